This is an optimization exercise on Yosys and OpenROAD, whose aim is small area and a short achievable clock period, not a production implementation.
RTL that was checked went through simulation tests only; none was proved equivalent to the original.
Order is by start time. A run may have started before the one above it ended, and the first run may already hold edits.
The series may have gaps, and a smaller design here may also do less where the tests do not look.
The RTL of run 2 was laid out without a check of its function.
The flow treats the clock pin as an ideal source, which a real chip does not have.
No activity file was given, so power comes from the tool's default toggle rates.

File: flow/design.v
module ram_design(input logic clk,
                  input logic en_a, en_b,  
                  input logic [4:0] addr_a, addr_b,
                  input logic [7:0] data_in_a, data_in_b,
                  output logic [7:0] data_out_a, data_out_b
                  );
  logic [31:0][7:0] ram;  
  always@(posedge clk) begin
    if(en_a)
      ram [addr_a] <= data_in_a;  
    if(en_b)
      ram [addr_b] <= data_in_b;  
  end
  always@(posedge clk)    
    if(en_a) begin
      data_out_a <= data_in_a;
    end
    else begin 
      data_out_a <= ram [addr_a];  
    end
  always@(posedge clk)   
    if(en_b) begin
      data_out_b <= data_in_b;
    end
    else begin 
      data_out_b <= ram [addr_b];
    end
endmodule
File: flow/run.sh
#!/bin/bash
# synth_recipe.tcl (not shown) runs the flow's synth.tcl, then flattens the netlist and writes it again
# the make line also repeats each setting of config.mk as NAME=value (left out here)
make -C /OpenROAD-flow-scripts/flow DESIGN_CONFIG=/design/flow/config.mk WORK_HOME=/design/flow/orfs CLKGATE_MAP_FILE= SYNTH_SCRIPT=/design/flow/synth_recipe.tcl finish
File: flow/config.mk
export PLATFORM = sky130hd
export DESIGN_NAME = ram_design
export DESIGN_NICKNAME = ram_design
export VERILOG_FILES = /design/flow/design.v
export SDC_FILE = /design/flow/constraint.sdc
export NUM_CORES = 4
export LEC_CHECK = 0
export CAP_MARGIN = 20
export CORE_MARGIN = 2
export CORE_UTILIZATION = 40
export SLEW_MARGIN = 20
File: flow/constraint.sdc
create_clock -name core_clock -period 3.0 [get_ports {clk}]
set_input_delay 0.6000 -clock core_clock [delete_from_list [all_inputs] [get_ports {clk}]]
set_output_delay 0.6000 -clock core_clock [all_outputs]
set_load 0.01 [all_outputs]
==> reports/metrics.cfg, run 1 <==
[pwr]
pwr-share-seq_pct = 40.7
intPower_uw = 9670
comb_power_share_pct = 31.8
p_leak_uw = 0.00824
irDropWorstVdd_uv = 520
p_per_area_nw_per_um2 = 687
p_switching_uw = 4790
swShare_pct = 33.1
clockPowerShare_pct = 27.4

[route]
wl_um = 71800
drc = 0
viasPerCell = 6.64
vias = 16800
wl_per_cell_um = 28.4
first_iter_violations = 2330
antenna_left = 0
drt_first_pass_iters = 6

[floorplan]
die_width_um = 207
io_pins = 45
fp.dieArea_sq_um = 42900
initial_utilization_pct = 40.5
die_h_um = 207
core_area_sq_um = 40700
std_cell_rows = 74

[critical_path]
slowest_delay_ns = 0.76
cp_slowest_cell = o41ai_1
crit_chain = clkdlybuf4s50_1 -> buf_4 -> and2_1 -> buf_12 -> a22o_1 -> a221oi_1 -> o22ai_1 -> o41ai_1 -> buf_4
cp.required_ns = 3.55
cp_common_cell = buf_4
start_kind = input pin
crit_fanout = 24
critPathKind = in -> reg
arrival_ns = 3.37
cp-end-kind = register
reg2regPathDepth = 6

[cts]
holdBufCountCts = 0
cts_max_level = 1
cts_resized = 0
clock_path_buffers = 3
insertion_delay_ns = 0.61
root_buffer = clkbuf_16
post_cts.repair.setup_buffers = 0
numCtsBuffers = 30
clkTransAtPathRegs_ns = 0.06
cts_tree = done
cts_num_sinks = 272

[placement]
post_dp_cell_area_sq_um = 20000
dpl.hpwl_um = 50600
place.gp.congestion = 1.01
portBuffers = 44
post-place-ws_ns = -0.279

[timing]
tightest_slew_ns = 1.01
max_freq_mhz = 355
finalCritPeriodShare_pct = 93.8
relSlewSlack_pct = 32.3
final_hold_viol_count = 0
final.setup.worst_slack_ns = 0.187
setup-violations-final = 0
grt_setup_unrepaired = no
fin_tns_setup_ns = 0
finClkSkew_ns = 0.0420
maxSlewViolCount = 0
timing.final.crit_period_ns = 2.81

[synthesis]
synth-seq-cells = 272
synthCells = 1815
ys.flop_type = dfxtp_1
ys_warn_count = 1
seq_area_frac_synth_pct = 33.0
synth_cell_types = 71
netlist_area_sq_um = 16500
synth_nets = 1851
syn_area_per_cell_sq_um = 9.09
synthArstFlopShare_pct = 0
synth_edf_count = 0

[flow_run]
cap_violations = 0

[finish]
fillCellCount = 3635
drive_gt1_share_pct = 28.4
multi_input_comb_area_sq_um = 10700
nNetsFinal = 2003
final_area_sq_um = 21100
area_growth_pct = 27.8
ff_latch_area_sq_um = 5450

[grt]
grt_max_degree = 46
grt_usage_pct = 32.3
grt_pass1_vias = 15900
overflow = 0
antenna_found_initial = 1
grt_pass1_wl_um = 105000

[worst_hold_path]
min_path_type = reg -> reg
min_delay_path_depth = 2

[status]
status = finished clean

[metrics by stage]
step,util (%),total power (uW),cells,hold slack (ns)
5_1_grt,51.7,15000,2523,0.569
3_5_place_dp,49.2,10400,2467,0.534
4_1_cts,51.7,14300,2523,0.543
2_1_floorplan,-,8750,1815,0.499
6_report,51.7,14500,2525,0.545
3_3_place_gp,49.2,10200,2467,0.521
[state kept, by name, indices dropped and copies added (netlist names)]
signal / flops
ram: 256
data_out_a: 8
data_out_b: 8
[Yosys cell counts, types with 9 or more instances]
cell type / n / area (sq um)
nor3_1: 12 / 60.1
a32oi_1: 105 / 920
mux2i_1: 207 / 2070
a32o_1: 38 / 380
o21ai_0: 140 / 701
and2_1: 20 / 125
buf_2: 33 / 165
mux2_2: 109 / 1230
o31ai_1: 13 / 97.6
inv_1: 19 / 71.3
a2bb2oi_1: 25 / 219
a22o_1: 16 / 140
o22ai_1: 27 / 169
or3_1: 9 / 56.3
a31oi_1: 12 / 75.1
a221oi_1: 34 / 298
nand3_1: 28 / 140
mux4_2: 34 / 766
dfxtp_1: 272 / 5450
nand2_1: 177 / 664
a21oi_1: 88 / 440
o2bb2ai_1: 11 / 96.3
nor2b_1: 9 / 56.3
clkbuf_1: 144 / 541
nor2_1: 79 / 297
a22oi_1: 32 / 240
[power by group through the flow]
stage               Clock [uW]  Sequential [uW]  Combinational [uW]
floorplan                    0             5580                3170
CTS                       3990             5820                4520
finish                    3970             5890                4610
global placement             0             5830                4380
detailed placement           0             5890                4510
global route              4130             5990                4920
[cell usage in the layout (no fill, tap or decap), types with 34 or more instances in the layout]
cell type and count:
nor2_1 76, clkdlybuf4s50_1 35, buf_4 215, nand2_1 177
o21ai_0 127, a32oi_1 105, a221oi_1 34, a21oi_1 64
dfxtp_1 272, buf_12 55, mux4_2 34, mux2_2 77
mux2i_1 207, a32o_1 38
[final cells by class]
| cell class | count | share of cell area (%) |
|---|---|---|
| clock buffers | 41 | 4.04 |
| flip-flops and latches | 272 | 25.8 |
| inverters | 20 | 0.398 |
| repair buffers | 314 | 14.8 |
| diodes | 2 | 0.0237 |
| multi-input cells | 1329 | 50.8 |
| clock inverters | 15 | 0.908 |
| well taps | 532 | 3.16 |
[per-layer routing]
layer  vias up  GRT usage, %  share of wire, %  wire length [um]
li1       7279             -                 -                 -
met1      8092          43.6                40             28400
met2      1181          49.5                44             31400
met3       225          5.78                11              7890
met4         0          16.2               5.6              4030
met5         -             0                 0                 0
[critical path: cells and delay by family]
kind,cells,cell delay (ns)
AO/OA/AOI/OAI,4,1.58
buffers and inverters,4,0.98
AND/OR/NAND/NOR,1,0.18
[cell families (layout without fill, tap and decap cells)]
logic type / after synthesis / after routing / synth area share (%)
mux: 353 / 353 / 24.9
flops: 272 / 272 / 33.0
fa+ha+maj: 7 / 7 / 0.531
buf+inv: 214 / 390 / 5.33
compound gates: 576 / 576 / 24.8
xor+xnor: 5 / 5 / 0.266
simple gates: 388 / 388 / 11.2
other cells: 0 / 2 / 0
[worst paths after layout]
check	from	endpoint	slack (ns)
max reg2reg	ram[119]$_DFF_P_	data_out_b[7]$_DFF_P_	0.69
max	addr_b[1]	data_out_b[7]$_DFF_P_	0.19
min reg2reg	ram[215]$_DFF_P_	ram[215]$_DFF_P_	0.55
min	ram[215]$_DFF_P_	ram[215]$_DFF_P_	0.55
==> run 2: changes to the inputs <==
==> flow/design.v (replaced) <==
module ram_design(input logic clk,
                  input logic en_a, en_b,  
                  input logic [4:0] addr_a, addr_b,
                  input logic [7:0] data_in_a, data_in_b,
                  output logic [7:0] data_out_a, data_out_b
                  );
  logic [31:0][7:0] ram;  
  logic [31:0] dec_a, dec_b;
  logic [31:0] wr_a, wr_b, hold;
  always_comb begin
    for (int i = 0; i < 32; i++) begin
      dec_a[i] = (addr_a == i[4:0]);
      dec_b[i] = (addr_b == i[4:0]);
      wr_b[i]  = en_b & dec_b[i];
      wr_a[i]  = en_a & dec_a[i] & ~wr_b[i];  
      hold[i]  = ~(wr_a[i] | wr_b[i]);
    end
  end
  always_ff @(posedge clk)
    for (int i = 0; i < 32; i++)
      ram[i] <= ({8{wr_a[i]}} & data_in_a) |
                ({8{wr_b[i]}} & data_in_b) |
                ({8{hold[i]}} & ram[i]);
  logic [7:0] rd_a, rd_b;
  always_comb begin
    rd_a = '0;
    rd_b = '0;
    for (int i = 0; i < 32; i++) begin
      rd_a = rd_a | ({8{dec_a[i]}} & ram[i]);
      rd_b = rd_b | ({8{dec_b[i]}} & ram[i]);
    end
  end
  always_ff @(posedge clk) begin
    data_out_a <= en_a ? data_in_a : rd_a;
    data_out_b <= en_b ? data_in_b : rd_b;
  end
endmodule
==> flow/flow/run.sh (new file) <==
#!/bin/bash
# Own layout flow: the standard flow (standard.sh), except that Yosys's abc
# call maps the combinational logic with flow/map.abc (an area-oriented &nf
# cut mapping) instead of ORFS's abc speed script. Registers, names, flattening
# and every later step are the standard ones.
set -euo pipefail
W=$(pwd)
F=$W/flow
{
  echo "proc abc {args} {"
  echo "  set i [lsearch -exact \$args -script]"
  echo "  if {\$i >= 0} { lset args [expr {\$i + 1}] $F/map.abc }"
  echo "  yosys abc {*}\$args"
  echo "}"
  cat "$W/synth_recipe.tcl"
} > "$W/own_synth.tcl"
sed -e "s|SYNTH_SCRIPT=[^ ]*|SYNTH_SCRIPT=$W/own_synth.tcl|" "$W/standard.sh" > "$W/own_standard.sh"
grep -q "SYNTH_SCRIPT=$W/own_synth.tcl" "$W/own_standard.sh"
bash "$W/own_standard.sh" finish > "$W/orfs_make.log" 2>&1
==> flow/flow/map.abc (new file) <==
strash
dch -f
&get -n
&nf -R 1000
&put
topo
==> flow/standard.sh (new file) <==
#!/bin/bash
# synth_recipe.tcl (not shown) runs the flow's synth.tcl, then flattens the netlist and writes it again
# the make line also repeats each setting of config.mk as NAME=value (left out here)
make -C /OpenROAD-flow-scripts/flow DESIGN_CONFIG=/design/flow/config.mk WORK_HOME=/design/flow/orfs CLKGATE_MAP_FILE= SYNTH_SCRIPT=/design/flow/synth_recipe.tcl "${@:-finish}"
removed: flow/run.sh
==> run 2 against run 1 <==
Net effect: still clean; non-clock buffer count is 86 lower; combinational power is 58% lower; clock power is 5.8% lower; first-iteration DRC count is 43% higher; wire length is 16% lower; critical path depth is 1 lower; register-to-register slack better by 0.48 ns.
==> reports/metrics.cfg, run 2 <==
[status]
status = finished clean

[synthesis]
synth_area_leader_cell = dfxtp_1
synthTopCellsByCount = 272 x a222oi_1, 272 x clkinv_1, 272 x dfxtp_1
yosys.area.top_type_share_pct = 42.9  ; +9.8 points
syn_area_per_cell_sq_um = 9.25  ; +1.7%
synth_area_leaders = dfxtp_1 43%, a222oi_1 21%, a22oi_1 9.8%, clkinv_1 8.0%, a21oi_1 2.5%
synth_edf_count = 0  ; unchanged
synthCells = 1374  ; -24%
synth_cell_types = 17  ; -76%
synth-seq-cells = 272  ; unchanged
ys_warn_count = 1  ; unchanged
seq_area_frac_synth_pct = 42.9  ; +9.8 points
netlist_area_sq_um = 12700  ; -23%
ys.flop_type = dfxtp_1
synthArstFlopShare_pct = 0  ; unchanged
synth_nets = 1403  ; -24%

[critical_path]
arrival_ns = 3.23  ; -0.14 ns
ff2ff_setup_slack_ns = 1.17  ; +0.48 ns
crit_chain = clkdlybuf4s50_1 -> and2_0 -> and3_1 -> a22o_1 -> a221oi_1 -> nand4_1 -> nor4_1 -> a21oi_1
cp-end-kind = register
crit_start = addr_a[1]
cp.required_ns = 3.44  ; -0.11 ns
critPathKind = in -> reg
reg2regPathDepth = 5  ; -1
cp_slowest_cell = clkdlybuf4s50_1
r2r_start = ram[254]$_DFF_P_
crit_buf_inv = 1  ; -3
critical_path.top_delay_family = simple AND/OR/NAND/NOR gates
slowest_delay_ns = 0.56  ; -0.20 ns
crit_fanout = 10  ; -58%
path_depth = 8  ; -1
r2r-end = data_out_a[6]$_DFF_P_
crit_path_end = data_out_a[6]$_DFF_P_
start_kind = input pin

[cts]
clock_path_buffers = 3  ; unchanged
holdBufCountCts = 0  ; unchanged
cts_num_sinks = 272  ; unchanged
insertion_delay_ns = 0.57  ; -0.04 ns
cts_tree = done
cts_resized = 0  ; unchanged
cts_max_level = 1  ; unchanged
numCtsBuffers = 30  ; unchanged
post_cts.repair.setup_buffers = 0  ; unchanged
clkTransAtPathRegs_ns = 0.06  ; about the same
root_buffer = clkbuf_16

[finish]
final_area_sq_um = 16000  ; -24%
nNetsFinal = 1663  ; -17%
ff_latch_area_sq_um = 5450  ; unchanged
area_growth_pct = 26.3
layout_common_cells = 272 x a222oi_1, 272 x clkinv_1, 272 x dfxtp_1
reg.largest.list = ram x256, data_out_a x8, data_out_b x8
largest_register_ffs = 256  ; unchanged
regMostFlops = ram
multi_input_comb_area_sq_um = 6250  ; -42%
drive_gt1_share_pct = 14.8  ; -14 points
fillCellCount = 2938  ; -19%

[grt]
antenna_found_initial = 3  ; +2
grt_max_degree = 53  ; +15%
grt_pass1_wl_um = 88300  ; -16%
overflow = 0  ; unchanged
grt_usage_pct = 35.1  ; +2.9 points
grt_pass1_vias = 13300  ; -16%

[pwr]
comb_power_share_pct = 17.4  ; -14 points
intPower_uw = 7670  ; -21%
p_switching_uw = 3550  ; -26%
p_total_uw = 11200  ; -22%
irDropWorstVdd_uv = 529  ; +1.8%
swShare_pct = 31.6  ; -1.5 points
p_leak_uw = 0.00599  ; -27%
clockPowerShare_pct = 33.3  ; +5.9 points
pwr-share-seq_pct = 49.3  ; +8.6 points
p_per_area_nw_per_um2 = 699  ; +1.9%

[timing]
final_hold_viol_count = 0  ; unchanged
timing.final.crit_period_ns = 2.79  ; -0.0267 ns
holdWs_ns = 0.483  ; -0.0623 ns
finClkSkew_ns = 0.0139  ; -0.0281 ns
relSlewSlack_pct = 21.4  ; -11 points
fin_tns_setup_ns = 0  ; unchanged
maxSlewViolCount = 0  ; unchanged
max_freq_mhz = 359  ; +0.96%
finalCritPeriodShare_pct = 92.9  ; -0.89 points
grt_setup_unrepaired = no
tightest_slew_ns = 1.18  ; +0.171 ns
setup-violations-final = 0  ; unchanged

[placement]
post_dp_cell_area_sq_um = 15100  ; -25%
portBuffers = 44  ; unchanged
dpl.hpwl_um = 42700  ; -16%
place.gp.congestion = 1.01  ; +0.48%

[route]
drt_first_pass_iters = 14  ; +8
vias = 14700  ; -12%
viasPerCell = 7.15  ; +7.6%
antenna_left = 0  ; unchanged
drc = 0  ; unchanged
wl_per_cell_um = 29.4  ; +3.2%
first_iter_violations = 3332  ; +43%
wl_um = 60300  ; -16%

[floorplan]
die_width_um = 182  ; -12%
std_cell_rows = 65  ; -12%
die_h_um = 182  ; -12%
io_pins = 45  ; unchanged
fp.dieArea_sq_um = 33200  ; -23%
initial_utilization_pct = 40.5  ; about the same
core_area_sq_um = 31400  ; -23%

[worst_hold_path]
min_path_type = in -> reg

[flow_run]
cap_violations = 0  ; unchanged

run 2: cell type report:
cell class,instances,area share [%]
antenna,1,0.0156
clock buffer,40,5.23
clock inverter,10,0.874
inverter,272,6.37
multi-input combinational,830,39.0
sequential,272,33.9
tap,402,3.14
timing repair buffer,228,11.5
run 2: cells by family after synthesis:
logic type	share of synthesized area, %
compound gates	37.8
buf+inv	8.04
flops	42.9
simple gates	11.3
run 2: power by group through the flow:
stage,sequential (uW),combinational (uW),clock [uW]
after global routing,5570,2130,3910
after detailed placement,5510,1920,0
final,5520,1950,3740
after CTS,5450,1930,3750
after floorplan,5100,1220,0
after global placement,5520,1870,0
run 2: how the worst min path moves through the flow:
| stage | startpoint | to | slack [ns] | cells after the start |
|---|---|---|---|---|
| floorplan | ram[152]$_DFF_P_ | ram[152]$_DFF_P_ | 0.47 | 2 |
| global placement | ram[72]$_DFF_P_ | ram[72]$_DFF_P_ | 0.49 | 2 |
| detailed placement | ram[72]$_DFF_P_ | ram[72]$_DFF_P_ | 0.50 | 2 |
| CTS | data_in_a[6] | data_out_a[6]$_DFF_P_ | 0.47 | 3 |
| global route | data_in_b[2] | data_out_b[2]$_DFF_P_ | 0.50 | 3 |
| finish | data_in_a[6] | data_out_a[6]$_DFF_P_ | 0.48 | 3 |
run 2: worst min-delay path, stage by stage:
cell	delay, ns
buf_2	0.24
clkinv_1	0.08
a21oi_1	0.06
run 2: per-layer routing:
metal / up-vias / share of wire [%] / GRT usage [%]
li1: 6263 / - / -
met1: 7135 / 40 / 49.3
met2: 1122 / 43 / 53.8
met3: 165 / 13 / 6.23
met4: 4 / 4.1 / 13.4
met5: - / 0.060 / 0
run 2: stage by stage:
step                      std cells  setup slack [ns]  util [%]
after CTS                      2054             0.279      51.1
after global routing           2054             0.165      51.1
final                          2055             0.214      51.1
after detailed placement       2004            -0.288      48.0
after global placement         2004            -0.339      48.0
after floorplan                1374             0.394         -
==> run 3: changes to the inputs <==
==> flow/design.v (replaced) <==
module ram_design(input logic clk,
                  input logic en_a, en_b,  
                  input logic [4:0] addr_a, addr_b,
                  input logic [7:0] data_in_a, data_in_b,
                  output logic [7:0] data_out_a, data_out_b
                  );
  logic [31:0][7:0] ram;  
  logic [7:0] hi_a_n, hi_b_n;
  logic [3:0] lr_a_n, lw_a_n, lr_b_n, lw_b_n;
  ram_predec u_pd_a (.addr(addr_a), .en(en_a), .hi_n(hi_a_n), .lr_n(lr_a_n), .lw_n(lw_a_n));
  ram_predec u_pd_b (.addr(addr_b), .en(en_b), .hi_n(hi_b_n), .lr_n(lr_b_n), .lw_n(lw_b_n));
  logic [31:0] rs_a, rs_b, wr_a, wr_b, wr;
  for (genvar i = 0; i < 32; i++) begin : g_sel
    ram_wordsel u_sel (.hi_a_n(hi_a_n[i/4]), .lr_a_n(lr_a_n[i%4]), .lw_a_n(lw_a_n[i%4]),
                       .hi_b_n(hi_b_n[i/4]), .lr_b_n(lr_b_n[i%4]), .lw_b_n(lw_b_n[i%4]),
                       .rs_a(rs_a[i]), .rs_b(rs_b[i]), .wa(wr_a[i]), .wb(wr_b[i]), .w(wr[i]));
  end
  wire [7:0] nd_a = ~data_in_a;
  wire [7:0] nd_b = ~data_in_b;
  logic [31:0][7:0] ram_next;
  for (genvar i = 0; i < 32; i++) begin : g_word
    for (genvar j = 0; j < 8; j++) begin : g_bit
      ram_bitcell u_cell (.q(ram[i][j]), .wa(wr_a[i]), .wb(wr_b[i]), .w(wr[i]),
                          .nda(nd_a[j]), .ndb(nd_b[j]), .d(ram_next[i][j]));
    end
  end
  always_ff @(posedge clk)
    ram <= ram_next;
  logic [7:0] rd_a, rd_b;
  for (genvar j = 0; j < 8; j++) begin : g_rd
    logic [32:0] v;
    for (genvar i = 0; i < 32; i++) begin : g_w
      assign v[i] = ram[i][j];
    end
    assign v[32] = 1'b0;
    ram_rdbit u_rd_a (.s({en_a, rs_a}), .v({data_in_a[j], v[31:0]}), .y(rd_a[j]));
    ram_rdbit u_rd_b (.s({en_b, rs_b}), .v({data_in_b[j], v[31:0]}), .y(rd_b[j]));
  end
  always_ff @(posedge clk) begin
    data_out_a <= rd_a;
    data_out_b <= rd_b;
  end
endmodule
module ram_predec(input logic [4:0] addr,
                  input logic en,
                  output logic [7:0] hi_n,
                  output logic [3:0] lr_n, lw_n);
  always_comb begin
    for (int m = 0; m < 8; m++)
      hi_n[m] = ~(addr[4:2] == m[2:0]);
    for (int k = 0; k < 4; k++) begin
      lr_n[k] = ~((addr[1:0] == k[1:0]) & ~en);
      lw_n[k] = ~((addr[1:0] == k[1:0]) & en);
    end
  end
endmodule
module ram_wordsel(input logic hi_a_n, lr_a_n, lw_a_n, hi_b_n, lr_b_n, lw_b_n,
                   output logic rs_a, rs_b, wa, wb, w);
  assign rs_a = ~(hi_a_n | lr_a_n);
  assign rs_b = ~(hi_b_n | lr_b_n);
  assign wb   = ~(hi_b_n | lw_b_n);
  assign wa   = ~(hi_a_n | lw_a_n | wb);
  assign w    = wa | wb;
endmodule
module ram_bitcell(input logic q, wa, wb, w, nda, ndb,
                   output logic d);
  assign d = ~((wa & nda) | (wb & ndb) | ~(q | w));
endmodule
module ram_rdbit(input logic [32:0] s, v,
                 output logic y);
  logic [10:0] p;
  for (genvar k = 0; k < 11; k++) begin : g_grp
    ram_aoi222 u_grp (.s(s[3*k+2:3*k]), .v(v[3*k+2:3*k]), .y(p[k]));
  end
  assign y = ~&p;
endmodule
module ram_aoi222(input logic [2:0] s, v,
                  output logic y);
  assign y = ~|(s & v);
endmodule
==> flow/flow/run.sh (replaced) <==
#!/bin/bash
# Own layout flow: the standard flow (standard.sh) with three changes:
#  - Yosys's abc call maps the logic with flow/map.abc (an area-oriented &nf
#    cut mapping) instead of ORFS's abc speed script; registers, names,
#    flattening and renaming are the standard synthesis's;
#  - port buffers are sky130_fd_sc_hd__buf_2 rather than the delay cell
#    buffer_ports picks by default;
#  - CTS uses clkbuf_4/clkbuf_8 and inserts no dummy loads.
# Every tool's output stays in orfs/logs; make's own output goes to
# orfs_make.log.
set -euo pipefail
W=$(pwd)
F=$W/flow
{
  echo "proc abc {args} {"
  echo "  set i [lsearch -exact \$args -script]"
  echo "  if {\$i >= 0} { lset args [expr {\$i + 1}] $F/map.abc }"
  echo "  yosys abc {*}\$args"
  echo "}"
  cat "$W/synth_recipe.tcl"
} > "$W/own_synth.tcl"
sed -e "s|SYNTH_SCRIPT=[^ ]*|SYNTH_SCRIPT=$W/own_synth.tcl|" "$W/standard.sh" > "$W/own_standard.sh"
grep -q "SYNTH_SCRIPT=$W/own_synth.tcl" "$W/own_standard.sh"
bash "$W/own_standard.sh" \
  "BUFFER_PORTS_ARGS=-buffer_cell sky130_fd_sc_hd__buf_2" \
  "CTS_ARGS=-sink_clustering_enable -repair_clock_nets -dont_use_dummy_load -buf_list {sky130_fd_sc_hd__clkbuf_4 sky130_fd_sc_hd__clkbuf_8}" \
  finish > "$W/orfs_make.log" 2>&1
--- a/flow/config.mk
+++ b/flow/config.mk
@@ -8,4 +8,8 @@
 export CAP_MARGIN = 20
 export CORE_MARGIN = 2
 export CORE_UTILIZATION = 40
+export GPL_TIMING_DRIVEN = 0
+export SETUP_SLACK_MARGIN = 1.2
 export SLEW_MARGIN = 20
+export SYNTH_HIERARCHICAL = 1
+export SYNTH_MINIMUM_KEEP_SIZE = 0
==> run 3 against run 2 <==
Net effect: highest routed layer is now met4; clock-buffer cell count increased by 8; clock power is 25% lower; combinational power about the same; non-clock buffer count shrank 93; die area decreased by 7.1%; register-to-register slack better by 0.05 ns; largest power group unchanged; sequential cell count unchanged; maximum frequency rose by 40%.
==> reports/metrics.cfg, run 3 <==
[timing]
finalCritPeriodShare_pct = 66.5  ; -26 points
grt_setup_unrepaired = yes
max_freq_mhz = 501  ; +40%
finClkSkew_ns = 0.0641  ; +0.0502 ns
final_hold_viol_count = 0  ; unchanged
maxSlewViolCount = 0  ; unchanged
tightest_slew_ns = 0.841  ; -0.337 ns
holdWs_ns = 0.299  ; -0.185 ns
relSlewSlack_pct = 43.9  ; +22 points
setup-violations-final = 0  ; unchanged
timing.final.crit_period_ns = 1.99  ; -0.792 ns

[synthesis]
synth_edf_count = 0  ; unchanged
ys_warn_count = 8  ; +7
synth_nets = 1265  ; -9.8%
synth_area_leader_cell = dfxtp_1
synthArstFlopShare_pct = 0  ; unchanged
syn_area_per_cell_sq_um = 9.54  ; +3.1%
ys.flop_type = dfxtp_1
synthCells = 1236  ; -10%
synth-seq-cells = 272  ; unchanged
synth_cell_types = 13  ; -4
yosysMostFrequentCell = nor2_1
seq_area_frac_synth_pct = 46.2  ; +3.3 points
yosys.area.top_type_share_pct = 46.2  ; +3.3 points
synth_area_leaders = dfxtp_1 46%, a221oi_1 19%, a222oi_1 15%, nor2_1 12%, nand4_1 2.5%
synthTopCellsByCount = 372 x nor2_1, 272 x dfxtp_1, 256 x a221oi_1
netlist_area_sq_um = 11800  ; -7.2%

[placement]
portBuffers = 44  ; unchanged
place_inst = 1667  ; -17%
dpl.hpwl_um = 33200  ; -22%
place.gp.congestion = 1.02  ; +0.51%

[flow_run]
cap_violations = 0  ; unchanged

[cts]
holdBufCountCts = 0  ; unchanged
cts_tree = done
insertion_delay_ns = 0.60  ; +0.03 ns
cts_max_level = 2  ; +1
numCtsBuffers = 48  ; +60%
root_buffer = clkbuf_8
clock_path_buffers = 3  ; unchanged
cts_num_sinks = 272  ; unchanged
clkTransAtPathRegs_ns = 0.07  ; about the same

[critical_path]
cp-end-kind = register
r2r_start = ram[175]$_DFF_P_
arrival_ns = 2.40  ; -0.83 ns
critPathKind = in -> reg
crit_start = en_b
crit_buf_inv = 3  ; +2
cp_common_cell = nand4_1
cp.required_ns = 3.40  ; -0.04 ns
crit_chain = buf_12 -> nand3b_1 -> buf_4 -> buf_8 -> nor2_4 -> a222oi_1 -> nand4_1 -> nor2_1 -> nand4_1
cp_slowest_cell = a222oi_1
crit_fanout = 8  ; -2
critical_path.top_delay_family = simple AND/OR/NAND/NOR gates
start_kind = input pin
slowest_delay_ns = 0.55  ; about the same

[grt]
grt_usage_pct = 34.1  ; -1.1 points
grt_pass1_wl_um = 80000  ; -9.4%
grt_max_degree = 33  ; -38%
grt_pass1_vias = 12800  ; -3.9%
antenna_found_initial = 0  ; -3
overflow = 0  ; unchanged

[floorplan]
initial_utilization_pct = 40.8  ; +0.38 points
io_pins = 45  ; unchanged
die_h_um = 176  ; -3.6%
die_width_um = 176  ; -3.6%
std_cell_rows = 62  ; -4.6%
core_area_sq_um = 28900  ; -8.1%
fp.dieArea_sq_um = 30900  ; -7.1%

[pwr]
irDropWorstVdd_uv = 266  ; -50%
p_leak_uw = 0.00531  ; -11%
p_per_area_nw_per_um2 = 693  ; -0.95%
p_total_uw = 10400  ; -6.8%

[finish]
fin_util_pct = 52.3  ; +1.2 points
multi_input_comb_area_sq_um = 7140  ; +14%
layout_common_cells = 288 x nor2_1, 272 x dfxtp_1, 256 x a221oi_1
final_common_cell = nor2_1
drive_gt1_share_pct = 25.4  ; +11 points
area_growth_pct = 28.0
reg.largest.list = ram x256, data_out_a x8, data_out_b x8
nNetsFinal = 1450  ; -13%
ff_latch_area_sq_um = 5450  ; unchanged
fillCellCount = 2647  ; -9.9%
largest_register_ffs = 256  ; unchanged
regMostFlops = ram
diodes = 0  ; -1
final_cells = 1803  ; -12%

[route]
drc = 0  ; unchanged
first_iter_violations = 3191  ; -4.2%
drt_first_pass_iters = 13  ; -1
wl_um = 55100  ; -8.7%
antenna_left = 0  ; unchanged
viasPerCell = 7.74  ; +8.2%
vias = 13900  ; -5.1%
wl_per_cell_um = 30.5  ; +4.1%

[worst_hold_path]
min_path_type = in -> reg
hp-start = data_in_a[0]

[status]
status = finished clean

==> run 3: cell types whose count changed after synthesis, sizes merged, moves of 34 or more <==
cell | before | now
a21oi | 64 | 0
a221oi | 29 | 256
a222oi | 272 | 176
a22oi | 166 | 0
and2 | 36 | 0
clkinv | 272 | 16
nand2 | 38 | 4
nor2 | 38 | 372
==> run 3: final cells by class <==
type	instances	share of cell area (%)
inverters	16	0.531
well taps	384	3.18
multi-input cells	948	47.3
flip-flops and latches	272	36.1
repair buffers	135	8.50
clock buffers	48	4.38
==> run 3: final timing paths <==
kind                                              end  slack (ns)  cells past startpoint
worst max register to register  data_out_a[7]$_DFF_P_        1.22                      4
worst max-delay path            data_out_b[1]$_DFF_P_        1.01                      9
worst min-delay path            data_out_a[0]$_DFF_P_        0.30                      3
worst min register to register       ram[110]$_DFF_P_        0.50                      2
==> run 3: power by group <==
part / leakage, uW / switching [uW] / internal (uW)
logic: 0.00267 / 1100 / 877
clock network: 0.000345 / 1400 / 1400
registers: 0.00229 / 972 / 4700
==> run 3: metrics by stage <==
step                cell area [sq um]  setup slack (ns)  TNS, ns
floorplan                       12000             0.965        0
global placement                12700            -0.224   -14.39
detailed placement              12800            -0.347   -14.89
CTS                             14500              1.14        0
global route                    15100              1.03        0
finish                          15100              1.01        0
==> run 3: cells by family after synthesis <==
| family | after synthesis | share of synthesized area (%) |
|---|---|---|
| simple gates | 484 | 17.6 |
| compound gates | 464 | 35.7 |
| flops | 272 | 46.2 |
| buf+inv | 16 | 0.510 |
==> run 3: repair_timing <==
item                                    in CTS  in global routing
resized for setup                          156                 68
buffers inserted                            57                 31
pin swaps                                   66                 73
endpoints found under the setup margin     270                145
==> run 3: per-layer routing <==
| metal | vias up | share of wire, % | GRT usage [%] |
|---|---|---|---|
| met2 | 1193 | 42 | 51.0 |
| met3 | 246 | 14 | 9.70 |
| met1 | 6695 | 38 | 44.7 |
| li1 | 5813 | - | - |
| met4 | 0 | 6.3 | 17.5 |
| met5 | - | 0 | 0 |
==> run 3: per-module statistics from Yosys, one instance, submodules excluded <==
module	cells inside	area (sq um)	times used
ram_predec	18	118	2
ram_wordsel	5	22.5	32
ram_design	288	5510	1
ram_aoi222	1	10.0	176
ram_rdbit	4	22.5	16
ram_bitcell	2	12.5	256
==> run 3: worst reg2reg max path: stages (launching register included) <==
cell and delay [ns]:
dfxtp_1 0.32, a222oi_1 0.60, nand4_1 0.38, nor2_2 0.27, nand4_1 0.12
==> run 4: changes to the inputs <==
--- a/flow/design.v
+++ b/flow/design.v
@@ -68,13 +68,14 @@
 endmodule
 module ram_rdbit(input logic [32:0] s, v,
                  output logic y);
-  logic [10:0] p;
-  for (genvar k = 0; k < 11; k++) begin : g_grp
-    ram_aoi222 u_grp (.s(s[3*k+2:3*k]), .v(v[3*k+2:3*k]), .y(p[k]));
+  logic [16:0] p;
+  for (genvar k = 0; k < 16; k++) begin : g_grp
+    ram_aoi22 u_grp (.s(s[2*k+1:2*k]), .v(v[2*k+1:2*k]), .y(p[k]));
   end
+  assign p[16] = ~(s[32] & v[32]);
   assign y = ~&p;
 endmodule
-module ram_aoi222(input logic [2:0] s, v,
-                  output logic y);
+module ram_aoi22(input logic [1:0] s, v,
+                 output logic y);
   assign y = ~|(s & v);
 endmodule
--- a/flow/flow/run.sh
+++ b/flow/flow/run.sh
@@ -23,5 +23,5 @@
 grep -q "SYNTH_SCRIPT=$W/own_synth.tcl" "$W/own_standard.sh"
 bash "$W/own_standard.sh" \
   "BUFFER_PORTS_ARGS=-buffer_cell sky130_fd_sc_hd__buf_2" \
-  "CTS_ARGS=-sink_clustering_enable -repair_clock_nets -dont_use_dummy_load -buf_list {sky130_fd_sc_hd__clkbuf_4 sky130_fd_sc_hd__clkbuf_8}" \
+  "CTS_ARGS=-sink_clustering_enable -repair_clock_nets -dont_use_dummy_load -sink_clustering_size 16 -sink_clustering_max_diameter 80 -buf_list {sky130_fd_sc_hd__clkbuf_4 sky130_fd_sc_hd__clkbuf_8}" \
   finish > "$W/orfs_make.log" 2>&1
==> run 4 against run 3 <==
Net effect: clock power down 34%; critical path type unchanged; wire length up 7.1%; largest power group unchanged; sequential cell count unchanged; synthesized area up 3.6%; highest routed layer unchanged; via count up 3.1%; non-clock buffer count down 4; die area up 3.5%.
==> reports/metrics.cfg, run 4 <==
[cts]
cts_num_sinks = 272  ; unchanged
clock_path_buffers = 3  ; unchanged
cts_tree = done
cts_max_level = 1  ; -1
root_buffer = clkbuf_8
numCtsBuffers = 21  ; -56%
clkTransAtPathRegs_ns = 0.10  ; +0.03 ns
insertion_delay_ns = 0.59  ; about the same
holdBufCountCts = 0  ; unchanged

[floorplan]
die_width_um = 179  ; +1.7%
die_h_um = 179  ; +1.7%
initial_utilization_pct = 40.9  ; about the same
std_cell_rows = 63  ; +1.6%
fp.dieArea_sq_um = 31900  ; +3.5%
core_area_sq_um = 29900  ; +3.5%
io_pins = 45  ; unchanged

[pwr]
clockPowerShare_pct = 19.2  ; -7.6 points
comb_power_share_pct = 21.2  ; +2.3 points
p_leak_uw = 0.00522  ; -1.7%
p_per_area_nw_per_um2 = 633  ; -8.7%
pwr-share-seq_pct = 59.6  ; +5.3 points
swShare_pct = 35.6  ; +2.5 points
intPower_uw = 6200  ; -11%
p_switching_uw = 3430  ; -0.95%
irDropWorstVdd_uv = 417  ; +57%

[synthesis]
syn_area_per_cell_sq_um = 8.95  ; -6.2%
yosys.area.top_type_share_pct = 44.6  ; -1.6 points
seq_area_frac_synth_pct = 44.6  ; -1.6 points
ys.flop_type = dfxtp_1
synth_cell_types = 14  ; +1
synthArstFlopShare_pct = 0  ; unchanged
synth_nets = 1393  ; +10%
synth_edf_count = 0  ; unchanged
synth-seq-cells = 272  ; unchanged
synth_area_leader_cell = dfxtp_1
synthTopCellsByCount = 356 x nor2_1, 272 x dfxtp_1, 256 x a221oi_1, 256 x a22oi_1, 64 x nand4_1
ys_warn_count = 8  ; unchanged
synth_area_leaders = dfxtp_1 45%, a221oi_1 18%, a22oi_1 16%, nor2_1 11%, nand4_1 3.3%
netlist_area_sq_um = 12200  ; +3.6%
yosysMostFrequentCell = nor2_1
synthCells = 1364  ; +10%

[timing]
setup-violations-final = 0  ; unchanged
timing.final.crit_period_ns = 1.88  ; -0.114 ns
maxSlewViolCount = 0  ; unchanged
finalCritPeriodShare_pct = 62.7  ; -3.8 points
final.setup.worst_slack_ns = 1.12  ; +0.114 ns
finClkSkew_ns = 0.0641  ; +0.0000235 ns
relSlewSlack_pct = 42.6  ; -1.3 points
tightest_slew_ns = 0.860  ; +0.0187 ns
max_freq_mhz = 532  ; +6.0%
final_hold_viol_count = 0  ; unchanged
holdWs_ns = 0.240  ; -0.0583 ns
fin_tns_setup_ns = 0  ; unchanged
grt_setup_unrepaired = yes

[route]
vias = 14400  ; +3.1%
viasPerCell = 7.54  ; -2.5%
wl_um = 59000  ; +7.1%
wl_per_cell_um = 30.9  ; +1.3%
drt_first_pass_iters = 7  ; -6
drc = 0  ; unchanged
first_iter_violations = 2392  ; -25%
antenna_left = 0  ; unchanged

[finish]
multi_input_comb_area_sq_um = 7740  ; +8.4%
final_cells = 1907  ; +5.8%
reg.largest.list = ram x256, data_out_a x8, data_out_b x8
largest_register_ffs = 256  ; unchanged
area_growth_pct = 24.8
drive_gt1_share_pct = 23.9  ; -1.6 points
final_area_sq_um = 15200  ; +0.96%
regMostFlops = ram
fillCellCount = 2828  ; +6.8%
nNetsFinal = 1548  ; +6.8%
diodes = 0  ; unchanged
ff_latch_area_sq_um = 5450  ; unchanged
layout_common_cells = 272 x dfxtp_1, 267 x nor2_1, 256 x a221oi_1
final_common_cell = dfxtp_1

[flow_run]
cap_violations = 0  ; unchanged

[grt]
grt_usage_pct = 35.7  ; +1.6 points
grt_pass1_vias = 12900  ; +0.39%
grt_pass1_wl_um = 84400  ; +5.5%
overflow = 0  ; unchanged
antenna_found_initial = 0  ; unchanged
grt_max_degree = 33  ; unchanged

[critical_path]
start_kind = input pin
reg2regPathDepth = 4  ; unchanged
cp-end-kind = register
crit_fanout = 16  ; +8
arrival_ns = 2.37  ; -0.03 ns
critPathKind = in -> reg
cp.required_ns = 3.49  ; +0.09 ns

[placement]
post_dp_cell_area_sq_um = 13500  ; +5.6%
place.gp.congestion = 0.958  ; -5.9%
dpl.hpwl_um = 38100  ; +15%
portBuffers = 44  ; unchanged
place_inst = 1815  ; +8.9%
post-place-ws_ns = -0.269  ; +0.0778 ns

[worst_hold_path]
min_delay_path_depth = 3  ; unchanged
min_path_type = in -> reg

[status]
status = finished clean

-- run 4: changes by cell type after synthesis --
cell	previous run	this run
a21oi_1	0	16
nand4_1	48	64
nor3_1	32	48
a222oi_1	176	0
a22oi_1	0	256
nand2_1	4	20
nor2_1	372	356
-- run 4: critical path, cell delays in order --
cell	delay (ns)
buf_2	0.15
nor2_1	0.20
nand2_4	0.37
nor2_2	0.50
nor3_2	0.19
a221oi_1	0.34
-- run 4: final cells by class --
cell class / count / share of cell area [%]
clock buffer: 21 / 1.90
inverter: 16 / 0.526
multi-input combinational: 1077 / 50.8
sequential: 272 / 35.7
tap: 390 / 3.20
timing repair buffer: 131 / 7.82
-- run 4: final timing paths --
kind              slack [ns]                    end              from
setup / recovery        1.12       ram[230]$_DFF_P_         addr_b[1]
hold / removal          0.24  data_out_a[1]$_DFF_P_      data_in_a[1]
setup reg to reg        1.51  data_out_a[0]$_DFF_P_  ram[112]$_DFF_P_
hold reg to reg         0.51       ram[149]$_DFF_P_  ram[149]$_DFF_P_
-- run 4: cells by family (layout without fill, tap and decap cells) --
| group | after synthesis | after routing | share of synthesized area, % |
|---|---|---|---|
| AOI/OAI and AO/OA | 560 | 560 | 36.4 |
| buffers and inverters | 16 | 168 | 0.492 |
| DFF | 272 | 272 | 44.6 |
| and+or+nand+nor | 516 | 517 | 18.5 |
-- run 4: repair_timing --
item	CTS	global route
pin swaps	13	23
setup buffers	37	33
resized for setup	96	104
cloned	0	1
setup endpoints to repair	272	217
-- run 4: per-module statistics from Yosys, one instance, submodules excluded --
| module | copies in the design | cells | area [sq um] |
|---|---|---|---|
| ram_predec | 2 | 18 | 118 |
| ram_design | 1 | 288 | 5510 |
| ram_bitcell | 256 | 2 | 12.5 |
| ram_rdbit | 16 | 7 | 38.8 |
| ram_wordsel | 32 | 5 | 22.5 |
| ram_aoi22 | 256 | 1 | 7.51 |
-- run 4: per-layer routing --
| layer | GRT usage [%] | routed length, um | up-vias |
|---|---|---|---|
| met1 | 49.4 | 23200 | 7007 |
| li1 | - | - | 6024 |
| met4 | 16.5 | 3180 | 0 |
| met5 | 0 | 0 | - |
| met2 | 53.7 | 25300 | 1124 |
| met3 | 6.64 | 7260 | 222 |
-- run 4: through the flow --
step | power (uW) | utilization (%)
global placement | 7420 | 44.0
finish | 9640 | 51.0
global route | 10000 | 51.0
floorplan | 6590 | -
CTS | 9420 | 48.4
detailed placement | 7530 | 45.1
-- run 4: power groups by stage --
stage          registers, uW  logic, uW  clock network [uW]
6_report                5740       2050                1850
5_1_grt                 5840       2230                1970
4_1_cts                 5670       1890                1860
3_5_place_dp            5730       1800                   0
3_3_place_gp            5730       1690                   0
2_1_floorplan           5370       1220                   0
==> run 5: changes to the inputs <==
--- a/flow/flow/run.sh
+++ b/flow/flow/run.sh
@@ -5,7 +5,9 @@
 #    flattening and renaming are the standard synthesis's;
 #  - port buffers are sky130_fd_sc_hd__buf_2 rather than the delay cell
 #    buffer_ports picks by default;
-#  - CTS uses clkbuf_4/clkbuf_8 and inserts no dummy loads.
+#  - CTS uses clkbuf_4/clkbuf_8 and inserts no dummy loads;
+#  - after the timing repair of CTS and of global routing, flow/recover.tcl
+#    downsizes cells whose extra drive does not help the worst slack.
 # Every tool's output stays in orfs/logs; make's own output goes to
 # orfs_make.log.
 set -euo pipefail
@@ -24,4 +26,6 @@
 bash "$W/own_standard.sh" \
   "BUFFER_PORTS_ARGS=-buffer_cell sky130_fd_sc_hd__buf_2" \
   "CTS_ARGS=-sink_clustering_enable -repair_clock_nets -dont_use_dummy_load -sink_clustering_size 16 -sink_clustering_max_diameter 80 -buf_list {sky130_fd_sc_hd__clkbuf_4 sky130_fd_sc_hd__clkbuf_8}" \
+  "POST_CTS_TCL=$F/post_cts.tcl" \
+  "PRE_GLOBAL_ROUTE_TCL=$F/pre_grt.tcl" \
   finish > "$W/orfs_make.log" 2>&1
==> flow/flow/post_cts.tcl (new file) <==
# POST_CTS_TCL hook: area recovery on placement parasitics after CTS repair.
source [file join [file dirname [info script]] recover.tcl]
estimate_parasitics -placement
area_recover -placement
==> flow/flow/pre_grt.tcl (new file) <==
# PRE_GLOBAL_ROUTE_TCL hook: global_route.tcl calls recover_power_helper between
# global_route -start_incremental and -end_incremental, after its own repair;
# run the area recovery there instead (on global-route parasitics), so the
# nets it touches are routed again.
source [file join [file dirname [info script]] recover.tcl]
proc recover_power_helper { } {
  estimate_parasitics -global_routing
  area_recover -global_routing
}
==> flow/flow/recover.tcl (new file) <==
# Area recovery: after repair_timing has sized the design, try each
# combinational cell at smaller drive strengths of the same function and keep
# the smallest that leaves the worst setup slack at least the slack before
# recovery (less 5 ps) and the worst hold slack non-negative. Clock-tree cells,
# registers and delay cells are left alone. Parasitics are estimated again
# after every change (parasitics is -placement or -global_routing).
proc area_recover { parasitics } {
  set wns0 [sta::worst_slack -max]
  set hold0 [sta::worst_slack -min]
  set setup_floor [expr {$wns0 - 0.005}]
  set hold_floor [expr {min(0.0, $hold0)}]
  set area0 [rsz::design_area]
  set db [ord::get_db]
  set n 0
  foreach inst [[ord::get_db_block] getInsts] {
    set m [[$inst getMaster] getName]
    if {![regexp {^(sky130_fd_sc_hd__(\w+?))_(\d+)$} $m -> base fn drv]} continue
    if {[regexp {^(df|clk|tap|fill|decap|conb|dly|sdf|edf|lpflow)} $fn]} continue
    if {[$inst isFixed]} continue
    set iname [$inst getName]
    foreach d {0 1 2 4 6 8 12 16} {
      if {$d >= $drv} break
      set cand "${base}_$d"
      if {[$db findMaster $cand] eq "NULL"} continue
      if {[get_lib_cells -quiet $cand] eq ""} continue
      if {[get_property [get_lib_cells $cand] dont_use]} continue
      replace_cell $iname $cand
      estimate_parasitics $parasitics
      if {[sta::worst_slack -max] >= $setup_floor && [sta::worst_slack -min] >= $hold_floor} {
        incr n
        break
      }
      replace_cell $iname $m
      estimate_parasitics $parasitics
    }
  }
  puts "area_recover: resized $n cells down, area [format %.1f [expr {$area0 * 1e12}]] -> [format %.1f [expr {[rsz::design_area] * 1e12}]] um2, setup wns $wns0 -> [sta::worst_slack -max], hold wns $hold0 -> [sta::worst_slack -min]"
}
==> run 5 against run 4 <==
Net effect: setup slack worse by 0.12 ns; utilization is 3.1 points lower; register-to-register slack worse by 0.07 ns; wire length hardly changed; critical path type unchanged; largest cell class unchanged.
==> reports/metrics.cfg, run 5 <==
[status]
status = finished clean

[worst_hold_path]
min_delay_path_depth = 3  ; unchanged
min_to = data_out_a[1]$_DFF_P_
hp-start = data_in_a[1]
min_path_type = in -> reg

[timing]
final_hold_viol_count = 0  ; unchanged
max_freq_mhz = 501  ; -5.8%
tightest_slew_ns = 0.994  ; +0.134 ns
finClkSkew_ns = 0.0701  ; +0.00599 ns
fin_tns_setup_ns = 0  ; unchanged
finalCritPeriodShare_pct = 66.6  ; +3.9 points
setup-violations-final = 0  ; unchanged
relSlewSlack_pct = 33.7  ; -8.9 points
timing.final.crit_period_ns = 2.00  ; +0.116 ns
holdWs_ns = 0.280  ; +0.0400 ns
maxSlewViolCount = 0  ; unchanged
grt_setup_unrepaired = yes

[critical_path]
cp.required_ns = 3.43  ; -0.06 ns
r2r_start = ram[66]$_DFF_P_
r2r-end = data_out_b[2]$_DFF_P_
crit_fanout = 8  ; -8
cp-end-kind = register
critPathKind = in -> reg
ff2ff_setup_slack_ns = 1.44  ; -0.07 ns
start_kind = input pin
arrival_ns = 2.43  ; +0.06 ns
reg2regPathDepth = 4  ; unchanged

[route]
antenna_left = 0  ; unchanged
drc = 0  ; unchanged
wl_met3_um = 6800  ; -6.4%
drt_first_pass_iters = 9  ; +2
wl_met1_um = 23500  ; +1.3%
vias = 14300  ; -0.43%
viasPerCell = 7.48  ; -0.80%
wl_per_cell_um = 30.8  ; -0.33%
wl_met2_um = 25400  ; +0.34%
first_iter_violations = 2204  ; -7.9%
top_layer = met5
wl_um = 59000  ; about the same

[synthesis]
synth-seq-cells = 272  ; unchanged
synth_xor_area_share_pct = 0  ; unchanged
synth_area_leader_cell = dfxtp_1
yosys.area.top_type_share_pct = 44.6  ; unchanged
syn_area_per_cell_sq_um = 8.95  ; unchanged
synth_top_family_by_area = compound AO/OA/AOI/OAI gates
seq_area_frac_synth_pct = 44.6  ; unchanged
synth_nets = 1393  ; unchanged
synth_area_leaders = dfxtp_1 45%, a221oi_1 18%, a22oi_1 16%, nor2_1 11%, nand4_1 3.3%
yosysMostFrequentCell = nor2_1
netlist_area_sq_um = 12200  ; unchanged
yosys.area_share.simple_pct = 18.5  ; unchanged
synth_edf_count = 0  ; unchanged
synthTopCellsByCount = 356 x nor2_1, 272 x dfxtp_1, 256 x a221oi_1, 256 x a22oi_1, 64 x nand4_1
synth.mux.area_fraction_pct = 0  ; unchanged
synthCells = 1364  ; unchanged
synth-compound-area-share_pct = 36.4  ; unchanged
ys.flop_type = dfxtp_1
synthArstFlopShare_pct = 0  ; unchanged
synthAdderAreaFrac_pct = 0  ; unchanged
ys_warn_count = 8  ; unchanged
synth_cell_types = 14  ; unchanged

[finish]
drive_gt1_share_pct = 16.3  ; -7.5 points
area_growth_pct = 17.2
fillCellCount = 2995  ; +5.9%
final_common_cell = nor2_1
reg.largest.list = ram x256, data_out_a x8, data_out_b x8
regMostFlops = ram
nNetsFinal = 1555  ; +0.45%
diodes = 0  ; unchanged
largest_register_ffs = 256  ; unchanged
layout_common_cells = 287 x nor2_1, 272 x dfxtp_1, 256 x a221oi_1

[flow_run]
cap_violations = 0  ; unchanged

[placement]
portBuffers = 44  ; unchanged
dpl.hpwl_um = 38100  ; unchanged
place.gp.congestion = 0.958  ; unchanged

[pwr]
p_per_area_nw_per_um2 = 663  ; +4.8%
p_leak_uw = 0.00478  ; -8.4%
irDropWorstVdd_uv = 410  ; -1.8%

[floorplan]
initial_utilization_pct = 40.9  ; unchanged
fp.dieArea_sq_um = 31900  ; unchanged
die_h_um = 179  ; unchanged
core_area_sq_um = 29900  ; unchanged
std_cell_rows = 63  ; unchanged
io_pins = 45  ; unchanged
die_width_um = 179  ; unchanged

[grt]
antenna_found_initial = 0  ; unchanged
grt_max_degree = 33  ; unchanged
grt_pass1_vias = 12900  ; +0.36%
overflow = 0  ; unchanged
grt_usage_pct = 35.6  ; -0.064 points
grt_pass1_wl_um = 84200  ; -0.26%

[cts]
insertion_delay_ns = 0.59  ; about the same
cts_num_sinks = 272  ; unchanged
cts_tree = done
clkTransAtPathRegs_ns = 0.10  ; about the same

run 5: routing by layer:
layer	track usage (%)	vias to the layer above
met5	0	-
met4	18.2	2
met3	7.38	217
met2	53.2	1058
met1	48.5	7006
li1	-	6032
run 5: per-stage QoR:
step | worst slack (ns) | area [sq um] | utilization, % | total power [uW] | instances
after floorplan | 0.965 | 12400 | - | 6590 | 1364
after global placement | -0.389 | 13100 | 44.0 | 7420 | 1798
after global routing | 1.07 | 14300 | 47.9 | 9900 | 1914
after detailed placement | -0.269 | 13500 | 45.1 | 7530 | 1815
final | 1.00 | 14300 | 47.9 | 9490 | 1914
run 5: Yosys stat by module, one instance, submodules excluded:
module       times used  cell area, sq um  cells  flops+latches
ram_predec            2               118     18              0
ram_rdbit            16              38.8      7              0
ram_design            1              5510    288            272
ram_bitcell         256              12.5      2              0
ram_aoi22           256              7.51      1              0
ram_wordsel          32              22.5      5              0
run 5: cell type report:
type | instances | area [sq um] | area share [%]
clock buffer | 21 | 289 | 2.02
inverter | 16 | 80.1 | 0.560
multi-input combinational | 1076 | 7330 | 51.2
sequential | 272 | 5450 | 38.1
tap | 390 | 488 | 3.41
timing repair buffer | 139 | 677 | 4.73
run 5: power breakdown:
group	internal, uW	leakage, uW	switching [uW]
Combinational	792	0.00234	1110
Sequential	4690	0.00229	1050
Clock	627	0.000151	1210
Total	6110	0.00478	3380
run 5: logic make-up (layout without fill, tap and decap cells):
| logic type | after synthesis | after routing |
|---|---|---|
| flops | 272 | 272 |
| compound gates | 560 | 560 |
| simple gates | 516 | 516 |
| buf+inv | 16 | 176 |
run 5: critical path, cell delays in order:
cell,delay (ns)
buf_2,0.16
or3b_4,0.33
clkbuf_4,0.21
nor2_2,0.09
a22oi_2,0.24
nand4_1,0.21
a21oi_1,0.43
nand2_1,0.17
run 5: how the worst max path moves through the flow:
stage | startpoint | endpoint | slack (ns) | depth (start not counted)
5_1_grt | addr_a[1] | data_out_a[0]$_DFF_P_ | 1.07 | 9
6_report | addr_b[1] | data_out_b[2]$_DFF_P_ | 1.00 | 8
3_3_place_gp | en_b | ram[207]$_DFF_P_ | -0.39 | 5
3_5_place_dp | en_b | ram[228]$_DFF_P_ | -0.27 | 5
2_1_floorplan | addr_b[1] | ram[104]$_DFF_P_ | 0.97 | 4
==> run 6: changes to the inputs <==
--- a/flow/config.mk
+++ b/flow/config.mk
@@ -9,7 +9,7 @@
 export CORE_MARGIN = 2
 export CORE_UTILIZATION = 40
 export GPL_TIMING_DRIVEN = 0
-export SETUP_SLACK_MARGIN = 1.2
+export SETUP_SLACK_MARGIN = 1.4
 export SLEW_MARGIN = 20
 export SYNTH_HIERARCHICAL = 1
 export SYNTH_MINIMUM_KEEP_SIZE = 0
==> run 6 against run 5 <==
Net effect: global-route usage grew 0.52 points; clock skew down 0.046 ns; maximum frequency increased by 8.6%; synthesized cell count is the same; die area is the same; wire length grew 0.91%; first-iteration DRC count decreased by 16%; design area rose by 6.0%; non-clock buffer count up 42; critical path depth is the same; total power is 0.48% higher; sequential power fell by 0.7%; critical path type unchanged; critical endpoint is now data_out_b[7]$_DFF_P_.
==> reports/metrics.cfg, run 6 <==
[status]
status = finished clean

[pwr]
irDropWorstVdd_uv = 498  ; +22%
p_per_area_nw_per_um2 = 629  ; -5.2%
p_leak_uw = 0.00503  ; +5.1%

[timing]
final.setup.worst_slack_ns = 1.16  ; +0.158 ns
relSlewSlack_pct = 33.7  ; about the same
max_freq_mhz = 544  ; +8.6%
grt_setup_unrepaired = yes
finalCritPeriodShare_pct = 61.3  ; -5.3 points
setup-violations-final = 0  ; unchanged
timing.final.crit_period_ns = 1.84  ; -0.158 ns
finClkSkew_ns = 0.0238  ; -0.0463 ns
final_hold_viol_count = 0  ; unchanged
tightest_slew_ns = 0.994  ; +0.0000657 ns
maxSlewViolCount = 0  ; unchanged

[synthesis]
seq_area_frac_synth_pct = 44.6  ; unchanged
ys.flop_type = dfxtp_1
syn_area_per_cell_sq_um = 8.95  ; unchanged
yosysMostFrequentCell = nor2_1
netlist_area_sq_um = 12200  ; unchanged
synth_cell_types = 14  ; unchanged
synth_area_leaders = dfxtp_1 45%, a221oi_1 18%, a22oi_1 16%, nor2_1 11%, nand4_1 3.3%
synth_edf_count = 0  ; unchanged
synthTopCellsByCount = 356 x nor2_1, 272 x dfxtp_1, 256 x a221oi_1, 256 x a22oi_1, 64 x nand4_1
synthCells = 1364  ; unchanged
synth_area_leader_cell = dfxtp_1
ys_warn_count = 8  ; unchanged
synth_nets = 1393  ; unchanged
synthArstFlopShare_pct = 0  ; unchanged
yosys.area.top_type_share_pct = 44.6  ; unchanged
synth-seq-cells = 272  ; unchanged

[floorplan]
std_cell_rows = 63  ; unchanged
io_pins = 45  ; unchanged
initial_utilization_pct = 40.9  ; unchanged
die_width_um = 179  ; unchanged
core_area_sq_um = 29900  ; unchanged
die_h_um = 179  ; unchanged
fp.dieArea_sq_um = 31900  ; unchanged

[route]
drc = 0  ; unchanged
first_iter_violations = 1861  ; -16%
vias = 14600  ; +2.2%
wl_um = 59500  ; +0.91%
drt_first_pass_iters = 8  ; -1
viasPerCell = 7.47  ; about the same
antenna_left = 0  ; unchanged
wl_per_cell_um = 30.4  ; -1.4%

[critical_path]
arrival_ns = 2.29  ; -0.14 ns
crit_fanout = 8  ; unchanged
critPathKind = in -> reg
cp-end-kind = register
cp.required_ns = 3.46  ; +0.03 ns
ff2ff_setup_slack_ns = 1.45  ; about the same
start_kind = input pin

[cts]
cts_tree = done
clkTransAtPathRegs_ns = 0.10  ; about the same
cts_num_sinks = 272  ; unchanged
insertion_delay_ns = 0.59  ; about the same

[grt]
grt_usage_pct = 36.1  ; +0.52 points
antenna_found_initial = 0  ; unchanged
grt_pass1_vias = 13300  ; +3.3%
overflow = 0  ; unchanged
grt_pass1_wl_um = 86100  ; +2.2%
grt_max_degree = 33  ; unchanged

[finish]
regMostFlops = ram
reg.largest.list = ram x256, data_out_a x8, data_out_b x8
ff_latch_area_sq_um = 5460  ; +0.25%
layout_common_cells = 271 x nor2_1, 261 x dfxtp_1, 255 x a221oi_1
fillCellCount = 2933  ; -2.1%
drive_gt1_share_pct = 21.2  ; +4.8 points
multi_input_comb_area_sq_um = 7790  ; +6.3%
diodes = 0  ; unchanged
area_growth_pct = 24.2
final_area_sq_um = 15200  ; +6.0%
final_common_cell = nor2_1
largest_register_ffs = 256  ; unchanged
nNetsFinal = 1599  ; +2.8%

[worst_hold_path]
min_path_type = in -> reg

[placement]
portBuffers = 44  ; unchanged
place.gp.congestion = 0.979  ; +2.2%
post-place-ws_ns = -0.308  ; -0.0390 ns
dpl.hpwl_um = 36300  ; -4.7%
post_dp_cell_area_sq_um = 13500  ; +0.20%

[flow_run]
cap_violations = 0  ; unchanged

-- run 6: stage by stage --
stage | hold slack, ns | setup TNS, ns | instances | utilization (%) | total power, uW
2_1_floorplan | 0.473 | 0 | 1364 | - | 6620
3_3_place_gp | 0.485 | -20.19 | 1798 | 44.8 | 7370
3_5_place_dp | 0.486 | -14.44 | 1804 | 45.2 | 7450
5_1_grt | 0.283 | 0 | 1958 | 50.7 | 9930
6_report | 0.296 | 0 | 1958 | 50.7 | 9530
-- run 6: path summary, 6_finish.rpt --
path,startpoint,depth (start not counted),to
worst max-delay path,addr_b[0],8,data_out_b[7]$_DFF_P_
worst min-delay path,data_in_b[5],3,data_out_b[5]$_DFF_P_
worst min register to register,ram[174]$_DFF_P_,2,ram[174]$_DFF_P_
worst max register to register,ram[135]$_DFF_P_,4,data_out_b[7]$_DFF_P_
-- run 6: power breakdown --
| group | internal, uW | switching [uW] | total [uW] |
|---|---|---|---|
| clock | 602 | 1230 | 1830 |
| combinational | 844 | 1160 | 2000 |
| sequential | 4690 | 1000 | 5700 |
-- run 6: cell families after synthesis --
family                 count (synthesis)  share of synthesized area [%]
AO/OA/AOI/OAI                        560                           36.4
flip-flops                           272                           44.6
buffers and inverters                 16                          0.492
AND/OR/NAND/NOR                      516                           18.5
-- run 6: metal layers --
| metal | wire length (um) | share of wire (%) | GRT usage, % | vias up |
|---|---|---|---|---|
| met5 | 0 | 0 | 0 | - |
| met1 | 23500 | 40 | 48.0 | 7181 |
| met3 | 6960 | 12 | 8.40 | 228 |
| met4 | 3400 | 5.7 | 19.7 | 0 |
| met2 | 25700 | 43 | 54.1 | 1100 |
| li1 | - | - | - | 6124 |
-- run 6: final cells by class --
cell class	count	share of cell area (%)
Inverter	16	0.528
Sequential cell	272	36.0
Tap cell	390	3.22
Multi-Input combinational cell	1079	51.4
Clock buffer	20	1.82
Timing Repair Buffer	181	7.06
-- run 6: modules after synthesis, one instance, submodules excluded --
module	times used	flops+latches	cells inside	cell area (sq um)
ram_wordsel	32	0	5	22.5
ram_rdbit	16	0	7	38.8
ram_design	1	272	288	5510
ram_predec	2	0	18	118
ram_aoi22	256	0	1	7.51
ram_bitcell	256	0	2	12.5
-- run 6: critical path, stage by stage --
cell and delay (ns):
buf_6 0.12, or3b_4 0.25, buf_6 0.14, nor2_2 0.09, a22oi_1 0.32, nand4_1 0.27, nor3_2 0.39, nand2_1 0.11
==> run 7: changes to the inputs <==
==> flow/flow/run.sh (replaced) <==
#!/bin/bash
# Own layout flow: the standard flow (standard.sh) with these changes:
#  - Yosys's abc call maps the logic with flow/map.abc (an area-oriented &nf
#    cut mapping) instead of ORFS's abc speed script; registers, names,
#    flattening and renaming are the standard synthesis's;
#  - port buffers are sky130_fd_sc_hd__buf_2 rather than the delay cell
#    buffer_ports picks by default;
#  - CTS uses clkbuf_4/clkbuf_8 and inserts no dummy loads;
#  - after the timing repair of CTS, flow/recover.tcl removes buffers and
#    downsizes cells whose extra drive does not help the worst slack, and
#    after the repair of global routing it downsizes again;
#  - global routing's timing repair aims at a 1.2 ns setup margin rather than
#    config.mk's (which CTS's repair uses).
# Every tool's output stays in orfs/logs; make's own output goes to
# orfs_make.log.
set -euo pipefail
W=$(pwd)
F=$W/flow
{
  echo "proc abc {args} {"
  echo "  set i [lsearch -exact \$args -script]"
  echo "  if {\$i >= 0} { lset args [expr {\$i + 1}] $F/map.abc }"
  echo "  yosys abc {*}\$args"
  echo "}"
  cat "$W/synth_recipe.tcl"
} > "$W/own_synth.tcl"
sed -e "s|SYNTH_SCRIPT=[^ ]*|SYNTH_SCRIPT=$W/own_synth.tcl|" "$W/standard.sh" > "$W/own_standard.sh"
grep -q "SYNTH_SCRIPT=$W/own_synth.tcl" "$W/own_standard.sh"
ARGS=(
  "BUFFER_PORTS_ARGS=-buffer_cell sky130_fd_sc_hd__buf_2"
  "CTS_ARGS=-sink_clustering_enable -repair_clock_nets -dont_use_dummy_load -sink_clustering_size 16 -sink_clustering_max_diameter 80 -buf_list {sky130_fd_sc_hd__clkbuf_4 sky130_fd_sc_hd__clkbuf_8}"
  "POST_CTS_TCL=$F/post_cts.tcl"
  "PRE_GLOBAL_ROUTE_TCL=$F/pre_grt.tcl"
)
# Up to CTS with config.mk's SETUP_SLACK_MARGIN; from global routing on with a
# lower margin (placement parasitics are optimistic, so CTS repair aims higher).
bash "$W/own_standard.sh" "${ARGS[@]}" cts > "$W/orfs_make_cts.log" 2>&1
bash "$W/own_standard.sh" "${ARGS[@]}" SETUP_SLACK_MARGIN=1.2 finish > "$W/orfs_make.log" 2>&1
==> flow/flow/post_cts.tcl (replaced) <==
# POST_CTS_TCL hook: buffer removal and area recovery on placement parasitics
# after the timing repair of CTS.
source [file join [file dirname [info script]] recover.tcl]
estimate_parasitics -placement
buf_remove_pass -placement
area_recover -placement
--- a/flow/flow/recover.tcl
+++ b/flow/flow/recover.tcl
@@ -1,7 +1,8 @@
 # Area recovery: after repair_timing has sized the design, try each
 # combinational cell at smaller drive strengths of the same function and keep
 # the smallest that leaves the worst setup slack at least the slack before
-# recovery (less 5 ps) and the worst hold slack non-negative. Clock-tree cells,
+# recovery (less 5 ps), the worst hold slack non-negative and adds no max
+# slew or max capacitance violation. Clock-tree cells,
 # registers and delay cells are left alone. Parasitics are estimated again
 # after every change (parasitics is -placement or -global_routing).
 proc area_recover { parasitics } {
@@ -9,6 +10,8 @@
   set hold0 [sta::worst_slack -min]
   set setup_floor [expr {$wns0 - 0.005}]
   set hold_floor [expr {min(0.0, $hold0)}]
+  set slew0 [sta::max_slew_violation_count]
+  set cap0 [sta::max_capacitance_violation_count]
   set area0 [rsz::design_area]
   set db [ord::get_db]
   set n 0
@@ -26,7 +29,9 @@
       if {[get_property [get_lib_cells $cand] dont_use]} continue
       replace_cell $iname $cand
       estimate_parasitics $parasitics
-      if {[sta::worst_slack -max] >= $setup_floor && [sta::worst_slack -min] >= $hold_floor} {
+      if {[sta::worst_slack -max] >= $setup_floor && [sta::worst_slack -min] >= $hold_floor
+          && [sta::max_slew_violation_count] <= $slew0
+          && [sta::max_capacitance_violation_count] <= $cap0} {
         incr n
         break
       }
@@ -36,3 +41,49 @@
   }
   puts "area_recover: resized $n cells down, area [format %.1f [expr {$area0 * 1e12}]] -> [format %.1f [expr {[rsz::design_area] * 1e12}]] um2, setup wns $wns0 -> [sta::worst_slack -max], hold wns $hold0 -> [sta::worst_slack -min]"
 }
+
+# Buffer removal: try taking out each buffer between two internal signal nets
+# (its loads move to its input net) and keep the change under the same
+# conditions as area_recover. Used on placement parasitics only, before global
+# routing, since it changes nets.
+proc buf_remove_pass { parasitics } {
+  set wns0 [sta::worst_slack -max]
+  set hold0 [sta::worst_slack -min]
+  set setup_floor [expr {$wns0 - 0.005}]
+  set hold_floor [expr {min(0.0, $hold0)}]
+  set slew0 [sta::max_slew_violation_count]
+  set cap0 [sta::max_capacitance_violation_count]
+  set area0 [rsz::design_area]
+  set block [ord::get_db_block]
+  set n 0
+  foreach inst [$block getInsts] {
+    set m [[$inst getMaster] getName]
+    if {![regexp {^sky130_fd_sc_hd__buf_\d+$} $m]} continue
+    if {[$inst isFixed]} continue
+    set a [$inst findITerm A]
+    set x [$inst findITerm X]
+    set in_net [$a getNet]
+    set out_net [$x getNet]
+    if {$in_net eq "NULL" || $out_net eq "NULL"} continue
+    if {[llength [$in_net getBTerms]] > 0 || [llength [$out_net getBTerms]] > 0} continue
+    if {[$out_net getSigType] eq "CLOCK" || [$in_net getSigType] eq "CLOCK"} continue
+    set loads {}
+    foreach it [$out_net getITerms] {
+      if {$it ne $x} { lappend loads $it }
+    }
+    foreach it $loads { $it disconnect; $it connect $in_net }
+    estimate_parasitics $parasitics
+    if {[sta::worst_slack -max] >= $setup_floor && [sta::worst_slack -min] >= $hold_floor
+        && [sta::max_slew_violation_count] <= $slew0 && [sta::max_capacitance_violation_count] <= $cap0} {
+      $a disconnect
+      $x disconnect
+      odb::dbInst_destroy $inst
+      odb::dbNet_destroy $out_net
+      incr n
+    } else {
+      foreach it $loads { $it disconnect; $it connect $out_net }
+    }
+  }
+  estimate_parasitics $parasitics
+  puts "buf_remove: removed $n buffers, area [format %.1f [expr {$area0 * 1e12}]] -> [format %.1f [expr {[rsz::design_area] * 1e12}]] um2, setup wns $wns0 -> [sta::worst_slack -max], hold wns $hold0 -> [sta::worst_slack -min]"
+}
--- a/flow/config.mk
+++ b/flow/config.mk
@@ -7,7 +7,7 @@
 export LEC_CHECK = 0
 export CAP_MARGIN = 20
 export CORE_MARGIN = 2
-export CORE_UTILIZATION = 40
+export CORE_UTILIZATION = 50
 export GPL_TIMING_DRIVEN = 0
 export SETUP_SLACK_MARGIN = 1.4
 export SLEW_MARGIN = 20
==> run 7 against run 6 <==
Net effect: still clean on timing, DRC and antenna; critical path depth did not move; register-to-register slack got worse by 0.03 ns; combinational power down 6%; clock-buffer cell count unchanged; largest cell class unchanged; highest routed layer unchanged.
==> reports/metrics.cfg, run 7 <==
[grt]
antenna_found_initial = 0  ; unchanged
grt_max_degree = 33  ; unchanged
grt_pass1_vias = 13300  ; -0.23%
overflow = 0  ; unchanged
grt_pass1_wl_um = 85100  ; -1.1%
grt_usage_pct = 43.6  ; +7.5 points

[route]
first_iter_violations = 2679  ; +44%
vias = 14200  ; -2.8%
viasPerCell = 7.93  ; +6.1%
drc = 0  ; unchanged
wl_per_cell_um = 32.2  ; +5.8%
antenna_left = 0  ; unchanged
wl_um = 57700  ; -3.1%
drt_first_pass_iters = 7  ; -1

[timing]
final.setup.worst_slack_ns = 1.11  ; -0.0512 ns
tightest_slew_ns = 0.973  ; -0.0214 ns
holdWs_ns = 0.295  ; -0.00120 ns
final_hold_viol_count = 0  ; unchanged
setup-violations-final = 0  ; unchanged
maxSlewViolCount = 0  ; unchanged
finalCritPeriodShare_pct = 63.0  ; +1.7 points
finClkSkew_ns = 0.0261  ; +0.00229 ns
grt_setup_unrepaired = yes
timing.final.crit_period_ns = 1.89  ; +0.0512 ns
max_freq_mhz = 529  ; -2.7%
fin_tns_setup_ns = 0  ; unchanged
relSlewSlack_pct = 35.1  ; +1.4 points

[pwr]
clockPowerShare_pct = 19.2  ; about the same
p_switching_uw = 3340  ; -1.5%
p_per_area_nw_per_um2 = 670  ; +6.6%
pwr-share-seq_pct = 60.7  ; +0.9 points
intPower_uw = 6070  ; -1.2%
swShare_pct = 35.5  ; -0.078 points
p_leak_uw = 0.00469  ; -6.7%
irDropWorstVdd_uv = 482  ; -3.3%
comb_power_share_pct = 20.1  ; -0.9 points

[synthesis]
synth_area_leader_cell = dfxtp_1
synthAdderAreaFrac_pct = 0  ; unchanged
synth_area_leaders = dfxtp_1 45%, a221oi_1 18%, a22oi_1 16%, nor2_1 11%, nand4_1 3.3%
yosys.area.top_type_share_pct = 44.6  ; unchanged
synthArstFlopShare_pct = 0  ; unchanged
ys.flop_type = dfxtp_1
synth_nets = 1393  ; unchanged
netlist_area_sq_um = 12200  ; unchanged
synthCells = 1364  ; unchanged
synth_xor_area_share_pct = 0  ; unchanged
yosysMostFrequentCell = nor2_1
synth.mux.area_fraction_pct = 0  ; unchanged
synthTopCellsByCount = 356 x nor2_1, 272 x dfxtp_1, 256 x a221oi_1, 256 x a22oi_1, 64 x nand4_1
synth-compound-area-share_pct = 36.4  ; unchanged
ys_warn_count = 8  ; unchanged
yosys.area_share.simple_pct = 18.5  ; unchanged
syn_area_per_cell_sq_um = 8.95  ; unchanged
seq_area_frac_synth_pct = 44.6  ; unchanged
synth-seq-cells = 272  ; unchanged
synth_edf_count = 0  ; unchanged
synth_cell_types = 14  ; unchanged
synth_top_family_by_area = compound AO/OA/AOI/OAI gates

[worst_hold_path]
min_path_type = in -> reg

[placement]
dpl.hpwl_um = 37100  ; +2.1%
place_inst = 1749  ; -3.0%
place.gp.congestion = 0.998  ; +2.0%
post-place-ws_ns = -0.208  ; +0.100 ns
portBuffers = 44  ; unchanged

[critical_path]
critPathKind = in -> reg
start_kind = input pin
cp.required_ns = 3.47  ; about the same
crit_fanout = 8  ; unchanged
arrival_ns = 2.36  ; +0.07 ns
cp-end-kind = register

[finish]
drive_gt1_share_pct = 15.1  ; -6.1 points
reg.largest.list = ram x256, data_out_a x8, data_out_b x8
layout_common_cells = 278 x nor2_1, 272 x dfxtp_1, 256 x a221oi_1
final_common_cell = nor2_1
diodes = 0  ; unchanged
area_growth_pct = 15.0
largest_register_ffs = 256  ; unchanged
regMostFlops = ram
final_cells = 1793  ; -8.4%
nNetsFinal = 1500  ; -6.2%

[floorplan]
die_h_um = 160  ; -10%
fp.dieArea_sq_um = 25700  ; -20%
initial_utilization_pct = 50.5  ; +9.6 points
die_width_um = 160  ; -10%
std_cell_rows = 57  ; -9.5%
io_pins = 45  ; unchanged
core_area_sq_um = 24200  ; -19%

[cts]
insertion_delay_ns = 0.59  ; about the same
clkTransAtPathRegs_ns = 0.11  ; about the same
cts_tree = done
cts_num_sinks = 272  ; unchanged

[status]
status = finished clean

[flow_run]
cap_violations = 0  ; unchanged

run 7: cells by family (layout without fill, tap and decap cells):
group	count (synthesis)	after routing
AND/OR/NAND/NOR	516	517
buffers and inverters	16	120
flip-flops	272	272
AO/OA/AOI/OAI	560	560
run 7: modules after synthesis (local to each module, per instance):
module       cells inside  flip-flops and latches  cell area [sq um]  copies in the design
ram_predec             18                       0                118                     2
ram_bitcell             2                       0               12.5                   256
ram_aoi22               1                       0               7.51                   256
ram_wordsel             5                       0               22.5                    32
ram_rdbit               7                       0               38.8                    16
ram_design            288                     272               5510                     1
run 7: cell type report:
| class | instances | area, sq um |
|---|---|---|
| Clock buffer | 20 | 275 |
| Timing Repair Buffer | 84 | 464 |
| Inverter | 16 | 80.1 |
| Sequential cell | 272 | 5450 |
| Multi-Input combinational cell | 1077 | 7360 |
| Tap cell | 324 | 405 |
| Fill cell | 2284 | 10100 |
run 7: worst max-delay path, cell delays in order:
cell and delay (ns):
buf_4 0.15, or3b_4 0.28, buf_6 0.22, nor2_2 0.12, a22oi_1 0.25, nand4_1 0.19, a21oi_1 0.44, nand2_1 0.10
run 7: worst paths after layout:
kind / cells after the start / start / end / slack [ns]
worst max-delay path: 8 / addr_a[1] / data_out_a[6]$_DFF_P_ / 1.11
worst min-delay path: 3 / data_in_b[6] / data_out_b[6]$_DFF_P_ / 0.29
worst max register to register: 4 / ram[131]$_DFF_P_ / data_out_b[3]$_DFF_P_ / 1.42
worst min register to register: 2 / ram[250]$_DFF_P_ / ram[250]$_DFF_P_ / 0.51
run 7: layer usage:
metal | wire (um) | GRT usage (%) | vias to the layer above
met5 | 0 | 0 | -
met4 | 3770 | 24.9 | 0
met3 | 8420 | 10.9 | 249
met2 | 23900 | 62.0 | 1196
met1 | 21600 | 60.1 | 6862
li1 | - | - | 5916
run 7: power groups by stage:
stage          clock [uW]  sequential [uW]  combinational, uW
2_1_floorplan           0             5370               1250
3_3_place_gp            0             5710               1700
3_5_place_dp            0             5700               1820
5_1_grt              1920             5810               2060
6_report             1800             5710               1890
run 7: stage by stage:
stage	total power [uW]	util [%]	instance area [sq um]
floorplan	6620	-	12700
finish	9410	58.0	14000
global placement	7410	55.0	13300
global route	9790	58.0	14000
detailed placement	7520	56.4	13600
==> run 8: changes to the inputs <==
--- a/flow/flow/run.sh
+++ b/flow/flow/run.sh
@@ -7,8 +7,10 @@
 #    buffer_ports picks by default;
 #  - CTS uses clkbuf_4/clkbuf_8 and inserts no dummy loads;
 #  - after the timing repair of CTS, flow/recover.tcl removes buffers and
-#    downsizes cells whose extra drive does not help the worst slack, and
-#    after the repair of global routing it downsizes again;
+#    downsizes cells whose extra drive does not help the worst slack, then a
+#    sizing-only repair aiming at 1.5 ns and another downsizing follow; after
+#    the repair of global routing, a sizing-only repair and a downsizing run
+#    again;
 #  - global routing's timing repair aims at a 1.2 ns setup margin rather than
 #    config.mk's (which CTS's repair uses).
 # Every tool's output stays in orfs/logs; make's own output goes to
==> flow/flow/post_cts.tcl (replaced) <==
# POST_CTS_TCL hook: buffer removal and area recovery on placement parasitics
# after the timing repair of CTS, then a sizing-only repair (legalized again)
# and area recovery.
source [file join [file dirname [info script]] recover.tcl]
estimate_parasitics -placement
buf_remove_pass -placement
area_recover -placement
repair_timing -setup -sequence sizeup,swap -setup_margin 1.5
detailed_placement
check_placement
estimate_parasitics -placement
area_recover -placement
==> flow/flow/pre_grt.tcl (replaced) <==
# PRE_GLOBAL_ROUTE_TCL hook: global_route.tcl calls recover_power_helper between
# global_route -start_incremental and -end_incremental, after its own repair.
# Run instead: a sizing-only repair aiming higher (outside the incremental
# session, as global_route.tcl runs its repair), then, in a new incremental
# session that global_route.tcl closes, legalization and area recovery on
# global-route parasitics.
source [file join [file dirname [info script]] recover.tcl]
proc recover_power_helper { } {
  global_route -end_incremental
  estimate_parasitics -global_routing
  repair_timing -setup -sequence sizeup,swap -setup_margin 1.5
  global_route -start_incremental
  detailed_placement
  estimate_parasitics -global_routing
  area_recover -global_routing
}
==> run 8 against run 7 <==
Net effect: still clean; sequential power rose by 0.7%; wire length rose by 1.8%; first-iteration DRC count rose by 9.8%; worst hold slack improved by 0.012 ns; critical endpoint is now data_out_b[4]$_DFF_P_; largest power group unchanged.
==> reports/metrics.cfg, run 8 <==
[status]
status = finished clean

[floorplan]
core_area_sq_um = 24200  ; unchanged
io_pins = 45  ; unchanged
initial_utilization_pct = 50.5  ; unchanged
die_width_um = 160  ; unchanged
fp.dieArea_sq_um = 25700  ; unchanged
die_h_um = 160  ; unchanged
std_cell_rows = 57  ; unchanged

[synthesis]
yosys.area.top_type_share_pct = 44.6  ; unchanged
synthCells = 1364  ; unchanged
synth_xor_area_share_pct = 0  ; unchanged
synth-compound-area-share_pct = 36.4  ; unchanged
synth_edf_count = 0  ; unchanged
syn_area_per_cell_sq_um = 8.95  ; unchanged
synthArstFlopShare_pct = 0  ; unchanged
seq_area_frac_synth_pct = 44.6  ; unchanged
synth_cell_types = 14  ; unchanged
synthTopCellsByCount = 356 x nor2_1, 272 x dfxtp_1, 256 x a221oi_1, 256 x a22oi_1, 64 x nand4_1
synth_area_leader_cell = dfxtp_1
synth_area_leaders = dfxtp_1 45%, a221oi_1 18%, a22oi_1 16%, nor2_1 11%, nand4_1 3.3%
synth.mux.area_fraction_pct = 0  ; unchanged
yosysMostFrequentCell = nor2_1
yosys.area_share.simple_pct = 18.5  ; unchanged
synth_top_family_by_area = compound AO/OA/AOI/OAI gates
synth-seq-cells = 272  ; unchanged
ys.flop_type = dfxtp_1
synth_nets = 1393  ; unchanged
synthAdderAreaFrac_pct = 0  ; unchanged
netlist_area_sq_um = 12200  ; unchanged
ys_warn_count = 8  ; unchanged

[grt]
grt_pass1_vias = 13500  ; +1.7%
overflow = 0  ; unchanged
grt_pass1_wl_um = 86100  ; +1.2%
grt_max_degree = 33  ; unchanged
grt_usage_pct = 44.1  ; +0.52 points
antenna_found_initial = 2  ; +2

[cts]
insertion_delay_ns = 0.60  ; about the same
cts_num_sinks = 272  ; unchanged
cts_tree = done
clkTransAtPathRegs_ns = 0.11  ; about the same

[critical_path]
arrival_ns = 2.23  ; -0.13 ns
crit_fanout = 16  ; +8
cp-end-kind = register
critPathKind = in -> reg
critical_path.top_delay_family = simple AND/OR/NAND/NOR gates
cp_slowest_cell = a21oi_1
crit_buf_inv = 2  ; unchanged
crit_chain = buf_12 -> or3_4 -> buf_4 -> nor2_4 -> a22oi_1 -> nand4_1 -> a21oi_1 -> nand2_1
start_kind = input pin
slowest_delay_ns = 0.38  ; -0.06 ns
cp.required_ns = 3.46  ; about the same

[route]
first_iter_violations = 2942  ; +9.8%
drt_first_pass_iters = 10  ; +3
vias = 14300  ; +0.32%
wl_um = 58700  ; +1.8%
wl_per_cell_um = 32.7  ; +1.7%
viasPerCell = 7.95  ; +0.26%
antenna_left = 0  ; unchanged
drc = 0  ; unchanged

[finish]
drive_gt1_share_pct = 19.5  ; +4.4 points
largest_register_ffs = 256  ; unchanged
area_growth_pct = 19.6
final_common_cell = dfxtp_1
fin_util_pct = 60.4  ; +2.4 points
nNetsFinal = 1500  ; unchanged
final_area_sq_um = 14600  ; +4.1%
reg.largest.list = ram x256, data_out_a x8, data_out_b x8
regMostFlops = ram
layout_common_cells = 268 x dfxtp_1, 261 x nor2_1, 251 x a221oi_1

[pwr]
irDropWorstVdd_uv = 484  ; +0.48%
p_leak_uw = 0.00482  ; +2.8%
p_per_area_nw_per_um2 = 653  ; -2.6%

[timing]
max_freq_mhz = 563  ; +6.3%
finClkSkew_ns = 0.0322  ; +0.00609 ns
finalCritPeriodShare_pct = 59.2  ; -3.7 points
grt_setup_unrepaired = yes
maxSlewViolCount = 0  ; unchanged
relSlewSlack_pct = 19.0  ; -16 points
final_hold_viol_count = 0  ; unchanged
setup-violations-final = 0  ; unchanged
timing.final.crit_period_ns = 1.78  ; -0.112 ns
tightest_slew_ns = 1.21  ; +0.240 ns

[flow_run]
cap_violations = 0  ; unchanged

[placement]
portBuffers = 44  ; unchanged
dpl.hpwl_um = 37100  ; unchanged
post_dp_cell_area_sq_um = 13600  ; unchanged
place.gp.congestion = 0.998  ; unchanged

[worst_hold_path]
min_path_type = in -> reg

==> run 8: cell count changes in the layout (fill, tap and decap cells not counted), moves of 9 or more <==
| cell | change |
|---|---|
| nor2_2 | -22 |
| nor2_1 | -17 |
| nor2_4 | +39 |
| inv_2 | +13 |
| a22oi_1 | -15 |
| buf_1 | -9 |
| clkinv_2 | -13 |
| a22oi_2 | +15 |
==> run 8: layout make-up <==
type / instances / area (sq um)
timing repair buffer: 84 / 592
sequential: 272 / 5450
multi-input combinational: 1077 / 7810
inverter: 16 / 63.8
tap: 324 / 405
antenna: 1 / 2.50
fill: 2285 / 9570
clock buffer: 20 / 275
==> run 8: per-layer routing <==
layer | routed length (um) | vias up | track usage (%) | share of wire (%)
met2 | 24700 | 1212 | 63.5 | 42
met4 | 3590 | 0 | 25.7 | 6.1
met5 | 0 | - | 0 | 0
met1 | 21900 | 6871 | 59.7 | 37
li1 | - | 5936 | - | -
met3 | 8460 | 249 | 11.7 | 14
==> run 8: stage by stage <==
step	setup TNS [ns]	hold slack (ns)	total power [uW]	instances	setup WS, ns
after floorplan	0	0.473	6620	1364	0.965
after global placement	-25.26	0.488	7410	1732	-0.276
after detailed placement	-18.41	0.492	7520	1749	-0.208
after global routing	0	0.348	9890	1793	1.20
final	0	0.307	9530	1794	1.22
==> run 8: final timing paths <==
path / from / slack (ns) / cells past startpoint / endpoint
worst max-delay path: en_b / 1.22 / 8 / data_out_b[4]$_DFF_P_
worst max register to register: ram[115]$_DFF_P_ / 1.46 / 4 / data_out_b[3]$_DFF_P_
worst min-delay path: data_in_b[6] / 0.31 / 3 / data_out_b[6]$_DFF_P_
worst min register to register: ram[239]$_DFF_P_ / 0.52 / 2 / ram[239]$_DFF_P_
==> run 8: report_power, final <==
| part | switching [uW] | leakage [uW] | total (uW) | internal [uW] |
|---|---|---|---|---|
| Clock | 1210 | 0.000144 | 1810 | 601 |
| Combinational | 1170 | 0.00238 | 1970 | 807 |
| Sequential | 1060 | 0.00230 | 5750 | 4690 |
| Total | 3430 | 0.00482 | 9530 | 6100 |
==> run 8: worst reg2reg max path, delay by kind of cell, from the launching register on <==
kind | cells | cell delay [ns]
and+or+nand+nor | 3 | 0.77
AOI/OAI and AO/OA | 1 | 0.25
DFF | 1 | 0.36
==> run 8: kinds of logic (layout without fill, tap and decap cells) <==
kind of cell,after synthesis,after routing
flip-flops,272,272
buffers and inverters,16,120
AO/OA/AOI/OAI,560,560
other,0,1
AND/OR/NAND/NOR,516,517
==> run 8: modules after synthesis (local to each module, per instance) <==
module	cells inside	copies in the design
ram_aoi22	1	256
ram_bitcell	2	256
ram_design	288	1
ram_predec	18	2
ram_rdbit	7	16
ram_wordsel	5	32
==> run 9: changes to the inputs <==
--- a/flow/flow/run.sh
+++ b/flow/flow/run.sh
@@ -9,8 +9,7 @@
 #  - after the timing repair of CTS, flow/recover.tcl removes buffers and
 #    downsizes cells whose extra drive does not help the worst slack, then a
 #    sizing-only repair aiming at 1.5 ns and another downsizing follow; after
-#    the repair of global routing, a sizing-only repair and a downsizing run
-#    again;
+#    the repair of global routing it downsizes again;
 #  - global routing's timing repair aims at a 1.2 ns setup margin rather than
 #    config.mk's (which CTS's repair uses).
 # Every tool's output stays in orfs/logs; make's own output goes to
==> flow/flow/pre_grt.tcl (replaced) <==
# PRE_GLOBAL_ROUTE_TCL hook: global_route.tcl calls recover_power_helper between
# global_route -start_incremental and -end_incremental, after its own repair;
# run the area recovery there instead (on global-route parasitics), so the
# nets it touches are routed again.
source [file join [file dirname [info script]] recover.tcl]
proc recover_power_helper { } {
  estimate_parasitics -global_routing
  area_recover -global_routing
}
==> run 9 against run 8 <==
Net effect: wire length shrank 0.63%; clock skew shrank 0.0022 ns; first-iteration DRC count fell by 7.7%; design area fell by 3.9%; combinational power fell by 4%; die area unchanged; synthesized cell count is the same; highest routed layer unchanged.
==> reports/metrics.cfg, run 9 <==
[status]
status = finished clean

[placement]
dpl.hpwl_um = 37100  ; unchanged
place.gp.congestion = 0.998  ; unchanged
place_inst = 1749  ; unchanged
portBuffers = 44  ; unchanged

[pwr]
p_per_area_nw_per_um2 = 673  ; +3.1%
comb_power_share_pct = 20.1  ; -0.6 points
swShare_pct = 35.7  ; -0.32 points
pwr-share-seq_pct = 60.7  ; +0.4 points
clockPowerShare_pct = 19.2  ; +0.2 points
p_leak_uw = 0.00470  ; -2.5%
intPower_uw = 6070  ; -0.46%
irDropWorstVdd_uv = 480  ; -0.84%
p_switching_uw = 3370  ; -1.8%

[finish]
final_common_cell = nor2_1
fillCellCount = 2350  ; +2.8%
ff_latch_area_sq_um = 5450  ; about the same
nNetsFinal = 1500  ; unchanged
diodes = 0  ; -1
area_growth_pct = 14.9
layout_common_cells = 279 x nor2_1, 271 x dfxtp_1, 256 x a221oi_1
fin_util_pct = 58.0  ; -2.4 points
multi_input_comb_area_sq_um = 7300  ; -6.6%
drive_gt1_share_pct = 15.1  ; -4.4 points
final_cells = 1793  ; -0.056%
largest_register_ffs = 256  ; unchanged
regMostFlops = ram
reg.largest.list = ram x256, data_out_a x8, data_out_b x8

[grt]
grt_pass1_wl_um = 86100  ; unchanged
overflow = 0  ; unchanged
grt_pass1_vias = 13500  ; unchanged
antenna_found_initial = 1  ; -1
grt_usage_pct = 44.1  ; unchanged
grt_max_degree = 33  ; unchanged

[worst_hold_path]
min_path_type = in -> reg
hp-start = data_in_b[6]
min_to = data_out_b[6]$_DFF_P_
min_delay_path_depth = 3  ; unchanged

[critical_path]
cp-end-kind = register
slowest_delay_ns = 0.36  ; -0.02 ns
critical_path.top_delay_family = simple AND/OR/NAND/NOR gates
cp_slowest_cell = nor3_2
ff2ff_setup_slack_ns = 1.35  ; -0.11 ns
start_kind = input pin
reg2regPathDepth = 4  ; unchanged
critPathKind = in -> reg
arrival_ns = 2.34  ; +0.11 ns
r2r_start = ram[131]$_DFF_P_
crit_chain = buf_6 -> or3b_4 -> buf_4 -> nor2_4 -> a22oi_1 -> nand4_1 -> nor3_2 -> nand2_1
cp.required_ns = 3.44  ; -0.02 ns
crit_fanout = 8  ; -8
r2r-end = data_out_b[3]$_DFF_P_
crit_buf_inv = 2  ; unchanged

[synthesis]
ys.flop_type = dfxtp_1
synthArstFlopShare_pct = 0  ; unchanged
synth_edf_count = 0  ; unchanged
yosysMostFrequentCell = nor2_1
synth-seq-cells = 272  ; unchanged
synth_area_leaders = dfxtp_1 45%, a221oi_1 18%, a22oi_1 16%, nor2_1 11%, nand4_1 3.3%
synthTopCellsByCount = 356 x nor2_1, 272 x dfxtp_1, 256 x a221oi_1, 256 x a22oi_1, 64 x nand4_1
seq_area_frac_synth_pct = 44.6  ; unchanged
synthCells = 1364  ; unchanged
synth_area_leader_cell = dfxtp_1
syn_area_per_cell_sq_um = 8.95  ; unchanged
synth_nets = 1393  ; unchanged
netlist_area_sq_um = 12200  ; unchanged
synth_cell_types = 14  ; unchanged
yosys.area.top_type_share_pct = 44.6  ; unchanged
ys_warn_count = 8  ; unchanged

[timing]
holdWs_ns = 0.304  ; -0.00251 ns
finClkSkew_ns = 0.0300  ; -0.00218 ns
relSlewSlack_pct = 29.7  ; +11 points
final_hold_viol_count = 0  ; unchanged
setup-violations-final = 0  ; unchanged
tightest_slew_ns = 1.05  ; -0.160 ns
max_freq_mhz = 527  ; -6.3%
finalCritPeriodShare_pct = 63.2  ; +4.0 points
fin_tns_setup_ns = 0  ; unchanged
timing.final.crit_period_ns = 1.90  ; +0.119 ns
grt_setup_unrepaired = yes
maxSlewViolCount = 0  ; unchanged

[floorplan]
std_cell_rows = 57  ; unchanged
fp.dieArea_sq_um = 25700  ; unchanged
initial_utilization_pct = 50.5  ; unchanged
core_area_sq_um = 24200  ; unchanged
die_h_um = 160  ; unchanged
io_pins = 45  ; unchanged
die_width_um = 160  ; unchanged

[route]
drc = 0  ; unchanged
antenna_left = 0  ; unchanged
wl_um = 58300  ; -0.63%
wl_per_cell_um = 32.5  ; -0.57%
viasPerCell = 7.92  ; -0.44%
first_iter_violations = 2714  ; -7.7%
vias = 14200  ; -0.50%
drt_first_pass_iters = 7  ; -3

[cts]
cts_num_sinks = 272  ; unchanged
insertion_delay_ns = 0.59  ; about the same
clkTransAtPathRegs_ns = 0.11  ; about the same
cts_tree = done

[flow_run]
cap_violations = 0  ; unchanged

-- run 9: how the worst max path moves through the flow --
| stage | from | to | cells past startpoint |
|---|---|---|---|
| global route | addr_b[2] | data_out_b[2]$_DFF_P_ | 7 |
| floorplan | addr_b[1] | ram[104]$_DFF_P_ | 4 |
| finish | addr_b[0] | data_out_b[3]$_DFF_P_ | 8 |
| global placement | en_b | ram[146]$_DFF_P_ | 5 |
| detailed placement | en_a | ram[115]$_DFF_P_ | 4 |
-- run 9: worst reg2reg max path: stages, from the launching register on --
cell and delay, ns:
dfxtp_1 0.34, a22oi_1 0.31, nand4_1 0.34, nor3_2 0.36, nand2_1 0.18
-- run 9: cells by family after synthesis --
family          count (synthesis)  synth area share [%]
simple gates                  516                  18.5
buf+inv                        16                 0.492
flops                         272                  44.6
compound gates                560                  36.4
-- run 9: per-stage QoR --
stage          setup WS (ns)  power, uW  area, sq um
2_1_floorplan          0.965       6620        12700
3_3_place_gp          -0.276       7410        13300
3_5_place_dp          -0.208       7520        13600
5_1_grt                 1.12       9800        14000
6_report                1.10       9440        14000
-- run 9: layer usage --
metal / part of all wire, % / track usage (%) / vias to the layer above / wire (um)
li1: - / - / 5913 / -
met1: 38 / 59.7 / 6868 / 22200
met2: 42 / 63.5 / 1158 / 24300
met3: 14 / 11.7 / 258 / 7970
met4: 6.6 / 25.7 / 0 / 3860
met5: 0 / 0 / - / 0
-- run 9: cell type report --
cell class	instances	share of cell area, %
multi-input combinational	1077	52.0
sequential	272	38.8
timing repair buffer	84	3.75
tap	324	2.89
clock buffer	20	1.96
inverter	16	0.562
-- run 9: power groups by stage --
stage / Combinational, uW / Clock, uW / Sequential [uW]
final: 1900 / 1810 / 5730
after global routing: 2060 / 1920 / 5820
after detailed placement: 1820 / 0 / 5700
after global placement: 1700 / 0 / 5710
after floorplan: 1250 / 0 / 5370
-- run 9: modules after synthesis, one instance, submodules excluded --
module       cells inside  times used
ram_aoi22               1         256
ram_bitcell             2         256
ram_design            288           1
ram_predec             18           2
ram_rdbit               7          16
ram_wordsel             5          32
==> run 10: changes to the inputs <==
--- a/flow/design.v
+++ b/flow/design.v
@@ -5,14 +5,14 @@
                   output logic [7:0] data_out_a, data_out_b
                   );
   logic [31:0][7:0] ram;  
-  logic [7:0] hi_a_n, hi_b_n;
-  logic [3:0] lr_a_n, lw_a_n, lr_b_n, lw_b_n;
-  ram_predec u_pd_a (.addr(addr_a), .en(en_a), .hi_n(hi_a_n), .lr_n(lr_a_n), .lw_n(lw_a_n));
-  ram_predec u_pd_b (.addr(addr_b), .en(en_b), .hi_n(hi_b_n), .lr_n(lr_b_n), .lw_n(lw_b_n));
+  logic [3:0] lo_a_n, lo_b_n;
+  logic [7:0] hr_a_n, hw_a_n, hr_b_n, hw_b_n;
+  ram_predec u_pd_a (.addr(addr_a), .en(en_a), .lo_n(lo_a_n), .hr_n(hr_a_n), .hw_n(hw_a_n));
+  ram_predec u_pd_b (.addr(addr_b), .en(en_b), .lo_n(lo_b_n), .hr_n(hr_b_n), .hw_n(hw_b_n));
   logic [31:0] rs_a, rs_b, wr_a, wr_b, wr;
   for (genvar i = 0; i < 32; i++) begin : g_sel
-    ram_wordsel u_sel (.hi_a_n(hi_a_n[i/4]), .lr_a_n(lr_a_n[i%4]), .lw_a_n(lw_a_n[i%4]),
-                       .hi_b_n(hi_b_n[i/4]), .lr_b_n(lr_b_n[i%4]), .lw_b_n(lw_b_n[i%4]),
+    ram_wordsel u_sel (.lo_a_n(lo_a_n[i%4]), .hr_a_n(hr_a_n[i/4]), .hw_a_n(hw_a_n[i/4]),
+                       .lo_b_n(lo_b_n[i%4]), .hr_b_n(hr_b_n[i/4]), .hw_b_n(hw_b_n[i/4]),
                        .rs_a(rs_a[i]), .rs_b(rs_b[i]), .wa(wr_a[i]), .wb(wr_b[i]), .w(wr[i]));
   end
   wire [7:0] nd_a = ~data_in_a;
@@ -43,23 +43,23 @@
 endmodule
 module ram_predec(input logic [4:0] addr,
                   input logic en,
-                  output logic [7:0] hi_n,
-                  output logic [3:0] lr_n, lw_n);
+                  output logic [3:0] lo_n,
+                  output logic [7:0] hr_n, hw_n);
   always_comb begin
-    for (int m = 0; m < 8; m++)
-      hi_n[m] = ~(addr[4:2] == m[2:0]);
-    for (int k = 0; k < 4; k++) begin
-      lr_n[k] = ~((addr[1:0] == k[1:0]) & ~en);
-      lw_n[k] = ~((addr[1:0] == k[1:0]) & en);
+    for (int k = 0; k < 4; k++)
+      lo_n[k] = ~(addr[1:0] == k[1:0]);
+    for (int m = 0; m < 8; m++) begin
+      hr_n[m] = ~((addr[4:2] == m[2:0]) & ~en);
+      hw_n[m] = ~((addr[4:2] == m[2:0]) & en);
     end
   end
 endmodule
-module ram_wordsel(input logic hi_a_n, lr_a_n, lw_a_n, hi_b_n, lr_b_n, lw_b_n,
+module ram_wordsel(input logic lo_a_n, hr_a_n, hw_a_n, lo_b_n, hr_b_n, hw_b_n,
                    output logic rs_a, rs_b, wa, wb, w);
-  assign rs_a = ~(hi_a_n | lr_a_n);
-  assign rs_b = ~(hi_b_n | lr_b_n);
-  assign wb   = ~(hi_b_n | lw_b_n);
-  assign wa   = ~(hi_a_n | lw_a_n | wb);
+  assign rs_a = ~(lo_a_n | hr_a_n);
+  assign rs_b = ~(lo_b_n | hr_b_n);
+  assign wb   = ~(lo_b_n | hw_b_n);
+  assign wa   = ~(lo_a_n | hw_a_n | wb);
   assign w    = wa | wb;
 endmodule
 module ram_bitcell(input logic q, wa, wb, w, nda, ndb,
--- a/flow/flow/run.sh
+++ b/flow/flow/run.sh
@@ -9,7 +9,8 @@
 #  - after the timing repair of CTS, flow/recover.tcl removes buffers and
 #    downsizes cells whose extra drive does not help the worst slack, then a
 #    sizing-only repair aiming at 1.5 ns and another downsizing follow; after
-#    the repair of global routing it downsizes again;
+#    the repair of global routing, a sizing-only repair and a downsizing run
+#    again;
 #  - global routing's timing repair aims at a 1.2 ns setup margin rather than
 #    config.mk's (which CTS's repair uses).
 # Every tool's output stays in orfs/logs; make's own output goes to
==> flow/flow/pre_grt.tcl (replaced) <==
# PRE_GLOBAL_ROUTE_TCL hook: global_route.tcl calls recover_power_helper between
# global_route -start_incremental and -end_incremental, after its own repair.
# Run instead: a sizing-only repair aiming higher (outside the incremental
# session, as global_route.tcl runs its repair), then, in a new incremental
# session that global_route.tcl closes, legalization and area recovery on
# global-route parasitics.
source [file join [file dirname [info script]] recover.tcl]
proc recover_power_helper { } {
  global_route -end_incremental
  estimate_parasitics -global_routing
  repair_timing -setup -sequence sizeup,swap -setup_margin 1.5
  global_route -start_incremental
  detailed_placement
  estimate_parasitics -global_routing
  area_recover -global_routing
}
==> run 10 against run 9 <==
Net effect: worst hold slack worse by 0.027 ns; setup slack better by 0.10 ns; total power is 1.4% higher; design area is 5.3% higher; largest power group unchanged; still clean; final cell count is 0.89% higher; via count is 2.3% higher; first-iteration DRC count is 0.22% lower; sequential share of layout area is 1.9 points lower; utilization is 2.9 points higher; sequential cell count stayed put.
==> reports/metrics.cfg, run 10 <==
[floorplan]
initial_utilization_pct = 50.7  ; +0.21 points
die_h_um = 161  ; +0.35%
fp.dieArea_sq_um = 25900  ; +0.70%
core_area_sq_um = 24200  ; +0.30%
std_cell_rows = 57  ; unchanged
io_pins = 45  ; unchanged
die_width_um = 161  ; +0.35%

[finish]
regMostFlops = ram
area_growth_pct = 20.2
nNetsFinal = 1516  ; +1.1%
largest_register_ffs = 256  ; unchanged
fin_util_pct = 61.0  ; +2.9 points
layout_common_cells = 266 x dfxtp_1, 265 x nor2_1, 251 x a221oi_1
drive_gt1_share_pct = 20.6  ; +5.5 points
reg.largest.list = ram x256, data_out_a x8, data_out_b x8
final_common_cell = dfxtp_1
diodes = 0  ; unchanged

[cts]
clkTransAtPathRegs_ns = 0.10  ; about the same
cts_tree = done
insertion_delay_ns = 0.60  ; about the same
cts_num_sinks = 272  ; unchanged

[timing]
finalCritPeriodShare_pct = 59.8  ; -3.4 points
max_freq_mhz = 557  ; +5.7%
fin_tns_setup_ns = 0  ; unchanged
tightest_slew_ns = 1.09  ; +0.0380 ns
finClkSkew_ns = 0.0480  ; +0.0180 ns
relSlewSlack_pct = 27.3  ; -2.4 points
timing.final.crit_period_ns = 1.79  ; -0.102 ns
setup-violations-final = 0  ; unchanged
grt_setup_unrepaired = yes
final_hold_viol_count = 0  ; unchanged
maxSlewViolCount = 0  ; unchanged

[synthesis]
synth.mux.area_fraction_pct = 0  ; unchanged
yosys.area_share.simple_pct = 19.1  ; +0.58 points
syn_area_per_cell_sq_um = 8.90  ; -0.59%
ys_warn_count = 8  ; unchanged
ys.flop_type = dfxtp_1
synthAdderAreaFrac_pct = 0  ; unchanged
synth_area_leader_cell = dfxtp_1
synthCells = 1382  ; +1.3%
synthTopCellsByCount = 360 x nor2_1, 272 x dfxtp_1, 256 x a221oi_1, 256 x a22oi_1, 66 x nand4_1
synthArstFlopShare_pct = 0  ; unchanged
yosys.area.top_type_share_pct = 44.3  ; -0.32 points
synth_nets = 1411  ; +1.3%
seq_area_frac_synth_pct = 44.3  ; -0.32 points
synth-compound-area-share_pct = 36.1  ; -0.26 points
synth_top_family_by_area = compound AO/OA/AOI/OAI gates
synth_edf_count = 0  ; unchanged
yosysMostFrequentCell = nor2_1
synth_area_leaders = dfxtp_1 44%, a221oi_1 18%, a22oi_1 16%, nor2_1 11%, nand4_1 3.4%
synth-seq-cells = 272  ; unchanged
netlist_area_sq_um = 12300  ; +0.72%
synth_xor_area_share_pct = 0  ; unchanged
synth_cell_types = 18  ; +4

[status]
status = finished clean

[route]
wl_per_cell_um = 33.5  ; +2.8%
first_iter_violations = 2708  ; -0.22%
viasPerCell = 8.03  ; +1.4%
drc = 0  ; unchanged
antenna_left = 0  ; unchanged
vias = 14500  ; +2.3%
drt_first_pass_iters = 6  ; -1
wl_um = 60500  ; +3.7%

[grt]
grt_pass1_wl_um = 87000  ; +1.0%
overflow = 0  ; unchanged
grt_max_degree = 33  ; unchanged
grt_pass1_vias = 13300  ; -1.5%
grt_usage_pct = 44.6  ; +0.49 points
antenna_found_initial = 0  ; -1

[critical_path]
start_kind = input pin
critPathKind = in -> reg
cp-end-kind = register
arrival_ns = 2.23  ; -0.11 ns
cp.required_ns = 3.43  ; about the same
ff2ff_setup_slack_ns = 1.46  ; +0.11 ns
crit_fanout = 9  ; +1

[placement]
dpl.hpwl_um = 37200  ; +0.12%
place.gp.congestion = 0.973  ; -2.6%
portBuffers = 44  ; unchanged

[worst_hold_path]
min_path_type = in -> reg

[pwr]
p_per_area_nw_per_um2 = 648  ; -3.7%
p_switching_uw = 3460  ; +2.8%
p_leak_uw = 0.00491  ; +4.7%
clockPowerShare_pct = 18.7  ; -0.5 points
pwr-share-seq_pct = 60.1  ; -0.6 points
comb_power_share_pct = 21.2  ; +1.1 points
swShare_pct = 36.2  ; +0.49 points
intPower_uw = 6110  ; +0.67%
irDropWorstVdd_uv = 463  ; -3.5%

[flow_run]
cap_violations = 0  ; unchanged

==> run 10: final timing paths <==
path,from,end,cells after the start
setup / recovery,addr_a[1],data_out_a[7]$_DFF_P_,7
hold / removal,data_in_b[2],data_out_b[2]$_DFF_P_,3
setup reg to reg,ram[39]$_DFF_P_,data_out_a[7]$_DFF_P_,4
hold reg to reg,ram[199]$_DFF_P_,ram[199]$_DFF_P_,2
==> run 10: cells by family (layout without fill, tap and decap cells) <==
| family | Yosys count | after routing |
|---|---|---|
| buf+inv | 16 | 110 |
| simple gates | 534 | 543 |
| flops | 272 | 272 |
| compound gates | 560 | 560 |
==> run 10: routing by layer <==
metal	part of all wire, %	wire length [um]	vias up	GRT usage, %
met5	0	0	-	0
met4	6.2	3770	0	24.3
met3	14	8460	261	11.9
met2	43	25700	1198	66.0
met1	37	22600	7080	59.5
li1	-	-	5981	-
==> run 10: through the flow <==
stage / std cells / hold slack (ns) / instance area, sq um / worst slack [ns] / power [uW]
3_5_place_dp: 1766 / 0.488 / 14400 / 0.0597 / 7610
5_1_grt: 1809 / 0.295 / 14800 / 1.20 / 9910
2_1_floorplan: 1382 / 0.473 / 13400 / 1.16 / 6680
3_3_place_gp: 1750 / 0.488 / 14100 / 0.0736 / 7490
6_report: 1809 / 0.277 / 14800 / 1.21 / 9580
==> run 10: critical path, cell delays in order <==
cell,delay (ns)
buf_8,0.16
or2_4,0.33
nor2_4,0.11
a22oi_1,0.37
nand4_1,0.27
nor3_1,0.27
nand2_1,0.11
==> run 10: power groups by stage <==
stage,Clock [uW],Sequential (uW),Combinational [uW]
floorplan,0,5370,1300
global placement,0,5720,1770
detailed placement,0,5720,1890
global route,1910,5840,2170
finish,1790,5760,2030
==> run 10: layout make-up <==
cell class	instances	area [sq um]
inverters	16	61.3
repair buffers	74	503
well taps	324	405
clock buffers	20	275
multi-input cells	1103	8080
fillers	2214	9470
flip-flops and latches	272	5450
==> run 10: per-module statistics from Yosys, one instance, submodules excluded <==
| module | copies in the design | cells | cell area (sq um) |
|---|---|---|---|
| ram_aoi22 | 256 | 1 | 7.51 |
| ram_bitcell | 256 | 2 | 12.5 |
| ram_design | 1 | 288 | 5510 |
| ram_predec | 2 | 27 | 161 |
| ram_rdbit | 16 | 7 | 38.8 |
| ram_wordsel | 32 | 5 | 22.5 |
==> run 11: changes to the inputs <==
--- a/flow/flow/run.sh
+++ b/flow/flow/run.sh
@@ -7,10 +7,8 @@
 #    buffer_ports picks by default;
 #  - CTS uses clkbuf_4/clkbuf_8 and inserts no dummy loads;
 #  - after the timing repair of CTS, flow/recover.tcl removes buffers and
-#    downsizes cells whose extra drive does not help the worst slack, then a
-#    sizing-only repair aiming at 1.5 ns and another downsizing follow; after
-#    the repair of global routing, a sizing-only repair and a downsizing run
-#    again;
+#    downsizes cells whose extra drive does not help the worst slack, and
+#    after the repair of global routing it downsizes again;
 #  - global routing's timing repair aims at a 1.2 ns setup margin rather than
 #    config.mk's (which CTS's repair uses).
 # Every tool's output stays in orfs/logs; make's own output goes to
==> flow/flow/post_cts.tcl (replaced) <==
# POST_CTS_TCL hook: buffer removal and area recovery on placement parasitics
# after the timing repair of CTS.
source [file join [file dirname [info script]] recover.tcl]
estimate_parasitics -placement
buf_remove_pass -placement
area_recover -placement
==> flow/flow/pre_grt.tcl (replaced) <==
# PRE_GLOBAL_ROUTE_TCL hook: global_route.tcl calls recover_power_helper between
# global_route -start_incremental and -end_incremental, after its own repair;
# run the area recovery there instead (on global-route parasitics), so the
# nets it touches are routed again.
source [file join [file dirname [info script]] recover.tcl]
proc recover_power_helper { } {
  estimate_parasitics -global_routing
  area_recover -global_routing
}
==> run 11 against run 10 <==
Net effect: clock power about the same; global-route usage shrank 0.24 points; critical path type unchanged; die area is the same; worst hold slack better by 0.0096 ns; maximum frequency down 4.7%.
==> reports/metrics.cfg, run 11 <==
[timing]
tightest_slew_ns = 0.923  ; -0.167 ns
fin_tns_setup_ns = 0  ; unchanged
maxSlewViolCount = 0  ; unchanged
grt_setup_unrepaired = yes
setup-violations-final = 0  ; unchanged
finalCritPeriodShare_pct = 62.7  ; +2.9 points
final_hold_viol_count = 0  ; unchanged
finClkSkew_ns = 0.0517  ; +0.00364 ns
relSlewSlack_pct = 38.4  ; +11 points
timing.final.crit_period_ns = 1.88  ; +0.0882 ns
max_freq_mhz = 531  ; -4.7%

[synthesis]
synth_area_leader_cell = dfxtp_1
synth_cell_types = 18  ; unchanged
netlist_area_sq_um = 12300  ; unchanged
synthAdderAreaFrac_pct = 0  ; unchanged
synthTopCellsByCount = 360 x nor2_1, 272 x dfxtp_1, 256 x a221oi_1, 256 x a22oi_1, 66 x nand4_1
ys.flop_type = dfxtp_1
synthArstFlopShare_pct = 0  ; unchanged
yosys.area_share.simple_pct = 19.1  ; unchanged
synthCells = 1382  ; unchanged
ys_warn_count = 8  ; unchanged
synth-compound-area-share_pct = 36.1  ; unchanged
synth_xor_area_share_pct = 0  ; unchanged
synth_edf_count = 0  ; unchanged
synth_area_leaders = dfxtp_1 44%, a221oi_1 18%, a22oi_1 16%, nor2_1 11%, nand4_1 3.4%
yosysMostFrequentCell = nor2_1
syn_area_per_cell_sq_um = 8.90  ; unchanged
synth_top_family_by_area = compound AO/OA/AOI/OAI gates
yosys.area.top_type_share_pct = 44.3  ; unchanged
synth.mux.area_fraction_pct = 0  ; unchanged
seq_area_frac_synth_pct = 44.3  ; unchanged
synth-seq-cells = 272  ; unchanged
synth_nets = 1411  ; unchanged

[finish]
largest_register_ffs = 256  ; unchanged
reg.largest.list = ram x256, data_out_a x8, data_out_b x8
final_common_cell = nor2_1
regMostFlops = ram
layout_common_cells = 280 x nor2_1, 269 x dfxtp_1, 256 x a221oi_1
area_growth_pct = 15.0
diodes = 0  ; unchanged
final_cells = 1811  ; +0.11%
nNetsFinal = 1518  ; +0.13%
drive_gt1_share_pct = 15.6  ; -5.0 points

[grt]
grt_usage_pct = 44.4  ; -0.24 points
grt_max_degree = 33  ; unchanged
grt_pass1_vias = 13300  ; -0.26%
grt_pass1_wl_um = 86600  ; -0.51%
overflow = 0  ; unchanged
antenna_found_initial = 0  ; unchanged

[route]
drt_first_pass_iters = 8  ; +2
first_iter_violations = 2663  ; -1.7%
wl_per_cell_um = 32.9  ; -1.5%
drc = 0  ; unchanged
wl_um = 59700  ; -1.4%
vias = 14300  ; -1.3%
viasPerCell = 7.92  ; -1.4%
antenna_left = 0  ; unchanged

[status]
status = finished clean

[floorplan]
die_h_um = 161  ; unchanged
io_pins = 45  ; unchanged
core_area_sq_um = 24200  ; unchanged
fp.dieArea_sq_um = 25900  ; unchanged
die_width_um = 161  ; unchanged
std_cell_rows = 57  ; unchanged
initial_utilization_pct = 50.7  ; unchanged

[pwr]
p_per_area_nw_per_um2 = 668  ; +3.1%
irDropWorstVdd_uv = 452  ; -2.4%
comb_power_share_pct = 20.5  ; -0.7 points
p_switching_uw = 3370  ; -2.8%
p_total_uw = 9450  ; -1.4%
clockPowerShare_pct = 19.0  ; +0.3 points
pwr-share-seq_pct = 60.5  ; +0.4 points
p_leak_uw = 0.00477  ; -2.8%
swShare_pct = 35.6  ; -0.53 points
intPower_uw = 6080  ; -0.56%

[critical_path]
arrival_ns = 2.38  ; +0.15 ns
cp-end-kind = register
crit_fanout = 12  ; +3
cp.required_ns = 3.49  ; +0.06 ns
critPathKind = in -> reg
start_kind = input pin

[flow_run]
cap_violations = 0  ; unchanged

[placement]
portBuffers = 44  ; unchanged
dpl.hpwl_um = 37200  ; unchanged
place.gp.congestion = 0.973  ; unchanged
place_inst = 1766  ; unchanged

[cts]
cts_tree = done
insertion_delay_ns = 0.60  ; about the same
cts_num_sinks = 272  ; unchanged
clkTransAtPathRegs_ns = 0.11  ; about the same

[worst_hold_path]
min_path_type = in -> reg

[run 11: cell type report]
cell class              count  area (sq um)
fillers                  2264         10100
multi-input cells        1103          7470
flip-flops and latches    272          5450
repair buffers             76           452
well taps                 324           405
clock buffers              20           275
inverters                  16          80.1
[run 11: final timing paths]
check / endpoint / cells past startpoint / startpoint / slack [ns]
setup / recovery: data_out_a[3]$_DFF_P_ / 7 / addr_a[0] / 1.12
hold / removal: data_out_b[2]$_DFF_P_ / 3 / data_in_b[2] / 0.29
setup reg to reg: data_out_a[3]$_DFF_P_ / 4 / ram[51]$_DFF_P_ / 1.44
hold reg to reg: ram[90]$_DFF_P_ / 2 / ram[90]$_DFF_P_ / 0.51
[run 11: worst max-delay path, cell delays in order]
cell	delay [ns]
buf_6	0.14
nand2_4	0.33
nor2_2	0.16
a22oi_1	0.32
nand4_1	0.35
nor3_4	0.35
nand2_1	0.11
[run 11: through the flow]
step           instance area, sq um  util, %  hold WS (ns)  setup slack [ns]
6_report                      14100     58.3         0.287              1.12
3_3_place_gp                  14100     58.0         0.488            0.0736
3_5_place_dp                  14400     59.4         0.488            0.0597
2_1_floorplan                 13400        -         0.473              1.16
5_1_grt                       14100     58.3         0.305              1.16
[run 11: cell families after synthesis]
family	after synthesis
AOI/OAI and AO/OA	560
and+or+nand+nor	534
DFF	272
buffers and inverters	16
[run 11: power by group through the flow]
stage / Combinational [uW] / Clock, uW / Sequential (uW)
global route: 2090 / 1910 / 5800
detailed placement: 1890 / 0 / 5720
floorplan: 1300 / 0 / 5370
global placement: 1770 / 0 / 5720
finish: 1930 / 1790 / 5720
[run 11: modules after synthesis (local to each module, per instance)]
module	cells inside	area (sq um)
ram_bitcell	2	12.5
ram_rdbit	7	38.8
ram_predec	27	161
ram_design	288	5510
ram_aoi22	1	7.51
ram_wordsel	5	22.5
[run 11: layer usage]
metal / global-route usage, % / vias up / routed length (um)
met3: 12.3 / 261 / 8470
li1: - / 5988 / -
met5: 0 / - / 0
met2: 65.6 / 1207 / 25100
met1: 58.6 / 6879 / 22200
met4: 24.9 / 0 / 3900

[afterwards: timing with drivers on the ports]
No port has a modelled driver above. Below, the same layouts with a new extraction and two added sets of constraints. Step 1: set_driving_cell puts a clkbuf_16 on clk and a buf_2 on each other input, an assumption about the parent block. Step 2 also shifts input and output timing later by t, the mid clock arrival at the registers, as if the neighbouring blocks saw the same clock. a / b / c = no drivers / after step 1 / after step 2; a / b = the first two.
run | t, ns | setup WS [ns] | hold slack, ns | latest minus earliest clock arrival (ns) | cell pins on the clock port's net
run 1 | 0.644 | 0.187 / 0.223 / -0.421 | 0.545 / 0.545 / 0.545 | 0.044 / 0.044 | 1
run 2 | 0.621 | 0.214 / 0.246 / -0.374 | 0.483 / 0.453 / 0.517 | 0.016 / 0.015 | 1
run 3 | 0.611 | 1.005 / 0.989 / 0.378 | 0.299 / 0.279 / 0.501 | 0.064 / 0.064 | 1
run 4 | 0.607 | 1.119 / 1.140 / 0.533 | 0.240 / 0.219 / 0.505 | 0.073 / 0.073 | 1
run 5 | 0.609 | 1.003 / 1.029 / 0.420 | 0.280 / 0.257 / 0.506 | 0.076 / 0.076 | 1
run 6 | 0.620 | 1.162 / 1.104 / 0.484 | 0.296 / 0.278 / 0.511 | 0.025 / 0.026 | 1
run 7 | 0.632 | 1.110 / 1.134 / 0.502 | 0.295 / 0.267 / 0.511 | 0.030 / 0.030 | 1
run 8 | 0.631 | 1.223 / 1.208 / 0.577 | 0.307 / 0.280 / 0.516 | 0.034 / 0.035 | 1
run 9 | 0.633 | 1.104 / 1.106 / 0.474 | 0.304 / 0.277 / 0.512 | 0.033 / 0.033 | 1
run 10 | 0.621 | 1.206 / 1.184 / 0.563 | 0.277 / 0.259 / 0.514 | 0.049 / 0.049 | 1
run 11 | 0.623 | 1.118 / 1.087 / 0.463 | 0.287 / 0.267 / 0.511 | 0.052 / 0.053 | 1
Met with ideal ports but missed after step 2: setup timing in run 1 and run 2. The setup slack of run 6, which loses most, moves by -0.058 ns with the drivers and by -0.678 ns with both steps.
